Source: an optimization exercise on an open RTL-to-GDS flow (aim: small area). Production flows keep margins and buffers that such runs may drop. RTL that was checked went through simulation tests only; none was proved equivalent to the original. Order is by start time. A run may have started before the one above it ended, and the first run may already hold edits. Some runs may be left out. An edit can pass the tests and still lose a function that they never use. Only the layout flow was run in run 2; the RTL was not checked for function there. Power and IR drop assume default switching activity.

## flow/config.mk

```make
export PLATFORM = sky130hd
export DESIGN_NAME = mycpu_top
export DESIGN_NICKNAME = mycpu_top
export VERILOG_FILES = /design/flow/design.v
export SDC_FILE = /design/flow/constraint.sdc
export NUM_CORES = 4
export LEC_CHECK = 0
export CAP_MARGIN = 20
export CORE_MARGIN = 2
export CORE_UTILIZATION = 30
export SLEW_MARGIN = 20
```

## flow/constraint.sdc

```tcl
create_clock -name core_clock -period 11.0 [get_ports {clk}]
set_input_delay 2.2000 -clock core_clock [delete_from_list [all_inputs] [get_ports {clk}]]
set_output_delay 2.2000 -clock core_clock [all_outputs]
set_load 0.01 [all_outputs]
```

## flow/design.v

```verilog
module ALU(
    input [3:0] control,
    input [31:0] alu_num1,
    input [31:0] alu_num2,
    input [5:0]  shamt_e,
    output [31:0] ans,
    output [1:0]zero_m,
    output  over
    );
    function [34:0]ALU_output; 
    input [3:0] control;
    input [31:0] alu_num1;
    input [31:0] alu_num2;
    input [5:0]  shamt_e;
    begin
        ALU_output = 35'b0;
        case(control)
            4'b0001:begin
                ALU_output[31:0] = alu_num1 + alu_num2;
                if (alu_num1[31]==alu_num2[31] && alu_num1[31]!=ALU_output[31]) begin
                        ALU_output[34]=1'b1;
                end
                else begin
                    ALU_output[34]=1'b0;
                end
            end
            4'b0010:begin
                ALU_output[31:0] = alu_num1 - alu_num2; 
                if (alu_num1[31]==alu_num2[31] && alu_num1[31]!=ALU_output[31]) begin
                   ALU_output[34]=1'b1;
                end
                else begin
                    ALU_output[34]=1'b0;
                end
            end
            4'b0011:begin
                ALU_output[31:0] = alu_num1&alu_num2; 
                ALU_output[34]=1'b0;
            end
            4'b0100:begin
                ALU_output[31:0] = alu_num1|alu_num2; 
                ALU_output[34]=1'b0;
            end
            4'b0101:begin
                ALU_output[31:0] = alu_num1^alu_num2; 
                ALU_output[34]=1'b0;
            end
            4'b0110:begin
                ALU_output[31:0] = alu_num2 << 16; 
                ALU_output[34]=1'b0;
            end
            4'b0111:begin
                case({alu_num1[31],alu_num2[31]})
                    2'b00:begin
                        if(alu_num1<alu_num2)begin
                            ALU_output[31:0]=32'b1;
                        end
                        else begin
                            ALU_output[31:0]=32'b0;
                        end
                    end
                    2'b10:begin
                        ALU_output[31:0]=32'b1;
                    end
                    2'b01:begin
                        ALU_output[31:0]=32'b0;
                    end
                    2'b11:begin
                         if(alu_num1<alu_num2)begin
                            ALU_output[31:0]=32'b1;
                        end
                        else begin
                            ALU_output[31:0]=32'b0;
                        end
                    end
                endcase
                ALU_output[34]=1'b0;
            end
            4'b1000:begin
                if({1'b0, alu_num1}<{1'b0,alu_num2}) begin
                    ALU_output[31:0]=32'b01;
                end
                else begin
                    ALU_output[31:0]=32'b0;
                end
                ALU_output[34]=1'b0;
            end
            4'b1001:begin
                ALU_output[31:0]=alu_num2>>shamt_e;
                ALU_output[34]=1'b0;
             end
             4'b1010:begin
                ALU_output[31:0]=alu_num2<<shamt_e;
                ALU_output[34]=1'b0;                
             end
            4'b1011:begin
                ALU_output[31:0]=alu_num1;
                ALU_output[34]=1'b0;  
            end
            4'b1100:begin
                ALU_output[31:0]=alu_num1+4;
                ALU_output[34]=1'b0;      
            end
            4'b0000:begin
                ALU_output[31:0]=32'b0;
                ALU_output[33:32] = 2'b00;
                ALU_output[34]=1'b0;
            end
            default:begin
                ALU_output[31:0]=32'b0;
                ALU_output[34]=1'b0;
            end
            endcase
            if(ALU_output[31:0] > 0) ALU_output[33:32] = 2'b01;
            else if(ALU_output[31:0] == 0) ALU_output[33:32] = 2'b10;
            else if(ALU_output[31:0] < 0) ALU_output[33:32] = 2'b11;
    end
    endfunction
    assign {over,zero_m,ans} = ALU_output(control,alu_num1,alu_num2,shamt_e);
endmodule
`timescale 1ns / 1ps
module D_E(
    input wire clk,
    input wire reset,
    input wire [2:0]branch_d,
    input wire reg_write_d,
    input wire mem_to_reg_d,
    input wire [3:0]mem_write_d,
    input wire [3:0]alu_control_d,
    input wire alu_src_d,
    input wire [4:0]reg_dst_d,
    input wire [31:0]rd1_d,
    input wire [31:0]rd2_d,
    input wire [4:0]rt_d,
    input wire [4:0]rd_d,
    input wire [31:0]sign_imm_d,
    input wire [31:0]PC_plus4_d,
    output reg [2:0]branch_e,
    output reg reg_write_e,
    output reg mem_to_reg_e,
    output reg [3:0]mem_write_e,
    output reg [3:0]alu_control_e,
    output reg alu_src_e,
    output reg [4:0]reg_dst_e,
    output reg [31:0]rd1_e,
    output reg [31:0]rd2_e,
    output reg [4:0]rt_e,
    output reg [4:0]rd_e,
    output reg [31:0]imm_e,
    output reg [31:0]PC_plus4_e,
    input wire [31:0]debug_wb_pc_d,
    output reg [31:0]debug_wb_pc_e,
    input wire [4:0] shamt_d,
    output reg [4:0] shamt_e,
    input wire [25:0] jmp_addr_d,
    output reg [25:0] jmp_addr_e
    );
    always@(posedge clk or posedge reset) begin
        if(reset) begin
            branch_e <= 0;
            reg_write_e <= 0;
            mem_to_reg_e <= 0;
            mem_write_e <= 0;
            alu_control_e <= 0;
            alu_src_e <= 0;
            reg_dst_e <= 0;
            rd1_e <= 0;
            rd2_e <= 0;
            rt_e <= 0;
            rd_e <= 0;
            imm_e <= 0;
            PC_plus4_e <= 0;
            debug_wb_pc_e<=0;
            jmp_addr_e<=0;
            shamt_e<=0;
        end
        else begin
            branch_e <= branch_d;
            reg_write_e <= reg_write_d;
            mem_to_reg_e <= mem_to_reg_d;
            mem_write_e <= mem_write_d;
            alu_control_e <= alu_control_d;
            alu_src_e <= alu_src_d;
            reg_dst_e <= reg_dst_d;
            rd1_e <= rd1_d;
            rd2_e <= rd2_d;
            rt_e <= rt_d;
            rd_e <= rd_d;
            PC_plus4_e <= PC_plus4_d; 
            jmp_addr_e<=jmp_addr_d;
            debug_wb_pc_e<=debug_wb_pc_d;
            shamt_e<=shamt_d;
            imm_e <= sign_imm_d;
        end
    end
endmodule
`timescale 1ns / 1ps
module E_M(
    input wire clk,
    input wire reset,
    input wire [2:0]branch_e,
    input wire reg_write_e,
    input wire mem_to_reg_e,
    input wire [3:0]mem_write_e,
    input wire [1:0]zero_e,
    input wire [31:0]alu_out_e,
    input wire [4:0]write_reg_e,
    input wire [31:0]write_data_e,
    input wire [31:0]PC_branch_e,
    output reg [2:0]branch_m,
    output reg reg_write_m,
    output reg mem_to_reg_m,
    output reg [3:0]mem_write_m,
    output reg [1:0]zero_m,
    output reg [31:0]alu_out_m,
    output reg [4:0]write_reg_m,
    output reg [31:0]write_data_m,
    output reg [31:0]PC_branch_m,
    input wire [31:0]debug_wb_pc_e,
    output reg [31:0]debug_wb_pc_m
    );
    always@(posedge clk or posedge reset) begin
        if(reset) begin
            branch_m <= 0;
            reg_write_m <= 0;
            mem_to_reg_m <= 0;
            mem_write_m <= 0;
            zero_m <= 0;
            alu_out_m <= 0;
            write_reg_m <= 0;
            write_data_m <= 0;
            PC_branch_m <= 0;
            debug_wb_pc_m<=0;
        end
        else begin
            branch_m <= branch_e;
            reg_write_m <= reg_write_e;
            mem_to_reg_m <= mem_to_reg_e;
            mem_write_m <= mem_write_e;
            zero_m <= zero_e;
            alu_out_m <= alu_out_e;
            write_reg_m <= write_reg_e;
            write_data_m <= write_data_e;
            PC_branch_m <= PC_branch_e;
            debug_wb_pc_m<=debug_wb_pc_e;
        end
    end
endmodule
`timescale 1ns / 1ps
module F_D(
    input wire clk,
    input wire reset,
    input wire [31:0]instr,
    input wire [31:0]PC_plus4_f,   
    output reg [4:0]addr1,
    output reg [4:0]addr2,
    output reg [4:0]rt_d,
    output reg [4:0]rd_d,
    output reg [15:0]imm,
    output reg [31:0]PC_plus4_d,
    output reg PC_stall,
    output reg [31:0] instr_d,
    input wire [31:0]debug_wb_pc_f,
    output reg [31:0]debug_wb_pc_d,       
    output reg [4:0] shamt_d,
    output reg [25:0] jmp_addr_d
    );
    reg [3:0]stall;
    always@(posedge clk or posedge reset) begin
        if(reset)begin
            instr_d<=0;
            addr1 <= 0;
            addr2 <= 0;
            rt_d <= 0;
            rd_d <= 0;
            imm <= 0;
            stall <= 0;
            PC_plus4_d <= 0;
            PC_stall <= 0;
            debug_wb_pc_d<=0;
            shamt_d<=0;
            jmp_addr_d<=0;            
        end
        else if(stall > 0)begin
            instr_d<=0;
            addr1 <= 0;
            addr2 <= 0;
            rt_d <= 0;
            rd_d <= 0;
            imm <= 0;
            PC_plus4_d <= 0;
            debug_wb_pc_d<=0;
            shamt_d<=0;
            jmp_addr_d<=0;
           if (stall>1)begin
                PC_stall <= 1;
                end
            else begin
                PC_stall<=0;
            end
            stall <= stall - 1;
        end
        else if(instr[31:26] == 6'b100011||instr[31:26] == 6'b101011) begin 
            instr_d<=instr;
            addr1 <= instr[25:21]; 
            addr2 <= instr[20:16];
            rt_d <= instr[20:16];
            rd_d <= instr[15:11];
            imm <= instr[15:0];
            shamt_d<=instr[10:6];
            jmp_addr_d<=instr[25:0];
            debug_wb_pc_d<=debug_wb_pc_f;
            PC_plus4_d <= PC_plus4_f;
            PC_stall <= 1;
            stall <= 2;
        end
        else if(instr[31:26] == 6'b000100||instr[31:26] == 6'b000101
        ||instr[31:26] == 6'b000001||instr[31:26] == 6'b000010||instr[31:26] ==6'b000011||(instr[31:26]==6'b000000 && instr[5:0]==6'b001000)) begin 
            instr_d<=instr;
            addr1 <= instr[25:21]; 
            addr2 <= instr[20:16];
            rt_d <= instr[20:16];
            rd_d <= instr[15:11];
            imm <= instr[15:0];
            shamt_d<=instr[10:6];
            jmp_addr_d<=instr[25:0];
            debug_wb_pc_d<=debug_wb_pc_f;
            PC_plus4_d <= PC_plus4_f;
            PC_stall <= 1;
            stall <= 3;
        end
        else begin
            instr_d<=instr;
            addr1 <= instr[25:21]; 
            addr2 <= instr[20:16];
            rt_d <= instr[20:16];
            rd_d <= instr[15:11];
            imm <= instr[15:0];
            shamt_d<=instr[10:6];
            jmp_addr_d<=instr[25:0];
            debug_wb_pc_d<=debug_wb_pc_f;
            PC_plus4_d <= PC_plus4_f;
            PC_stall <= 0;
        end
    end
endmodule
`timescale 1ns / 1ps
module M_W(
    input wire clk,
    input wire reset,
    input wire reg_write_m,
    input wire [31:0]result_m,
    input wire [4:0]write_reg_m,
    output reg reg_write_w,
    output reg [31:0]result_w,
    output reg [4:0]write_reg_w,
    input wire [31:0]debug_wb_pc_m,
    output reg [31:0]debug_wb_pc_w
    );
    always@(posedge clk or posedge reset) begin
        if(reset) begin
            reg_write_w <= 0;
            result_w <= 0;
            write_reg_w <= 0;
            debug_wb_pc_w<=0;
        end
        else begin
            reg_write_w <= reg_write_m;
            result_w <= result_m;
            write_reg_w <= write_reg_m;
            debug_wb_pc_w<=debug_wb_pc_m;
        end
    end
endmodule
`timescale 1ns / 1ps
module control(
    input wire [31:0] instr,
    output wire [2:0] branch,
    output wire reg_write,
    output wire mem_to_reg,
    output wire [3:0]mem_write,
    output wire [3:0] alu_control,
    output wire unsign,
    output wire alu_src,
    output wire reg_dst
    );
    wire [12:0] out;      
    wire [5:0] op;
    wire [5:0] func;
    assign op=instr[31:26];
    assign func=instr[5:0];
    assign out = opdec(op, func,instr);    
    function [12:0] opdec(input [5:0] op, input [5:0] func,input [31:0] instr);
    begin
        case(op)
            6'b000000:begin
                case(func)
                    6'b100000: opdec = {1'b0,3'b001, 1'b1, 1'b0, 1'b0, 4'b0001, 1'b0, 1'b0};    
                    6'b100010: opdec = {1'b0,3'b001, 1'b1, 1'b0, 1'b0, 4'b0010, 1'b0, 1'b0};    
                    6'b100100: opdec = {1'b0,3'b001, 1'b1, 1'b0, 1'b0, 4'b0011, 1'b0, 1'b0};    
                    6'b100101: opdec = {1'b0,3'b001, 1'b1, 1'b0, 1'b0, 4'b0100, 1'b0, 1'b0};    
                    6'b100110: opdec = {1'b0,3'b001, 1'b1, 1'b0, 1'b0, 4'b0101, 1'b0, 1'b0};    
                    6'b100001: opdec = {1'b0,3'b001, 1'b1, 1'b0, 1'b0, 4'b0001, 1'b0, 1'b0};  
                    6'b101010: opdec = {1'b0,3'b001, 1'b1, 1'b0, 1'b0, 4'b0111, 1'b0, 1'b0}; 
                    6'b101011: opdec = {1'b0,3'b001, 1'b1, 1'b0, 1'b0, 4'b1000, 1'b0, 1'b0}; 
                    6'b100011: opdec = {1'b0,3'b001, 1'b1, 1'b0, 1'b0, 4'b0010, 1'b0, 1'b0}; 
                    6'b000010: opdec = {1'b0,3'b001, 1'b1, 1'b0, 1'b0, 4'b1001, 1'b0, 1'b0}; 
                    6'b001000: opdec = {1'b0,3'b110, 1'b0, 1'b0, 1'b0, 4'b1011, 1'b0, 1'b0}; 
                    6'b000000: begin
                                if (instr==32'b0) begin
                                opdec = {1'b0,3'b000, 1'b0, 1'b0, 1'b0, 4'b0000, 1'b0, 1'b0};
                                end    
                                else begin
                                opdec = {1'b0,3'b001, 1'b1, 1'b0, 1'b0, 4'b1010, 1'b0, 1'b0}; 
                                end                               
                               end
                    default: opdec = 13'b0;
                endcase
            end
            6'b001000: opdec = {1'b0,3'b001, 1'b1, 1'b0, 1'b0, 4'b0001, 1'b1, 1'b1};    
            6'b001100: opdec = {1'b0,3'b001, 1'b1, 1'b0, 1'b0, 4'b0011, 1'b1, 1'b1};    
            6'b001101: opdec = {1'b1,3'b001, 1'b1, 1'b0, 1'b0, 4'b0100, 1'b1, 1'b1};    
            6'b001110: opdec = {1'b1,3'b001, 1'b1, 1'b0, 1'b0, 4'b0101, 1'b1, 1'b1};    
            6'b001111: opdec = {1'b0,3'b001, 1'b1, 1'b0, 1'b0, 4'b0110, 1'b1, 1'b1};    
            6'b100011: opdec = {1'b0,3'b001, 1'b1, 1'b1, 1'b0, 4'b0001, 1'b1, 1'b1};    
            6'b101011: opdec = {1'b0,3'b001, 1'b0, 1'b0, 1'b1, 4'b0001, 1'b1, 1'b0};    
            6'b000100: opdec = {1'b0,3'b010, 1'b0, 1'b0, 1'b0, 4'b0010, 1'b0, 1'b0};    
            6'b000101: opdec = {1'b0,3'b011, 1'b0, 1'b0, 1'b0, 4'b0010, 1'b0, 1'b0};    
            6'b000001: opdec = {1'b0,3'b100, 1'b0, 1'b0, 1'b0, 4'b0010, 1'b0, 1'b0};    
            6'b001001: opdec = {1'b0,3'b001, 1'b1, 1'b0, 1'b0, 4'b0001, 1'b1, 1'b1}; 
            6'b000011: opdec = {1'b0,3'b111, 1'b1, 1'b0, 1'b0, 4'b1100, 1'b0, 1'b0}; 
            6'b000010: opdec = {3'b101, 1'b0, 1'b0, 1'b0, 4'b0000, 1'b0, 1'b0};    
            default: opdec = 13'b0;
        endcase
    end
    endfunction
    assign unsign=out[12];
    assign branch = out[11:9];
    assign reg_write = out[8];
    assign mem_to_reg = out[7];
    assign mem_write = {out[6],out[6],out[6],out[6]};
    assign alu_control = out[5:2];
    assign alu_src = out[1];
    assign reg_dst = out[0];
endmodule
`timescale 1ns / 1ps
module  judge_is_jmp(
    input   [2:0]branch_m,
    input   [1:0]zero_m,
    output  is_jmp
);
assign is_jmp=judge(branch_m,zero_m);
function judge(input [2:0]branch_m, input [1:0]zero_m);
    case(branch_m)
        3'b001: judge = 1'b0;
        3'b010: begin
                    if (zero_m==2'b10) begin
                        judge=1'b1;
                    end
                    else begin
                        judge=1'b0;
                    end
                end
         3'b011: begin
                    if (zero_m==2'b10) begin
                        judge=1'b0;
                    end
                    else begin
                        judge=1'b1;
                    end
                end
          3'b100: begin
                    if (zero_m==2'b01) begin
                        judge=1'b1;
                    end
                    else if(zero_m==2'b10)begin
                        judge=1'b1;
                    end
                    else begin
                        judge=1'b0;
                    end
                end
           3'b101:begin
                    judge=1'b1;
                  end
           3'b110:begin
                    judge=1'b1;
           end
           3'b111:begin
                    judge=1'b1;
           end
           default: judge=1'b0;         
    endcase
endfunction
endmodule
module mux2_1_32(
    input [31:0]src1,
    input [31:0]src2,
    input select,
    output [31:0]out
);
assign out=choose(src1,src2,select);
function [31:0]choose(input [31:0] src1,input [31:0] src2,input select);
case(select)
    1'b0: choose=src1;
    1'b1: choose=src2;
    default: choose=32'b0;
endcase
endfunction
endmodule
module mux2_1_5(
    input [31:0]src1,
    input [31:0]src2,
    input select,
    output [31:0]out
);
assign out=choose(src1,src2,select);
function [31:0]choose(input [31:0] src1,input [31:0] src2,input select);
case(select)
    1'b0: choose=src1;
    1'b1: choose=src2;
    default: choose=32'b0;
endcase
endfunction
endmodule
module pc_plus4(
    input [31:0] pc,
    input PC_stall,
    output [31:0] out
);
assign out=outs(pc,PC_stall);
function [31:0]outs(input [31:0] pc, input PC_stall);
case(PC_stall)
       1'b0: outs=pc+32'b00100;
       1'b1: outs=pc;
endcase
endfunction
endmodule
module is_stall(
    input [5:0] opcode,
    output [1:0] number_of_stall
);
assign number_of_stall=choose(opcode);
function [1:0]choose(input [5:0] opcode);
case(opcode)
    6'b000010: choose=2'b10;
    6'b000001: choose=2'b10;
    6'b000101: choose=2'b10;
    6'b000100: choose=2'b10;
    6'b100011: choose=2'b01;
    default: choose=2'b00;
endcase
endfunction
endmodule
module pc_plus(
    input [31:0] pc,
    input [25:0] jmp,
    input [31:0] rd1_e,
    input [2:0] branch_e,
    output [31:0] out
);
assign out=outs(pc,jmp,branch_e);
function [31:0]outs(input [31:0] pc, input[25:0] jmp ,input [2:0]branch_e);
case(branch_e)
       3'b101: begin
            outs={pc[31:28],jmp[25:0],2'b0};
       end 
       3'b110:begin
            outs=rd1_e;
       end
       3'b111:begin
            outs={pc[31:28],jmp[25:0],2'b0};
       end
       default:outs=pc+{{14{jmp[15]}},jmp[15:0],2'b0};
endcase
endfunction
endmodule
module PC(
    input [31:0]pc_in,
    input clk,
    input reset,
    output [31:0]pc_out
);
reg [31:0] pc;
assign pc_out=pc;
always@(posedge clk) begin
          if(reset==1'b1) begin
                   pc<=32'hbfc00000;
          end
          else begin
            pc<=pc_in;
          end
     end
endmodule
`timescale 1ns / 1ps
module forwarding_unit(
    input [4:0] addr1,
    input [4:0] addr2,
    input reg_write_e,
    input reg_write_m,
    input [4:0]write_reg_e,
    input [4:0]write_reg_m,
    input [31:0]alu_out_e,
    input [31:0]result_m,
    output [31:0]rd1,
    output [31:0]rd2,
    output choose1,
    output choose2
    );
function [65:0]rd_cal; 
input [4:0] addr1,addr2;
input reg_write_e;
input reg_write_m;
input [4:0]write_reg_e;
input [4:0]write_reg_m;
input [31:0]alu_out_e;
input [31:0]result_m;
begin
    rd_cal[64] = 0;
    rd_cal[65] = 0;
    case({reg_write_e,reg_write_m})
        2'b01: begin
               if(write_reg_m==addr1) begin
                   rd_cal[63:32] = result_m;
                   rd_cal[65] = 1;
               end 
               if(write_reg_m==addr2) begin
                    rd_cal[31:0] = result_m;
                    rd_cal[64] = 1;
               end
        end
        2'b10:begin
               if(write_reg_e==addr1) begin
                   rd_cal[63:32] = alu_out_e;
                   rd_cal[65] = 1;
               end 
               if(write_reg_e==addr2) begin
                    rd_cal[31:0] = alu_out_e;
                    rd_cal[64] = 1;
               end 
        end
        2'b11:begin
            if(write_reg_e==write_reg_m) begin
               if(write_reg_e==addr1) begin
                   rd_cal[63:32] = alu_out_e;
                   rd_cal[65] = 1;
               end 
               if(write_reg_e==addr2) begin
                    rd_cal[31:0] = alu_out_e;
                    rd_cal[64] = 1;
               end
            end
            else begin
               if(write_reg_e==addr1) begin
                   rd_cal[63:32] = alu_out_e;
                   rd_cal[65] = 1;
               end 
               if(write_reg_e==addr2) begin
                    rd_cal[31:0] = alu_out_e;
                    rd_cal[64] = 1;
               end 
              if(write_reg_m==addr1) begin
                   rd_cal[63:32] = result_m;
                   rd_cal[65] = 1;
               end 
               if(write_reg_m==addr2) begin
                    rd_cal[31:0] = result_m;
                    rd_cal[64] = 1;
               end
            end
        end
    endcase
end
endfunction
assign {choose1,choose2,rd1,rd2} = rd_cal(addr1,addr2,reg_write_e,reg_write_m,write_reg_e,write_reg_m,alu_out_e,result_m);
endmodule
module jal_mux_32(
    input [31:0]src1,
    input [31:0]src2,
    input [2:0] select,
    output [31:0]out
);
assign out=choose(src1,src2,select);
function [31:0]choose(input [31:0] src1,input [31:0] src2,input [2:0]select);
case(select)
    3'b111: choose=src1;
    default: choose=src2;
endcase
endfunction
endmodule
module jal_mux_5(
    input [4:0]src1,
    input [4:0]src2,
    input [2:0] select,
    output [4:0]out
);
assign out=choose(src1,src2,select);
function [4:0]choose(input [4:0] src1,input [4:0] src2,input [2:0]select);
case(select)
    3'b111: choose=src1;
    default: choose=src2;
endcase
endfunction
endmodule
module pre_read(
    input [31:0]inst_in,
    input clk,
    output [31:0]inst_out
);
reg [31:0] pc;
assign inst_out=pc;
always@(negedge clk) begin
            pc<=inst_in;
     end
endmodule
`timescale 1ns / 1ps
module regfile(
    input wire clk,
	input wire reset,
	input wire [4:0] addr1,
	input wire [4:0] addr2,
	input wire [4:0] addr3,  
	input wire [31:0] wd,   
	input wire we,
	output wire [31:0] rd1,
	output wire [31:0] rd2
);
	reg [31:0] data[31:0];
	assign rd1 = data[addr1];
	assign rd2 = data[addr2];
	integer i;
	always @(posedge reset or negedge clk)
		if (reset)
			for (i = 0; i < 32; i = i + 1)
				data[i] <= 32'h00000000;
		else if (we)
			data[addr3] <= wd;
endmodule
`timescale 1ns / 1ps
module signextend( 
    input [15:0] imm,
    input unsign,
    output [31:0] imm_out
);
function [31:0] outs(input [15:0] imm,input unsign);
begin
case(unsign)
    1'b0:
        outs = {{16{imm[15]}},imm[15:0]};
    1'b1:
        outs = {16'b0,imm[15:0]};    
endcase
end
endfunction
assign imm_out=outs(imm,unsign);
endmodule
`timescale 1ns / 1ps
module mycpu_top(
    input clk,
    input resetn,
    input int_in, 
    output inst_sram_en,
    output [3:0] inst_sram_wen, 
    output [31:0] inst_sram_addr,
    output [31:0] inst_sram_wdata, 
    input  [31:0] inst_sram_rdata,
    output data_sram_en,
    output [3:0]data_sram_wen,
    output [31:0]data_sram_addr,
    output [31:0]data_sram_wdata,
    input  [31:0]data_sram_rdata,
    output [31:0]debug_wb_pc,
    output [3:0] debug_wb_rf_wen,
    output [4:0] debug_wb_rf_wnum,
    output [31:0]debug_wb_rf_wdata,
    output over
    );
assign inst_sram_wen=4'b0000;
assign inst_sram_wdata=32'b0;
wire [31:0]PC_plus4_f;
wire is_jmp;
wire [31:0]pc_in;
wire [31:0] rom_addr;
wire [31:0] rom_rd;
wire [4:0] ram_addr;
wire [31:0] ram_rd;
wire [31:0] ram_wd;
wire ram_we;
wire [5:0]op;
wire [5:0]func;
wire [4:0] addr1;
wire [4:0] addr2;
wire [4:0] rt_d;
wire [4:0] rd_d;
wire [15:0] imm;
wire[2:0] branch_d;
wire reg_write_d;
wire mem_to_reg_d;
wire [3:0]mem_write_d;
wire [3:0]alu_control_d;
wire alu_src_d;
wire reg_dst_d;
wire unsign_d;
wire [31:0]rd1_src0;
wire [31:0]rd2_src0;
wire [31:0]rd1_src1;
wire [31:0]rd2_src1;
wire rd1_choose;
wire rd2_choose;
wire [31:0]rd1;
wire [31:0]rd2;
wire [31:0] imm_out;
wire [4:0] rt_e;
wire [4:0] rd_e;
wire [4:0] write_data_e;
wire reg_dst_e;
wire [31:0] imm_e;
wire alu_src_e;
wire [31:0] alu_src2;
wire [31:0] alu_src1;
wire [1:0]  zero;
wire [31:0]alu_out_e;
wire [31:0]instr_d;
wire [31:0] PC_plus4_e;
wire [31:0]pc_jmp_out;
wire[2:0] branch_e;
wire reg_write_e;
wire mem_to_reg_e;
wire [3:0]mem_write_e;
wire [3:0]alu_control_e;
wire [31:0]rd1_e;
wire [31:0]rd2_e;
wire [31:0]PC_plus4_d;
wire [4:0]write_reg_e;
wire [31:0]write_reg_e_pre;
wire [31:0] rd1_e_final;
wire [2:0]branch_m;
wire reg_write_m;
wire mem_to_reg_m;
wire [3:0]mem_write_m;
wire [1:0]zero_m;
wire [31:0]alu_out_m;
wire [4:0] write_reg_m;
wire [31:0] write_data_m;
wire [31:0] PC_branch_m;
wire reg_write_w;
wire [31:0] result_w;
wire [4:0]write_reg_w;
wire [31:0]result_m;
wire over_flag;
assign over=over_flag;
wire PC_stall;
wire [31:0]debug_wb_pc_f;
wire [31:0]debug_wb_pc_d;
wire [31:0]debug_wb_pc_e;
wire [31:0]debug_wb_pc_m;
wire [31:0]debug_wb_pc_w;
wire [4:0]shamt_d;
wire [4:0]shamt_e;
wire [25:0] jmp_addr_e;
wire [25:0] jmp_addr_d;
assign debug_wb_rf_wen={reg_write_w,reg_write_w,reg_write_w,reg_write_w};
assign debug_wb_rf_wdata=result_w;
assign debug_wb_rf_wnum=write_reg_w;
assign debug_wb_pc=debug_wb_pc_w;
assign inst_sram_addr={3'b0,pc_in[28:0]};
pre_read cpu_pre_read(
    .inst_in(inst_sram_rdata),
    .clk(clk),
    .inst_out(rom_rd)
);
assign debug_wb_pc_f=rom_addr;
assign inst_sram_en=1'b1;
mux2_1_32 mux_choose_pc(
    .src1(PC_plus4_f),
    .src2(PC_branch_m),
    .select(is_jmp),
    .out(pc_in)
);
PC cpu_pc(
    .clk(clk),
    .reset(~resetn),
    .pc_in(pc_in),
    .pc_out(rom_addr)
);
pc_plus4 pc_plus(
    .pc(rom_addr),
    .out(PC_plus4_f),    
    .PC_stall(PC_stall)
);
F_D f_d(
    .clk(clk),
    .reset(~resetn),
    .instr(rom_rd),
    .PC_plus4_f(PC_plus4_f),
    .instr_d(instr_d),
    .addr1(addr1),
    .addr2(addr2),
    .rt_d(rt_d),
    .rd_d(rd_d),
    .imm(imm),
    .PC_plus4_d(PC_plus4_d),
    .PC_stall(PC_stall),
    .shamt_d(shamt_d),
    .debug_wb_pc_f(debug_wb_pc_f),
    .debug_wb_pc_d(debug_wb_pc_d),
    .jmp_addr_d(jmp_addr_d)
);
control cpu_control(
       .instr(instr_d),
       .branch(branch_d),
       .reg_write(reg_write_d),
       .mem_to_reg(mem_to_reg_d),
       .mem_write(mem_write_d),
       .alu_control(alu_control_d),
       .alu_src(alu_src_d),
       .reg_dst(reg_dst_d),
       .unsign(unsign_d)
);
jal_mux_32 jal_mux_data(
    .src1(debug_wb_pc_e+4),
    .src2(rd1_e),
    .select(branch_e),
    .out(rd1_e_final)
);
jal_mux_5 jal_mux_addr(
    .src1(32'b11111),
    .src2(write_reg_e_pre),
    .select(branch_e),
    .out(write_reg_e)  
);
regfile cpu_regfile(
    .clk(clk),
	.reset(~resetn),
	.addr1(addr1),
	.addr2(addr2),
	.addr3(write_reg_w),  
	.wd(result_w),   
	.we(reg_write_w),
	.rd1(rd1_src0),
	.rd2(rd2_src0)
);
signextend cpu_signextend( 
    .imm(imm),
    .unsign(unsign_d),
    .imm_out(imm_out)
);
forwarding_unit cpu_forwarding_unit(
    .addr1(addr1),
    .addr2(addr2),
    .reg_write_e(reg_write_e),
    .reg_write_m(reg_write_m),
    .write_reg_e(write_reg_e),
    .write_reg_m(write_reg_m),
    .alu_out_e(alu_out_e),
    .result_m(result_m),
    .rd1(rd1_src1),
    .rd2(rd2_src1),
    .choose1(rd1_choose),
    .choose2(rd2_choose)
    );
mux2_1_32 mux_choose_rd1(
    .src1(rd1_src0),
    .src2(rd1_src1),
    .select(rd1_choose),
    .out(rd1)
);
mux2_1_32 mux_choose_rd2(
    .src1(rd2_src0),
    .src2(rd2_src1),
    .select(rd2_choose),
    .out(rd2)
);
mux2_1_5 mux_choose_reg_write(
    .src1(rd_e),
    .src2(rt_e),
    .select(reg_dst_e),
    .out(write_reg_e_pre)
);
mux2_1_32 mux_choose_alu_src(
    .src1(rd2_e),
    .src2(imm_e),
    .select(alu_src_e),
    .out(alu_src2)
);
ALU cpu_alu(
    .control(alu_control_e),
    .alu_num1(rd1_e_final),
    .alu_num2(alu_src2),
    .shamt_e({1'b0,shamt_e}),
    .ans(alu_out_e),
    .zero_m(zero),
    .over(over_flag)
    );
pc_plus pc_plus_jmp(
    .pc(PC_plus4_e),
    .branch_e(branch_e),
    .rd1_e(rd1_e),
    .jmp(jmp_addr_e),
    .out(pc_jmp_out)
);
assign data_sram_wen=mem_write_m;
assign data_sram_wdata=write_data_m;
assign ram_rd=data_sram_rdata;
assign data_sram_en=1'b1;
mux2_1_32 mux_choos_ram_addr(
    .src1({3'b0,alu_out_e[28:0]}),
    .src2({3'b0,alu_out_m[28:0]}),
    .select(mem_write_m),
    .out(data_sram_addr)
);
judge_is_jmp  cpu_judge_is_jmp(
   .branch_m(branch_m),
    .zero_m(zero_m),
    .is_jmp(is_jmp)
);
mux2_1_32 mux_choose_result_src(
    .src1(alu_out_m),
    .src2(ram_rd),
    .select(mem_to_reg_m),
    .out(result_m)
);
D_E d_e(
    .clk(clk),
    .reset(~resetn),
    .branch_d(branch_d), 
    .reg_write_d(reg_write_d),
    .mem_to_reg_d(mem_to_reg_d),
    .mem_write_d(mem_write_d),
    .alu_control_d(alu_control_d), 
    .alu_src_d(alu_src_d),
    .reg_dst_d(reg_dst_d), 
    .rd1_d(rd1), 
    .rd2_d(rd2), 
    .rt_d(rt_d), 
    .rd_d(rd_d), 
    .sign_imm_d(imm_out), 
    .PC_plus4_d(PC_plus4_d), 
    .branch_e(branch_e), 
    .reg_write_e(reg_write_e),
    .mem_to_reg_e(mem_to_reg_e),
    .mem_write_e(mem_write_e),
    .alu_control_e(alu_control_e), 
    .alu_src_e(alu_src_e),
    .reg_dst_e(reg_dst_e), 
    .rd1_e(rd1_e), 
    .rd2_e(rd2_e), 
    .rt_e(rt_e), 
    .rd_e(rd_e), 
    .imm_e(imm_e), 
    .PC_plus4_e(PC_plus4_e), 
    .debug_wb_pc_d(debug_wb_pc_d),
    .debug_wb_pc_e(debug_wb_pc_e),
    .shamt_d(shamt_d),
    .shamt_e(shamt_e),
    .jmp_addr_e(jmp_addr_e),
    .jmp_addr_d(jmp_addr_d)
    );
E_M e_m(
     .clk(clk),
     .reset(~resetn),
     .branch_e(branch_e), 
     .reg_write_e(reg_write_e),
     .mem_to_reg_e(mem_to_reg_e),
     .mem_write_e(mem_write_e),
     .zero_e(zero), 
     .alu_out_e(alu_out_e), 
     .write_reg_e(write_reg_e), 
     .write_data_e(rd2_e), 
     .PC_branch_e(pc_jmp_out), 
     .branch_m(branch_m), 
     .reg_write_m(reg_write_m),
     .mem_to_reg_m(mem_to_reg_m),
     .mem_write_m(mem_write_m),
     .zero_m(zero_m), 
     .alu_out_m(alu_out_m), 
     .write_reg_m(write_reg_m), 
     .write_data_m(write_data_m), 
     .PC_branch_m(PC_branch_m), 
     .debug_wb_pc_e(debug_wb_pc_e),
    .debug_wb_pc_m(debug_wb_pc_m)
    );
M_W m_w(
     .clk(clk),
     .reset(~resetn),
     .reg_write_m(reg_write_m),
     .result_m(result_m), 
     .write_reg_m(write_reg_m), 
     .reg_write_w(reg_write_w),
     .result_w(result_w), 
     .write_reg_w(write_reg_w), 
     .debug_wb_pc_m(debug_wb_pc_m),
    .debug_wb_pc_w(debug_wb_pc_w)
    );
endmodule
```

## flow/run.sh

```bash
#!/bin/bash
# synth_recipe.tcl (not shown) runs the flow's synth.tcl, then flattens the netlist and writes it again
# the make line also repeats each setting of config.mk as NAME=value (left out here)
make -C /OpenROAD-flow-scripts/flow DESIGN_CONFIG=/design/flow/config.mk WORK_HOME=/design/flow/orfs CLKGATE_MAP_FILE= SYNTH_SCRIPT=/design/flow/synth_recipe.tcl finish
```

==> results of run 1 <==
worst max-delay path, cell delays in order, from the launching register on:
cell,delay (ns)
dfrtp_1,0.59
and4_1,0.66
a21oi_1,0.14
o21ai_0,0.60
o21ai_0,0.49
inv_1,0.23
ha_1,0.28
a211o_1,0.13
o22ai_1,0.12
a32oi_1,1.04
o31a_1,0.39
a311oi_1,0.21
nor4_1,0.41
buf_4,0.21
o21ai_0,0.12
o31a_1,0.29
mux2i_1,0.13
a211oi_1,0.28
buf_4,0.20
inv_1,0.05
mux2_2,0.37
clkdlybuf4s50_1,0.52
registers in the layout (all words and copies together), names as in the netlist, 7 cells and up:
name               count
cpu_regfile.data    1024
cpu_pc.pc             32
cpu_pre_read.pc       32
d_e.PC_plus4_e        32
d_e.rd1_e             32
d_e.rd2_e             32
e_m.PC_branch_m       32
e_m.alu_out_m         32
e_m.debug_wb_pc_m     32
e_m.write_data_m      32
f_d.PC_plus4_d        32
m_w.debug_wb_pc_w     32
m_w.result_w          32
d_e.debug_wb_pc_e     30
f_d.debug_wb_pc_d     30
d_e.jmp_addr_e        26
f_d.jmp_addr_d        25
f_d.instr_d            7
metal layers:
metal	part of all wire, %	track usage [%]	vias to the layer above
li1	-	-	28830
met4	8.9	20.42	34
met1	36	34.41	37290
met2	42	42.39	6383
met3	14	11.94	2140
met5	0.12	0.6496	-
kinds of logic after synthesis:
| family | Yosys count |
|---|---|
| fa+ha+maj | 145 |
| mux | 1252 |
| compound gates | 2051 |
| simple gates | 1584 |
| xor+xnor | 125 |
| flops | 1563 |
| buf+inv | 890 |
| other cells | 2 |
how the worst max path moves through the flow:
stage,startpoint,endpoint,slack [ns],cells past startpoint
after floorplan,d_e.branch_e[2],data_sram_addr[28],3.10,24
after global placement,d_e.branch_e[2],data_sram_addr[28],1.64,22
after detailed placement,d_e.branch_e[0],data_sram_addr[22],1.69,18
after CTS,d_e.branch_e[2],data_sram_addr[28],0.75,20
after global routing,d_e.branch_e[2],data_sram_addr[22],0.30,18
final,d_e.debug_wb_pc_e[4],data_sram_addr[28],0.45,21
cell type report:
cell class	count	share of cell area, %
diodes	24	0.06223
clock buffers	251	5.140
clock inverters	93	1.278
inverters	160	0.6223
multi-input cells	5201	43.10
flip-flops and latches	1563	40.22
well taps	3705	4.803
repair buffers	507	4.772
Yosys cell counts, types with 18 or more instances:
cell type / instances / share of area, %
mux2_2: 1092 / 15
dfrtn_1: 1024 / 31
clkbuf_1: 518 / 2.3
dfrtp_1: 475 / 14
nor2_1: 422 / 1.9
a22oi_1: 369 / 3.3
nand2_1: 339 / 1.5
a21oi_1: 293 / 1.8
a221oi_1: 291 / 3.1
a22o_1: 276 / 2.9
nand4_1: 200 / 1.5
o21ai_0: 190 / 1.1
inv_1: 157 / 0.71
ha_1: 138 / 2.1
nand3_1: 131 / 0.79
mux2i_1: 117 / 1.4
o22ai_1: 115 / 0.86
and2_1: 106 / 0.80
buf_4: 86 / 0.78
buf_1: 80 / 0.36
xnor2_1: 71 / 0.75
nor3_1: 69 / 0.41
o211ai_1: 69 / 0.62
dfxtp_1: 64 / 1.5
nand2b_1: 58 / 0.44
xor2_1: 52 / 0.55
a31oi_1: 45 / 0.34
a21o_1: 41 / 0.37
mux4_2: 41 / 1.1
nor2b_1: 38 / 0.29
a211oi_1: 35 / 0.32
a222oi_1: 35 / 0.42
and3_1: 35 / 0.26
buf_2: 33 / 0.20
nor4_1: 31 / 0.23
o32ai_1: 30 / 0.32
o221ai_1: 28 / 0.29
or3_1: 21 / 0.16
a211o_1: 20 / 0.21
or2_2: 19 / 0.14
nor3b_1: 18 / 0.16
per-stage QoR:
| step | utilization [%] | worst slack [ns] |
|---|---|---|
| 4_1_cts | 34.89 | 0.7493 |
| 6_report | 34.94 | 0.4529 |
| 3_5_place_dp | 32.65 | 1.692 |
| 5_1_grt | 34.92 | 0.2979 |
| 2_1_floorplan | - | 3.096 |
| 3_3_place_gp | 32.64 | 1.641 |
power by group through the flow:
stage	Clock, W	Sequential [W]	Combinational [W]
2_1_floorplan	0.0000183	0.00758	0.00631
3_3_place_gp	0.0000183	0.00854	0.0109
3_5_place_dp	0.0000183	0.00858	0.0109
4_1_cts	0.00626	0.00849	0.0110
5_1_grt	0.00652	0.00866	0.0118
6_report	0.00622	0.00858	0.0114
==> flow_summary.ini, run 1 <==
[grt]
grt_pass1_wl_microns = 577600
grt_pass1_vias = 71110
antenna_found_initial = 48
globalRouteOverflowTotal = 0
grt_max_degree = 200
grtUsageTotal_pct = 29.03

[placement]
gp_congestion = 1.009
io_buffer_count = 233
dp_hpwl_microns = 269600
place_area_sq_mm = 0.09020
dp_cells = 11130

[sta]
finalHoldViolCount = 0
tightestPinTransition_ns = 1.339
holdWs_ns = 0.3087
finalSetupViolations = 0
drv_slew = 0
rsz0062_at_grt = no
tns_ns = 0
post-route-min-period_ns = 10.55
skew_ns = 0.1794
period_share_pct = 95.88
fmax_mhz = 94.81
max_slew_margin_pct = 10.76

[yosys]
yosys.area_share.xor_xnor_pct = 1.333
yosys_most_used_dff = dfrtn_1
synth_cell_types = 118
synth_warnings = 25
seq_area_frac_synth_pct = 46.59
synth_fa_ha_area_share_pct = 2.195
syn_avg_cell_area_sq_um = 10.94
synthCells = 7612
synth_top_family_by_area = compound AO/OA/AOI/OAI gates
synth_compound_area_share_pct = 18.31
synth_edf_count = 0
netlist_area_sq_mm = 0.08327
synthMuxAreaShare_pct = 17.32
synth_seq_cells = 1563
synth-simple-area-share_pct = 9.680
async_reset_ff_share_pct = 95.91

[power_and_ir_drop]
power_density_mw_per_mm2 = 271.9
power.internal_w = 0.01430
power.total_w = 0.02624
ir_worst_vdd_uv = 206.6
pwr-share-comb_pct = 43.6
p_leak_nw = 42.43
p_seq_share_pct = 32.7
p_sw_w = 0.01194
p_clk_share_pct = 23.7
netSwitchingFraction_pct = 45.50

[cells_and_area]
regArea_sq_mm = 0.03882
area_growth_pct = 15.90
nFillCells = 27310
final_common_cell = mux2_2
final_cell_mix = mux2_2, dfrtn_1, dfrtp_1
multi_input_area_sq_mm = 0.04159
drive_above_1_share_pct = 24.14
finalNetCount = 7841
stdcell_area_sq_mm = 0.09651
instances_no_fill = 11500

[floorplanning]
ioPinCount = 279
initial_core_util_pct = 30.14
die_w_microns = 530.8
rows = 193
core_sq_mm = 0.2763
die_area_sq_mm = 0.2818
die_h_microns = 530.8

[clock_tree]
cts-root-buf = clkbuf_16
hold_buffers = 0
clk_latency_ns = 0.91
cts_buffer_depth = 3
path_clk_slew_ns = 0.06
cts_sinks = 1563
cts_resized = 0
tritoncts = done
cts_setup_buffers = 0
cts_buffers = 168
cts_max_level = 4

[detailed_routing]
vias = 74680
viasPerCell = 6.491
drcViolationCount = 0
ant_nets = 0
firstDrtPassIters = 11
totalWireLength_microns = 422300
drtIter0Drc = 12000
wl_per_cell_microns = 36.71

[worst_hold_path]
whs_path_depth = 0
whs_endpoint = d_e.PC_plus4_e[16]
min_from = f_d.PC_plus4_d[16]
hp-class = flip-flop to flip-flop

[run_status]
status = timing/DRC/antenna clean

[critical_path]
r2r_cells = 5
required_ns = 8.80
cp.arrival_ns = 8.35
r2r-start = m_w.reg_write_w
worstPathMaxFanout = 11
reg2reg_setup_slack_ns = 1.86
timing.rr.end = cpu_regfile.data[19][9]
crit_type = flip-flop to output port
cp-end-kind = output port
start_kind = flip-flop

[job]
maxCapViolCount = 0
==> inputs of run 2 (changes only) <==
==> flow/design.v (replaced) <==
`timescale 1ns / 1ps
module mycpu_top(
    input clk,
    input resetn,
    input int_in, 
    output inst_sram_en,
    output [3:0] inst_sram_wen,
    output [31:0] inst_sram_addr,
    output [31:0] inst_sram_wdata,
    input  [31:0] inst_sram_rdata,
    output data_sram_en,
    output [3:0]data_sram_wen,
    output [31:0]data_sram_addr,
    output [31:0]data_sram_wdata,
    input  [31:0]data_sram_rdata,
    output [31:0]debug_wb_pc,
    output [3:0] debug_wb_rf_wen,
    output [4:0] debug_wb_rf_wnum,
    output [31:0]debug_wb_rf_wdata,
    output over
    );
wire rst = ~resetn;
assign inst_sram_en    = 1'b1;
assign inst_sram_wen   = 4'b0000;
assign inst_sram_wdata = 32'b0;
assign data_sram_en    = 1'b1;
reg  [31:0] pc;
reg  [1:0]  stall;           
reg         isj_m;           
reg  [31:0] rd1_e;           
wire        pc_stall = |stall;
wire [31:0] pc_plus4 = pc + 32'd4;
wire [31:0] pc_in = isj_m ? rd1_e : (pc_stall ? pc : pc_plus4);
assign inst_sram_addr = {3'b0, pc_in[28:0]};
always @(posedge clk)
    if (rst) pc <= 32'hbfc00000;
    else     pc <= pc_in;
reg [31:0] ir_d;
reg        v_d;
wire [5:0] op_f = inst_sram_rdata[31:26];
wire memop_f = (op_f == 6'b100011) | (op_f == 6'b101011);
wire br_f    = (op_f == 6'b000100) | (op_f == 6'b000101) | (op_f == 6'b000001) |
               (op_f == 6'b000010) | (op_f == 6'b000011) |
               ((op_f == 6'b000000) & (inst_sram_rdata[5:0] == 6'b001000));
always @(posedge clk or posedge rst)
    if (rst) begin
        ir_d <= 32'b0; v_d <= 1'b0; stall <= 2'd0;
    end else if (pc_stall) begin
        ir_d <= 32'b0; v_d <= 1'b0; stall <= stall - 2'd1;
    end else begin
        ir_d <= inst_sram_rdata; v_d <= 1'b1;
        stall <= memop_f ? 2'd2 : br_f ? 2'd3 : 2'd0;
    end
reg          rw_w;
reg  [4:0]   wr_w;
reg  [31:0]  result_w;
reg  [1023:0] rf;
reg  [31:0]  rf_v;           
genvar gi;
generate for (gi = 0; gi < 32; gi = gi + 1) begin : g_rf
    always @(negedge clk)
        if (rw_w && wr_w == gi) rf[gi*32 +: 32] <= result_w;
end endgenerate
always @(negedge clk or posedge rst)
    if (rst) rf_v <= 32'b0;
    else if (rw_w) rf_v[wr_w] <= 1'b1;
wire [4:0] a1 = ir_d[25:21];
wire [4:0] a2 = ir_d[20:16];
reg  ph_p, ph_n;
always @(posedge clk) ph_p <= ~ph_p;
always @(negedge clk) ph_n <= ph_p;
wire ph_hi = ph_p ^ ph_n;
wire [4:0]  ra  = ph_hi ? a2 : a1;
wire [31:0] sel = (32'b1 << ra) & rf_v;
reg  [31:0] rfr;
integer k;
always @* begin
    rfr = 32'b0;
    for (k = 0; k < 32; k = k + 1)
        rfr = rfr | ({32{sel[k]}} & rf[k*32 +: 32]);
end
reg  [31:0] rt_val;
always @(negedge clk)
    rt_val <= (rw_w && wr_w == a2) ? result_w : rfr;
wire        rw_e;
wire [4:0]  wr_e;
wire [31:0] alu_out_e;
reg         rw_m;
reg  [4:0]  wr_m;
wire [31:0] result_m;
wire [31:0] rd1 = (rw_e && wr_e == a1) ? alu_out_e :
                  (rw_m && wr_m == a1) ? result_m : rfr;
wire [31:0] rd2 = (rw_e && wr_e == a2) ? alu_out_e :
                  (rw_m && wr_m == a2) ? result_m : rt_val;
reg [31:0] ir_e;
reg        v_e;
reg [31:0] rd2_e;
wire       br_e;
wire [31:0] tgt_e;
always @(posedge clk or posedge rst)
    if (rst) begin
        ir_e <= 32'b0; v_e <= 1'b0; rd2_e <= 32'b0;
    end else begin
        ir_e <= ir_d; v_e <= v_d; rd2_e <= rd2;
    end
always @(posedge clk)
    rd1_e <= br_e ? tgt_e : rd1;
wire [5:0] op = ir_e[31:26];
wire [5:0] fn = ir_e[5:0];
wire rtype = (op == 6'b000000);
wire r_add  = rtype & ((fn == 6'b100000) | (fn == 6'b100001));
wire r_sub  = rtype & ((fn == 6'b100010) | (fn == 6'b100011));
wire r_and  = rtype & (fn == 6'b100100);
wire r_or   = rtype & (fn == 6'b100101);
wire r_xor  = rtype & (fn == 6'b100110);
wire r_slt  = rtype & (fn == 6'b101010);
wire r_sltu = rtype & (fn == 6'b101011);
wire r_srl  = rtype & (fn == 6'b000010);
wire r_jr   = rtype & (fn == 6'b001000);
wire r_sll  = rtype & (fn == 6'b000000) & (ir_e[25:6] != 20'b0);
wire i_addi = (op == 6'b001000) | (op == 6'b001001);
wire i_andi = (op == 6'b001100);
wire i_ori  = (op == 6'b001101);
wire i_xori = (op == 6'b001110);
wire i_lui  = (op == 6'b001111);
wire i_lw   = (op == 6'b100011);
wire i_sw   = (op == 6'b101011);
wire i_beq  = (op == 6'b000100);
wire i_bne  = (op == 6'b000101);
wire i_bgez = (op == 6'b000001);
wire i_j    = (op == 6'b000010);
wire i_jal  = (op == 6'b000011);
wire c_add = r_add | i_addi | i_lw | i_sw;
wire c_sub = r_sub | i_beq | i_bne | i_bgez;
wire c_and = r_and | i_andi;
wire c_or  = r_or  | i_ori;
wire c_xor = r_xor | i_xori;
wire reg_dst = i_addi | i_andi | i_ori | i_xori | i_lui | i_lw;
wire alu_src = reg_dst | i_sw;
wire unsign  = i_ori | i_xori;
assign br_e  = i_beq | i_bne | i_bgez | i_j | i_jal | r_jr;
wire   stl_e = br_e | i_lw | i_sw;    
assign rw_e = r_add | r_sub | r_and | r_or | r_xor | r_slt | r_sltu | r_srl | r_sll |
              reg_dst | i_jal;
assign wr_e = i_jal ? 5'd31 : reg_dst ? ir_e[20:16] : ir_e[15:11];
wire [31:0] imm  = {{16{~unsign & ir_e[15]}}, ir_e[15:0]};
wire [31:0] num1 = rd1_e;
wire [31:0] num2 = alu_src ? imm : rd2_e;
wire        sub_mode = c_sub | r_slt | r_sltu;
wire [32:0] sum = {1'b0, num1} + {1'b0, sub_mode ? ~num2 : num2} + {32'b0, sub_mode};
wire        ltu = ~sum[32];
wire        slt = (num1[31] ^ num2[31]) ? num1[31] : ltu;
wire [4:0]  sh  = ir_e[10:6];
assign over = (c_add | c_sub) & (num1[31] == num2[31]) & (num1[31] != sum[31]);
assign alu_out_e =
      ({32{c_add | c_sub}} & sum[31:0])
    | ({32{c_and}}  & (num1 & num2))
    | ({32{c_or}}   & (num1 | num2))
    | ({32{c_xor}}  & (num1 ^ num2))
    | ({32{i_lui}}  & {ir_e[15:0], 16'b0})
    | ({32{r_slt}}  & {31'b0, slt})
    | ({32{r_sltu}} & {31'b0, ltu})
    | ({32{r_srl}}  & (num2 >> sh))
    | ({32{r_sll}}  & (num2 << sh))
    | ({32{r_jr}}   & num1)
    | ({32{i_jal}}  & pc_plus4);
wire zero = (alu_out_e == 32'b0);
wire isj_e = (i_beq & zero) | (i_bne & ~zero) | i_bgez | i_j | i_jal | r_jr;
assign tgt_e = r_jr ? rd1_e :
               (i_j | i_jal) ? {pc[31:28], ir_e[25:0], 2'b00} :
               pc + {{14{ir_e[15]}}, ir_e[15:0], 2'b00};
reg [31:0] alu_out_m, wdata_m;
reg        m2r_m, mw_m, v_m, stl_m;
always @(posedge clk or posedge rst)
    if (rst) begin
        wdata_m <= 32'b0; mw_m <= 1'b0; rw_m <= 1'b0; isj_m <= 1'b0;
    end else begin
        wdata_m <= rd2_e; mw_m <= i_sw; rw_m <= rw_e; isj_m <= isj_e;
    end
always @(posedge clk) begin
    alu_out_m <= alu_out_e; m2r_m <= i_lw; wr_m <= wr_e;
    v_m <= v_e; stl_m <= stl_e;
end
assign data_sram_wen   = {4{mw_m}};
assign data_sram_wdata = wdata_m;
assign data_sram_addr  = {3'b0, mw_m ? alu_out_m[28:0] : alu_out_e[28:0]};
assign result_m = m2r_m ? data_sram_rdata : alu_out_m;
wire [1:0]  back_m = stl_m ? 2'd1 : stl_e ? 2'd2 : 2'd3;
wire [31:0] pc_m   = {pc[31:2] - {28'b0, back_m}, pc[1:0]};
reg [31:0] pc_w;
always @(posedge clk or posedge rst)
    if (rst) begin
        rw_w <= 1'b0; wr_w <= 5'b0; result_w <= 32'b0; pc_w <= 32'b0;
    end else begin
        rw_w <= rw_m; wr_w <= wr_m; result_w <= result_m; pc_w <= v_m ? pc_m : 32'b0;
    end
assign debug_wb_pc       = pc_w;
assign debug_wb_rf_wen   = {4{rw_w}};
assign debug_wb_rf_wnum  = wr_w;
assign debug_wb_rf_wdata = result_w;
endmodule
==> flow_summary.ini, run 2 <==
[run_status]
status = timing/DRC/antenna clean

[clock_tree]
cts_setup_buffers = 0
hold_buffers = 0
cts_buffers = 146
cts_max_level = 4
cts_sinks = 1399
cts_resized = 0
tritoncts = done
cts-root-buf = clkbuf_16
path_clk_slew_ns = 0.06
cts_buffer_depth = 3
clk_latency_ns = 0.82

[sta]
tns_ns = 0
max_slew_margin_pct = 13.57
finalHoldViolCount = 0
skew_ns = 0.09661
finalSetupViolations = 0
tightestPinTransition_ns = 1.280
rsz0062_at_grt = no
drv_slew = 0

[critical_path]
cpMaxStageDelayCell = or4_1
cp_cell_sequence = xor2_2 > mux2i_1 > and2_1 > and3_2 > a22o_1 > a221oi_1 > nand3_1 > or4_1 > mux2i_1 > nor2_1 > a211oi_1 > nor3_1
slowest_delay_ns = 0.72
required_ns = 11.51
r2r-start = ph_n
reg2reg_setup_slack_ns = 0.69
cp-end-kind = flip-flop
cp.arrival_ns = 10.83
crit_type = flip-flop to flip-flop
critPathMostFrequentCell = mux2i_1
cp-startpoint = ph_n
worstPathMaxFanout = 20
start_kind = flip-flop

[power_and_ir_drop]
power.total_w = 0.01785
p_leak_nw = 32.74
ir_worst_vdd_uv = 157.6
power_density_mw_per_mm2 = 225.8

[grt]
grt_pass1_vias = 51410
grt_pass1_wl_microns = 386300
grtUsageTotal_pct = 25.18
grt_max_degree = 71
antenna_found_initial = 14
globalRouteOverflowTotal = 0

[yosys]
synth_compound_area_share_pct = 14.65
synth_warnings = 1
synthMuxAreaShare_pct = 5.571
synth_common_cells = edfxtp_1, a22oi_1, clkbuf_1, nand2_1, nor2_1
yosys_most_used_dff = edfxtp_1
synth_seq_cells = 1399
synth_area_leader_cell = edfxtp_1
synth_fa_ha_area_share_pct = 2.785
synth_most_common_cell = edfxtp_1
seq_area_frac_synth_pct = 61.97
netlist_area_sq_mm = 0.06416
yosys.area_share.xor_xnor_pct = 2.387
synth_cell_types = 100
synth-simple-area-share_pct = 8.848
synth_top_cells_by_area = edfxtp_1, dfrtp_1, a22oi_1, dfxtp_1, mux2_2
syn_avg_cell_area_sq_um = 12.84
synth_top_family_by_area = compound AO/OA/AOI/OAI gates
synth_top_area_share_pct = 49.42
synthCells = 4996
synth_edf_count = 1056
async_reset_ff_share_pct = 16.94

[detailed_routing]
ant_nets = 0
vias = 52180
viasPerCell = 5.675
wl_per_cell_microns = 30.83
drcViolationCount = 0
totalWireLength_microns = 283500
drtIter0Drc = 7408
firstDrtPassIters = 8

[cells_and_area]
largest_reg_flops = 1024
finalNetCount = 6451
final_cell_mix = inv_1, edfxtp_1, a22oi_1
max_flop_register = rf
final_util_pct = 37.25
area_growth_pct = 23.24
drive_above_1_share_pct = 12.23
final_common_cell = inv_1

[floorplanning]
core_sq_mm = 0.2123
die_w_microns = 466.5
die_area_sq_mm = 0.2176
die_h_microns = 466.5
ioPinCount = 279
initial_core_util_pct = 30.22
rows = 169

[placement]
gp_congestion = 1.012
dp_hpwl_microns = 187600
io_buffer_count = 233

[job]
maxCapViolCount = 0

[worst_hold_path]
hp-class = flip-flop to flip-flop
min_from = ir_d[6]
==> run 2: changes by cell type in the layout (fill, tap and decap cells not counted), moves of 65 or more <==
cell,change
o22ai_1,-95
a221oi_1,-163
nor2_1,-139
a22o_1,-167
mux2_2,-922
a21oi_1,-120
edfxtp_1,+1056
dfrtn_1,-992
buf_4,-73
nand4_1,-100
nand2_1,-65
dfrtp_1,-279
inv_1,+1010
==> run 2: layout make-up <==
cell class	instances	area, sq um
antenna	11	27.53
clock inverter	1159	4866
clock buffer	165	3850
multi-input combinational	3087	22450
inverter	114	427.9
timing repair buffer	438	4126
fill	20590	133200
tap	2821	3530
sequential	1399	39800
==> run 2: power breakdown <==
| part | switching [W] | leakage [nW] | internal (W) |
|---|---|---|---|
| clock network | 0.00322 | 8.01 | 0.00326 |
| registers | 0.000934 | 13.7 | 0.00649 |
| logic | 0.00248 | 11.0 | 0.00147 |
| total | 0.00663 | 32.7 | 0.0112 |
==> run 2: stage by stage <==
stage	area [sq um]	cells	hold WS, ns	setup slack, ns
floorplan	64320	5038	0.3242	1.936
global placement	70150	7852	0.3263	0.8445
detailed placement	70280	7858	0.3358	0.7894
CTS	78990	9181	0.3504	0.8089
global route	79050	9186	0.3538	0.5789
finish	79070	9194	0.3468	0.6876
==> run 2: path summary, 6_finish.rpt <==
kind | end | cells after the start
max | rd1_e[0] | 12
min | ir_e[6] | 0
max reg2reg | rd1_e[0] | 12
min reg2reg | ir_e[6] | 0
max in group asynchronous | rf_v[29] | 1
min in group asynchronous | rw_m | 1
==> run 2: logic make-up (layout without fill, tap and decap cells) <==
family	count (synthesis)	count (layout)
multiplexers	303	303
AND/OR/NAND/NOR	1116	1116
flip-flops	1399	1399
buffers and inverters	552	1876
XOR/XNOR	174	174
AO/OA/AOI/OAI	1309	1309
adder cells (fa/ha/maj)	141	141
other	2	55
==> run 2: worst max-delay path: cells and delay by family (launching register included) <==
kind | cells | cell delay (ns)
and+or+nand+nor | 6 | 1.88
AOI/OAI and AO/OA | 3 | 1.17
muxes | 2 | 0.64
xor gates and xnor gates | 1 | 0.50
DFF | 1 | 0.35
==> run 2: metal layers <==
metal  up-vias  GRT usage, %  wire length (microns)  part of all wire [%]
li1      21720             -                      -                     -
met1     26080         30.25                 103600                    37
met2      3627         40.09                 131200                    46
met3       748         7.336                  31330                    11
met4         4         14.72                  17290                   6.1
met5         -             0                     27                0.0095
==> inputs of run 3 (changes only) <==
--- a/flow/design.v
+++ b/flow/design.v
@@ -22,2 +22,46 @@
 wire rst = ~resetn;
+function [29:0] inc30(input [29:0] a);
+    integer i, j;
+    reg [5:0] bc;
+    reg c;
+    begin
+        bc[0] = 1'b1;
+        for (j = 1; j < 6; j = j + 1)
+            bc[j] = bc[j-1] & (&a[5*(j-1) +: 5]);
+        for (i = 0; i < 30; i = i + 1) begin
+            c = bc[i/5];
+            for (j = 5 * (i / 5); j < i; j = j + 1)
+                c = c & a[j];
+            inc30[i] = a[i] ^ c;
+        end
+    end
+endfunction
+function [29:0] addsx(input [29:0] a, input [15:0] b);
+    integer i;
+    reg c, s;
+    begin
+        c = 1'b0;
+        for (i = 0; i < 16; i = i + 1) begin
+            addsx[i] = a[i] ^ b[i] ^ c;
+            c = (a[i] & b[i]) | (a[i] & c) | (b[i] & c);
+        end
+        s = b[15];
+        c = c ^ s;
+        for (i = 16; i < 30; i = i + 1) begin
+            addsx[i] = a[i] ^ c;
+            c = (a[i] ^ s) & c;
+        end
+    end
+endfunction
+function [29:0] add30(input [29:0] a, input [29:0] b);
+    integer i;
+    reg c;
+    begin
+        c = 1'b0;
+        for (i = 0; i < 30; i = i + 1) begin
+            add30[i] = a[i] ^ b[i] ^ c;
+            c = (a[i] & b[i]) | (a[i] & c) | (b[i] & c);
+        end
+    end
+endfunction
 assign inst_sram_en    = 1'b1;
@@ -31,3 +75,3 @@
 wire        pc_stall = |stall;
-wire [31:0] pc_plus4 = pc + 32'd4;
+wire [31:0] pc_plus4 = {inc30(pc[31:2]), pc[1:0]};
 wire [31:0] pc_in = isj_m ? rd1_e : (pc_stall ? pc : pc_plus4);
@@ -58,28 +102,13 @@
 reg  [31:0]  rf_v;           
+wire [31:0] we = rw_w ? (32'b1 << wr_w) : 32'b0;    
 genvar gi;
 generate for (gi = 0; gi < 32; gi = gi + 1) begin : g_rf
-    always @(negedge clk)
-        if (rw_w && wr_w == gi) rf[gi*32 +: 32] <= result_w;
+    always @(posedge clk)
+        if (we[gi]) rf[gi*32 +: 32] <= result_w;
 end endgenerate
-always @(negedge clk or posedge rst)
+always @(posedge clk or posedge rst)
     if (rst) rf_v <= 32'b0;
-    else if (rw_w) rf_v[wr_w] <= 1'b1;
+    else rf_v <= rf_v | we;
 wire [4:0] a1 = ir_d[25:21];
 wire [4:0] a2 = ir_d[20:16];
-reg  ph_p, ph_n;
-always @(posedge clk) ph_p <= ~ph_p;
-always @(negedge clk) ph_n <= ph_p;
-wire ph_hi = ph_p ^ ph_n;
-wire [4:0]  ra  = ph_hi ? a2 : a1;
-wire [31:0] sel = (32'b1 << ra) & rf_v;
-reg  [31:0] rfr;
-integer k;
-always @* begin
-    rfr = 32'b0;
-    for (k = 0; k < 32; k = k + 1)
-        rfr = rfr | ({32{sel[k]}} & rf[k*32 +: 32]);
-end
-reg  [31:0] rt_val;
-always @(negedge clk)
-    rt_val <= (rw_w && wr_w == a2) ? result_w : rfr;
 wire        rw_e;
@@ -90,2 +119,19 @@
 wire [31:0] result_m;
+reg  ph_p, ph_n;
+always @(posedge clk) ph_p <= ~ph_p;
+always @(negedge clk) ph_n <= ph_p;
+wire ph_hi = ph_p ^ ph_n;
+wire [4:0]  ra  = ph_hi ? a2 : a1;
+wire fw  = rw_w & (wr_w == ra);                         
+wire [31:0] sel = (32'b1 << ra) & rf_v & ~we;
+reg  [31:0] rfr;
+integer k;
+always @* begin
+    rfr = {32{fw}} & result_w;
+    for (k = 0; k < 32; k = k + 1)
+        rfr = rfr | ({32{sel[k]}} & rf[k*32 +: 32]);
+end
+reg  [31:0] rt_val;
+always @(negedge clk)
+    rt_val <= rfr;
 wire [31:0] rd1 = (rw_e && wr_e == a1) ? alu_out_e :
@@ -149,3 +195,4 @@
 wire        sub_mode = c_sub | r_slt | r_sltu;
-wire [32:0] sum = {1'b0, num1} + {1'b0, sub_mode ? ~num2 : num2} + {32'b0, sub_mode};
+wire [32:0] sum;
+bk_add32 alu_add(.a(num1), .b(sub_mode ? ~num2 : num2), .cin(sub_mode), .s(sum));
 wire        ltu = ~sum[32];
@@ -153,2 +200,7 @@
 wire [4:0]  sh  = ir_e[10:6];
+function [31:0] rev(input [31:0] x);
+    integer i;
+    for (i = 0; i < 32; i = i + 1) rev[i] = x[31-i];
+endfunction
+wire [31:0] shr = (r_sll ? rev(num2) : num2) >> sh;
 assign over = (c_add | c_sub) & (num1[31] == num2[31]) & (num1[31] != sum[31]);
@@ -162,4 +214,4 @@
     | ({32{r_sltu}} & {31'b0, ltu})
-    | ({32{r_srl}}  & (num2 >> sh))
-    | ({32{r_sll}}  & (num2 << sh))
+    | ({32{r_srl}}  & shr)
+    | ({32{r_sll}}  & rev(shr))
     | ({32{r_jr}}   & num1)
@@ -170,3 +222,3 @@
                (i_j | i_jal) ? {pc[31:28], ir_e[25:0], 2'b00} :
-               pc + {{14{ir_e[15]}}, ir_e[15:0], 2'b00};
+               {addsx(pc[31:2], ir_e[15:0]), pc[1:0]};
 reg [31:0] alu_out_m, wdata_m;
@@ -188,3 +240,3 @@
 wire [1:0]  back_m = stl_m ? 2'd1 : stl_e ? 2'd2 : 2'd3;
-wire [31:0] pc_m   = {pc[31:2] - {28'b0, back_m}, pc[1:0]};
+wire [31:0] pc_m   = {add30(pc[31:2], {28'h fffffff, ~back_m + 2'd1}), pc[1:0]};
 reg [31:0] pc_w;
@@ -201 +253,27 @@
 endmodule
+module bk_add32(
+    input  [31:0] a,
+    input  [31:0] b,
+    input         cin,
+    output [32:0] s
+);
+    reg [31:0] g, pp, p;
+    integer l, i;
+    always @* begin
+        p  = a ^ b;
+        g  = a & b;
+        pp = p;
+        g[0] = g[0] | (p[0] & cin);
+        for (l = 1; l < 32; l = l * 2)
+            for (i = 2 * l - 1; i < 32; i = i + 2 * l) begin
+                g[i]  = g[i] | (pp[i] & g[i - l]);
+                pp[i] = pp[i] & pp[i - l];
+            end
+        for (l = 8; l >= 1; l = l / 2)
+            for (i = 3 * l - 1; i < 32; i = i + 2 * l) begin
+                g[i]  = g[i] | (pp[i] & g[i - l]);
+                pp[i] = pp[i] & pp[i - l];
+            end
+    end
+    assign s = {g[31], p ^ {g[30:0], cin}};
+endmodule
==> flow_summary.ini, run 3 <==
[run_status]
status = timing/DRC/antenna clean

[yosys]
async_reset_ff_share_pct = 16.94
synth_fa_ha_area_share_pct = 4.046
synth_top_family_by_area = compound AO/OA/AOI/OAI gates
yosys_most_used_dff = edfxtp_1
synth_compound_area_share_pct = 12.78
synth_area_leader_cell = edfxtp_1
synth_seq_cells = 1399
synthMuxAreaShare_pct = 5.533
synthCells = 4303
synth-simple-area-share_pct = 7.079
synth_top_cells_by_area = edfxtp_1, dfrtp_1, a22oi_1, dfxtp_1, ha_1
synth_top_area_share_pct = 52.15
synth_warnings = 2
netlist_area_sq_mm = 0.06080
yosys.area_share.xor_xnor_pct = 1.585
synth_cell_types = 93
syn_avg_cell_area_sq_um = 14.13
synth_edf_count = 1056
seq_area_frac_synth_pct = 65.40
synth_most_common_cell = edfxtp_1
synth_common_cells = edfxtp_1, a22oi_1, dfrtp_1, clkbuf_1, nand2_1

[detailed_routing]
firstDrtPassIters = 5
drtIter0Drc = 6144
totalWireLength_microns = 242800
vias = 42120
ant_nets = 0
wl_per_cell_microns = 32.59
drcViolationCount = 0
viasPerCell = 5.652

[worst_hold_path]
whs_path_depth = 0
hp-class = flip-flop to flip-flop

[clock_tree]
cts-root-buf = clkbuf_16
path_clk_slew_ns = 0.06
cts_buffer_depth = 3
tritoncts = done
clk_latency_ns = 0.80
cts_max_level = 4
cts_sinks = 1399
cts_buffers = 143
cts_setup_buffers = 0

[floorplanning]
die_area_sq_mm = 0.2063
ioPinCount = 279
initial_core_util_pct = 30.11
die_w_microns = 454.2
rows = 165
die_h_microns = 454.2
core_sq_mm = 0.2019

[cells_and_area]
area_growth_pct = 19.22
stdcell_area_sq_mm = 0.07249
max_flop_register = rf
regArea_sq_mm = 0.03977
multi_input_area_sq_mm = 0.01960
largest_reg_flops = 1024
final_cell_mix = edfxtp_1, a22oi_1, clkdlybuf4s50_1
final_common_cell = edfxtp_1
finalNetCount = 4906
drive_above_1_share_pct = 15.56
nFillCells = 19420

[job]
maxCapViolCount = 0

[grt]
grt_max_degree = 134
antenna_found_initial = 15
grt_pass1_wl_microns = 330400
globalRouteOverflowTotal = 0
grtUsageTotal_pct = 22.93
grt_pass1_vias = 40170

[sta]
skew_ns = 0.05436
tns_ns = 0
post-route-min-period_ns = 10.76
finalHoldViolCount = 0
period_share_pct = 97.83
drv_slew = 0
finalSetupViolations = 0
rsz0062_at_grt = no
tightestPinTransition_ns = 1.248
fmax_mhz = 92.92
max_slew_margin_pct = 16.79

[placement]
gp_congestion = 0.9949
place_area_sq_mm = 0.06769
io_buffer_count = 233
dp_hpwl_microns = 153100

[critical_path]
start_kind = flip-flop
required_ns = 8.80
worstPathMaxFanout = 9
cp.buffers_inverters = 5
crit_type = flip-flop to output port
slowest_delay_ns = 0.60
cp_num_cells = 28
cp.arrival_ns = 8.56
cp-end-kind = output port
r2r_cells = 14
worst_path_dominant_cell_family = compound AO/OA/AOI/OAI gates
cpMaxStageDelayCell = nor4_4

[power_and_ir_drop]
p_leak_nw = 26.26
power_density_mw_per_mm2 = 211.5
ir_worst_vdd_uv = 176.7
run 3: changes by cell type after synthesis, sizes merged, moves of 52 or more:
| cell | delta |
|---|---|
| o21ai | -67 |
| mux2 | -76 |
| nand2 | -67 |
| a21oi | -86 |
| nor2 | -101 |
| a22oi | +52 |
| clkbuf | -85 |
run 3: final timing paths:
kind | slack [ns] | startpoint | endpoint
max | 0.24 | ir_e[28] | data_sram_addr[27]
min | 0.34 | v_e | v_m
max reg2reg | 0.60 | ph_n | rd1_e[19]
min reg2reg | 0.34 | v_e | v_m
max in group asynchronous | 7.86 | resetn | rf_v[5]
min in group asynchronous | 1.50 | resetn | pc_w[15]
run 3: area by class of cell:
class	instances	share of cell area [%]
antenna	3	0.01036
clock buffer	180	5.275
clock inverter	113	1.319
inverter	142	0.7353
multi-input combinational	2467	27.04
sequential	1399	54.86
tap	2672	4.612
timing repair buffer	475	6.145
run 3: layer usage:
metal | routed length [microns] | up-vias | share of wire, % | global-route usage, %
met3 | 25280 | 467 | 10 | 4.719
met5 | 51 | - | 0.021 | 0
met1 | 91940 | 21620 | 38 | 29.61
li1 | - | 17340 | - | -
met4 | 10890 | 8 | 4.5 | 9.530
met2 | 114600 | 2679 | 47 | 37.41
run 3: where the power goes:
group | switching (W) | leakage, nW | internal (W)
Sequential | 0.000482 | 13.7 | 0.00640
Combinational | 0.00221 | 10.1 | 0.00133
Clock | 0.00219 | 2.44 | 0.00273
run 3: per-stage QoR:
step | cells | hold slack (ns) | util (%) | worst slack [ns] | total power, W
after floorplan | 4345 | 0.3242 | - | 1.448 | 0.008552
after global placement | 7155 | 0.3277 | 33.52 | 0.8663 | 0.01041
after detailed placement | 7156 | 0.3294 | 33.53 | 0.8233 | 0.01045
after CTS | 7448 | 0.3407 | 35.89 | 0.1338 | 0.01532
after global routing | 7448 | 0.3542 | 35.90 | 0.04985 | 0.01584
final | 7451 | 0.3377 | 35.90 | 0.2383 | 0.01533
run 3: worst reg2reg max path: cells and delay by family (launching register included):
family / cells / cell delay [ns]
mux: 1 / 0.33
xor+xnor: 1 / 0.18
flops: 1 / 0.34
buf+inv: 1 / 0.28
simple gates: 5 / 1.39
compound gates: 6 / 2.15
run 3: kinds of logic after synthesis:
logic type	Yosys count
compound gates	1053
xor+xnor	110
fa+ha+maj	178
buf+inv	479
flops	1399
mux	278
other cells	2
simple gates	804
run 3: what timing repair did:
action,in CTS,in global routing
endpoints found under the setup margin,0,6
hold buffers,0,0
gates resized for setup,0,3
==> inputs of run 4 (changes only) <==
--- a/flow/design.v
+++ b/flow/design.v
@@ -141,2 +141,11 @@
 reg [31:0] ir_e;
+reg        alu_src, sub_mode;    
+wire [5:0] op_d = ir_d[31:26];
+wire [5:0] fn_d = ir_d[5:0];
+wire alu_src_d = (op_d == 6'b001000) | (op_d == 6'b001001) | (op_d == 6'b001100) |
+                 (op_d == 6'b001101) | (op_d == 6'b001110) | (op_d == 6'b001111) |
+                 (op_d == 6'b100011) | (op_d == 6'b101011);
+wire sub_d = (op_d == 6'b000100) | (op_d == 6'b000101) | (op_d == 6'b000001) |
+             ((op_d == 6'b000000) & ((fn_d == 6'b100010) | (fn_d == 6'b100011) |
+                                     (fn_d == 6'b101010) | (fn_d == 6'b101011)));
 reg        v_e;
@@ -148,4 +157,6 @@
         ir_e <= 32'b0; v_e <= 1'b0; rd2_e <= 32'b0;
+        alu_src <= 1'b0; sub_mode <= 1'b0;
     end else begin
         ir_e <= ir_d; v_e <= v_d; rd2_e <= rd2;
+        alu_src <= alu_src_d; sub_mode <= sub_d;
     end
@@ -184,3 +195,2 @@
 wire reg_dst = i_addi | i_andi | i_ori | i_xori | i_lui | i_lw;
-wire alu_src = reg_dst | i_sw;
 wire unsign  = i_ori | i_xori;
@@ -194,3 +204,2 @@
 wire [31:0] num2 = alu_src ? imm : rd2_e;
-wire        sub_mode = c_sub | r_slt | r_sltu;
 wire [32:0] sum;
==> flow_summary.ini, run 4 <==
[placement]
io_buffer_count = 233
dp_hpwl_microns = 162800
gp_congestion = 1.023

[critical_path]
crit_type = flip-flop to flip-flop
cp.arrival_ns = 10.60
start_kind = flip-flop
cp-end-kind = flip-flop
worstPathMaxFanout = 25
required_ns = 11.65
r2r_cells = 13

[job]
maxCapViolCount = 0

[detailed_routing]
viasPerCell = 5.861
ant_nets = 0
totalWireLength_microns = 259700
drtIter0Drc = 5763
firstDrtPassIters = 6
wl_per_cell_microns = 34.25
drcViolationCount = 0
vias = 44450

[cells_and_area]
final_cell_mix = edfxtp_1, a221oi_1, a22o_1
final_util_pct = 35.70
largest_reg_flops = 1024
drive_above_1_share_pct = 15.23
final_common_cell = edfxtp_1
max_flop_register = rf
finalNetCount = 5003
area_growth_pct = 18.62

[clock_tree]
cts_resized = 0
path_clk_slew_ns = 0.06
cts_sinks = 1401
cts_setup_buffers = 0
cts_max_level = 4
hold_buffers = 0
cts-root-buf = clkbuf_16
cts_buffers = 148
tritoncts = done
cts_buffer_depth = 3
clk_latency_ns = 0.81

[floorplanning]
initial_core_util_pct = 30.09
die_area_sq_mm = 0.2107
rows = 167
core_sq_mm = 0.2064
die_h_microns = 459.1
ioPinCount = 279
die_w_microns = 459.1

[yosys]
syn_avg_cell_area_sq_um = 13.95
seq_area_frac_synth_pct = 64.08
synth_edf_count = 1056
synth_common_cells = edfxtp_1, a221oi_1, a22o_1, dfrtp_1, clkbuf_1
yosys_most_used_dff = edfxtp_1
synth_cell_types = 95
synth_warnings = 2
synth_most_common_cell = edfxtp_1
synth_seq_cells = 1401
netlist_area_sq_mm = 0.06213
synth_top_area_share_pct = 51.04
synthCells = 4455
synth_area_leader_cell = edfxtp_1
synth_top_cells_by_area = edfxtp_1, dfrtp_1, a221oi_1, a22o_1, dfxtp_1
async_reset_ff_share_pct = 17.06

[sta]
tightestPinTransition_ns = 1.327
drv_slew = 0
finalHoldViolCount = 0
finalSetupViolations = 0
max_slew_margin_pct = 10.57
skew_ns = 0.05328
tns_ns = 0
rsz0062_at_grt = no

[worst_hold_path]
whs_path_depth = 0
hp-class = flip-flop to flip-flop

[power_and_ir_drop]
ir_worst_vdd_uv = 200.7
p_leak_nw = 26.75
power_density_mw_per_mm2 = 210.8

[grt]
grtUsageTotal_pct = 23.97
grt_pass1_wl_microns = 353100
grt_pass1_vias = 42720
globalRouteOverflowTotal = 0
grt_max_degree = 86
antenna_found_initial = 9

[run_status]
status = timing/DRC/antenna clean
==> run 4: changes by cell type in the layout (fill, tap and decap cells not counted), sizes merged, moves of 26 or more <==
cell	delta
a22oi	-377
a22o	+188
a221oi	+178
mux2	+52
nor4	+44
a21oi	+32
buf	-30
nor2	+26
==> run 4: power by group <==
| part | total (W) | switching (W) | internal (W) |
|---|---|---|---|
| logic | 0.00357 | 0.00227 | 0.00130 |
| clock network | 0.00508 | 0.00222 | 0.00286 |
| registers | 0.00689 | 0.000534 | 0.00635 |
| total | 0.0155 | 0.00502 | 0.0105 |
==> run 4: cell families (layout without fill, tap and decap cells) <==
family / count (synthesis) / count (layout) / share of synthesized area, %
other: 2 / 50 / 0.01209
flip-flops: 1401 / 1401 / 64.08
adder cells (fa/ha/maj): 178 / 178 / 3.959
AND/OR/NAND/NOR: 817 / 817 / 6.853
buffers and inverters: 492 / 868 / 3.698
multiplexers: 307 / 307 / 5.579
XOR/XNOR: 108 / 108 / 1.523
AO/OA/AOI/OAI: 1150 / 1150 / 14.29
==> run 4: cell type report <==
class	count	area [sq um]
Multi-Input combinational cell	2604	20740
Fill cell	19760	132800
Timing Repair Buffer	445	4254
Antenna cell	6	15.01
Clock buffer	194	4020
Inverter	125	469.2
Clock inverter	104	987.2
Sequential cell	1401	39830
Tap cell	2704	3383
==> run 4: stage by stage <==
step | setup WS [ns] | total power, W | hold slack, ns | area [sq um] | std cells
floorplan | 1.820 | 0.008567 | 0.3242 | 62280 | 4497
global placement | 1.175 | 0.01043 | 0.3257 | 68650 | 7279
detailed placement | 1.176 | 0.01047 | 0.3302 | 68650 | 7279
CTS | 1.201 | 0.01550 | 0.3437 | 73660 | 7576
global route | 0.9294 | 0.01602 | 0.3453 | 73680 | 7577
finish | 1.052 | 0.01554 | 0.3429 | 73690 | 7583
==> run 4: layer usage <==
layer	GRT usage [%]	routed length, microns
met5	0	40
met4	12.11	14810
met3	5.609	26320
met2	39.35	122800
met1	29.46	95800
==> run 4: worst paths after layout <==
kind	from	end	slack, ns
min in group asynchronous	resetn	pc_w[10]	1.40
worst min-delay path	v_e	v_m	0.34
worst max register to register	ph_n	rd1_e[3]	1.05
worst min register to register	v_e	v_m	0.34
max in group asynchronous	resetn	ir_e[6]	8.05
worst max-delay path	ph_n	rd1_e[3]	1.05
==> run 4: worst max-delay path: stages, from the launching register on <==
cell and delay, ns:
dfxtp_1 0.32, xor2_1 0.13, buf_4 0.27, mux2_2 0.53, nor4_2 0.92, buf_12 0.33
a22o_1 0.19, a221oi_1 0.05, nand4_1 0.12, a211o_1 0.29, mux2i_1 0.14, a21oi_1 0.65
mux2i_1 0.15, o21ai_0 0.17
==> inputs of run 5 (changes only) <==
--- a/flow/design.v
+++ b/flow/design.v
@@ -101,4 +101,4 @@
 reg  [1023:0] rf;
-reg  [31:0]  rf_v;           
 wire [31:0] we = rw_w ? (32'b1 << wr_w) : 32'b0;    
+wire [31:0] wd = rst ? 32'b0 : result_w;
 genvar gi;
@@ -106,7 +106,4 @@
     always @(posedge clk)
-        if (we[gi]) rf[gi*32 +: 32] <= result_w;
+        if (we[gi] | rst) rf[gi*32 +: 32] <= wd;
 end endgenerate
-always @(posedge clk or posedge rst)
-    if (rst) rf_v <= 32'b0;
-    else rf_v <= rf_v | we;
 wire [4:0] a1 = ir_d[25:21];
@@ -125,3 +122,3 @@
 wire fw  = rw_w & (wr_w == ra);                         
-wire [31:0] sel = (32'b1 << ra) & rf_v & ~we;
+wire [31:0] sel = (32'b1 << ra) & ~we;
 reg  [31:0] rfr;
@@ -215,7 +212,11 @@
 assign over = (c_add | c_sub) & (num1[31] == num2[31]) & (num1[31] != sum[31]);
+wire [3:0] lu_tt = {c_and | c_or | r_jr, c_or | c_xor | r_jr, c_or | c_xor, 1'b0};
+reg  [31:0] lu;
+integer b;
+always @*
+    for (b = 0; b < 32; b = b + 1)
+        lu[b] = lu_tt[{num1[b], num2[b]}];
 assign alu_out_e =
       ({32{c_add | c_sub}} & sum[31:0])
-    | ({32{c_and}}  & (num1 & num2))
-    | ({32{c_or}}   & (num1 | num2))
-    | ({32{c_xor}}  & (num1 ^ num2))
+    | lu
     | ({32{i_lui}}  & {ir_e[15:0], 16'b0})
@@ -225,3 +226,2 @@
     | ({32{r_sll}}  & rev(shr))
-    | ({32{r_jr}}   & num1)
     | ({32{i_jal}}  & pc_plus4);
--- a/flow/config.mk
+++ b/flow/config.mk
@@ -10,2 +10,4 @@
 export CORE_UTILIZATION = 30
+export CTS_CLUSTER_DIAMETER = 60
+export CTS_CLUSTER_SIZE = 30
 export SLEW_MARGIN = 20
==> flow_summary.ini, run 5 <==
[run_status]
status = timing/DRC/antenna clean

[critical_path]
cp.buffers_inverters = 2
cp.arrival_ns = 10.51
r2r-start = ph_n
timing.rr.end = rd1_e[25]
required_ns = 11.45
cp-startpoint = ph_n
start_kind = flip-flop
reg2reg_setup_slack_ns = 0.94
cp_cell_sequence = xnor2_1 > buf_4 > mux2_2 > nand2_1 > nor3_2 > buf_4 > a22o_1 > a221oi_1 > nand4_1 > a211o_1 > mux2i_1 > nor2_1 > a21oi_1 > o21ai_0
slowest_delay_ns = 0.73
crit_type = flip-flop to flip-flop
cp-end-kind = flip-flop
cpMaxStageDelayCell = a21oi_1
worstPathMaxFanout = 32
worst_path_dominant_cell_family = compound AO/OA/AOI/OAI gates
r2r_cells = 14
critPathMostFrequentCell = buf_4

[clock_tree]
cts_resized = 0
path_clk_slew_ns = 0.09
tritoncts = done
cts_max_level = 3
cts_setup_buffers = 0
cts_buffer_depth = 3
clk_latency_ns = 0.79
cts_buffers = 89
cts_sinks = 1369
cts-root-buf = clkbuf_16
hold_buffers = 0

[floorplanning]
core_sq_mm = 0.1997
ioPinCount = 279
die_area_sq_mm = 0.2044
initial_core_util_pct = 30.18
rows = 164
die_h_microns = 452.1
die_w_microns = 452.1

[sta]
rsz0062_at_grt = no
holdWs_ns = 0.3278
finalHoldViolCount = 0
tightestPinTransition_ns = 1.139
skew_ns = 0.09732
drv_slew = 0
finalSetupViolations = 0
tns_ns = 0
max_slew_margin_pct = 22.09

[detailed_routing]
wl_per_cell_microns = 34.32
viasPerCell = 5.871
vias = 42510
drtIter0Drc = 5776
drcViolationCount = 0
firstDrtPassIters = 6
totalWireLength_microns = 248500
ant_nets = 0

[yosys]
yosys_most_used_dff = edfxtp_1
synth_cell_types = 93
synth_most_common_cell = edfxtp_1
synth_seq_cells = 1369
synth_top_cells_by_area = edfxtp_1, dfrtp_1, dfxtp_1, a221oi_1, a22o_1
async_reset_ff_share_pct = 15.12
synth_warnings = 2
synth_top_area_share_pct = 52.63
seq_area_frac_synth_pct = 64.75
synth_edf_count = 1056
netlist_area_sq_mm = 0.06025
synth_common_cells = edfxtp_1, a221oi_1, a22o_1, clkbuf_1, dfrtp_1
syn_avg_cell_area_sq_um = 14.03
synthCells = 4293
synth_area_leader_cell = edfxtp_1

[cells_and_area]
final_common_cell = edfxtp_1
largest_reg_flops = 1024
max_flop_register = rf
finalNetCount = 4685
final_cell_mix = edfxtp_1, a221oi_1, clkdlybuf4s50_1
nFillCells = 19180
drive_above_1_share_pct = 13.49
final_util_pct = 35.06
area_growth_pct = 16.17

[worst_hold_path]
whs_path_depth = 0
min_from = ir_d[7]
hp-class = flip-flop to flip-flop
whs_endpoint = ir_e[7]

[power_and_ir_drop]
ir_worst_vdd_uv = 148.2
p_leak_nw = 25.45
power_density_mw_per_mm2 = 226.2

[job]
maxCapViolCount = 0

[grt]
globalRouteOverflowTotal = 0
antenna_found_initial = 6
grt_pass1_wl_microns = 336700
grt_pass1_vias = 40730
grtUsageTotal_pct = 23.49
grt_max_degree = 100

[placement]
io_buffer_count = 233
dp_hpwl_microns = 151000
gp_congestion = 0.9842
run 5: cells by family (layout without fill, tap and decap cells):
kind of cell | after synthesis | after routing | share of synthesized area, %
flip-flops | 1369 | 1369 | 64.75
AO/OA/AOI/OAI | 1119 | 1119 | 14.11
other | 2 | 47 | 0.01246
XOR/XNOR | 109 | 109 | 1.585
buffers and inverters | 430 | 676 | 3.294
AND/OR/NAND/NOR | 808 | 808 | 7.115
adder cells (fa/ha/maj) | 114 | 114 | 2.754
multiplexers | 342 | 342 | 6.380
run 5: where the power goes:
part           internal, W  switching, W
registers          0.00663      0.000731
clock network      0.00179       0.00212
logic              0.00168       0.00289
total               0.0101       0.00574
run 5: metrics by stage:
step	area, sq um	setup slack [ns]	total power, W	instances
global placement	66490	1.102	0.01186	7037
detailed placement	66490	1.064	0.01192	7037
CTS	69990	1.086	0.01577	7237
global route	69990	0.8496	0.01634	7237
floorplan	60410	1.961	0.009453	4335
finish	69990	0.9374	0.01584	7240
run 5: worst reg2reg max path: stages (launching register included):
cell	delay, ns
dfxtp_1	0.30
xnor2_1	0.14
buf_4	0.20
mux2_2	0.36
nand2_1	0.45
nor3_2	0.11
buf_4	0.42
a22o_1	0.39
a221oi_1	0.20
nand4_1	0.12
a211o_1	0.44
mux2i_1	0.21
nor2_1	0.05
a21oi_1	0.73
o21ai_0	0.16
run 5: cell type report:
type                       count  area [sq um]  area share, %
sequential                  1369         39020          55.75
multi-input combinational   2536         19980          28.54
timing repair buffer         401          3886          5.552
tap                         2656          3323          4.748
clock buffer                  92          2248          3.212
clock inverter               109          1247          1.782
inverter                      74         277.8         0.3968
antenna                        3         7.507        0.01073
run 5: routing by layer:
metal / wire, microns / track usage (%) / vias to the layer above
li1: - / - / 17310
met1: 91850 / 29.29 / 21900
met2: 117000 / 38.56 / 2735
met3: 23960 / 4.267 / 567
met4: 15670 / 12.83 / 2
met5: 8 / 0 / -
run 5: worst max-delay path by stage:
stage | cells after the start | endpoint
3_3_place_gp | 14 | rd1_e[26]
2_1_floorplan | 13 | rd1_e[23]
6_report | 14 | rd1_e[25]
5_1_grt | 14 | rd1_e[22]
4_1_cts | 14 | rd1_e[22]
3_5_place_dp | 14 | rd1_e[22]
==> inputs of run 6 (changes only) <==
==> flow/flow/run.sh (new file) <==
#!/bin/bash
# Standard ORFS layout (standard.sh, unchanged synthesis), with two
# knobs the flow settings do not reach:
#  - port buffers use the smallest buffer cell instead of clkdlybuf4s50_1;
#  - clock tree sink clusters of up to 30 flops within 60 um, no dummy loads.
set -euo pipefail
export BUFFER_PORTS_ARGS="-buffer_cell sky130_fd_sc_hd__buf_1"
export CTS_ARGS="-sink_clustering_enable -repair_clock_nets -sink_clustering_size 30 -sink_clustering_max_diameter 60 -dont_use_dummy_load"
bash standard.sh > standard_flow.log 2>&1
==> flow/standard.sh (new file) <==
#!/bin/bash
# synth_recipe.tcl (not shown) runs the flow's synth.tcl, then flattens the netlist and writes it again
# the make line also repeats each setting of config.mk as NAME=value (left out here)
make -C /OpenROAD-flow-scripts/flow DESIGN_CONFIG=/design/flow/config.mk WORK_HOME=/design/flow/orfs CLKGATE_MAP_FILE= SYNTH_SCRIPT=/design/flow/synth_recipe.tcl "${@:-finish}"
--- a/flow/config.mk
+++ b/flow/config.mk
@@ -10,4 +10,2 @@
 export CORE_UTILIZATION = 30
-export CTS_CLUSTER_DIAMETER = 60
-export CTS_CLUSTER_SIZE = 30
 export SLEW_MARGIN = 20
removed: flow/run.sh
==> flow_summary.ini, run 6 <==
[detailed_routing]
drcViolationCount = 0
ant_nets = 0
drtIter0Drc = 6465
vias = 42320
wl_per_cell_microns = 34.61
totalWireLength_microns = 248600
viasPerCell = 5.893
firstDrtPassIters = 7

[clock_tree]
cts_buffers = 92
cts_buffer_depth = 3
cts_max_level = 3
cts_setup_buffers = 0
path_clk_slew_ns = 0.07
clk_latency_ns = 0.81
cts-root-buf = clkbuf_16
cts_sinks = 1369
tritoncts = done
cts_resized = 0
hold_buffers = 0

[sta]
rsz0062_at_grt = no
drv_slew = 0
skew_ns = 0.1663
fin_ws_ns = 0.9265
finalHoldViolCount = 0
tns_ns = 0
tightestPinTransition_ns = 1.284
finalSetupViolations = 0
max_slew_margin_pct = 13.05

[placement]
io_buffer_count = 233
pre_cts_slack_ns = 1.074
gp_congestion = 0.9721
dp_hpwl_microns = 152400

[yosys]
synth_seq_cells = 1369
synth_common_cells = edfxtp_1, a221oi_1, a22o_1, clkbuf_1, dfrtp_1
yosys_most_used_dff = edfxtp_1
synth_top_cells_by_area = edfxtp_1, dfrtp_1, dfxtp_1, a221oi_1, a22o_1
async_reset_ff_share_pct = 15.12
netlist_area_sq_mm = 0.06025
synth_edf_count = 1056
synth_most_common_cell = edfxtp_1
seq_area_frac_synth_pct = 64.75
synthCells = 4293
synth_cell_types = 93
syn_avg_cell_area_sq_um = 14.03
synth_warnings = 2
synth_area_leader_cell = edfxtp_1
synth_top_area_share_pct = 52.63

[critical_path]
required_ns = 11.37
start_kind = flip-flop
reg2reg_setup_slack_ns = 0.93
timing.rr.end = rd1_e[0]
crit_type = flip-flop to flip-flop
r2r-start = ph_n
r2r_cells = 15
cp-end-kind = flip-flop
cp.arrival_ns = 10.44
worstPathMaxFanout = 23

[power_and_ir_drop]
power_density_mw_per_mm2 = 219.3
p_clk_share_pct = 21.5
p_leak_nw = 24.42
p_sw_w = 0.005283
ir_worst_vdd_uv = 98.98
p_seq_share_pct = 49.5
netSwitchingFraction_pct = 35.71
pwr-share-comb_pct = 29.0
power.internal_w = 0.009512

[grt]
grt_max_degree = 80
grt_pass1_vias = 39940
busiest_layer = met2
grtUsageTotal_pct = 23.47
grtUsageMet2_pct = 38.33
globalRouteOverflowTotal = 0
grt_pass1_wl_microns = 335000
met1_usage_pct = 28.97
use_met3_pct = 4.705
antenna_found_initial = 10

[floorplanning]
initial_core_util_pct = 30.18
core_sq_mm = 0.1997
die_h_microns = 452.1
die_w_microns = 452.1
ioPinCount = 279
die_area_sq_mm = 0.2044
rows = 164

[cells_and_area]
final_common_cell = edfxtp_1
largest_reg_flops = 1024
final_cell_mix = edfxtp_1, a221oi_1, buf_1
drive_above_1_share_pct = 12.44
finalNetCount = 4702
area_growth_pct = 11.98
max_flop_register = rf

[worst_hold_path]
hp-class = flip-flop to flip-flop
whs_endpoint = ir_e[9]
whs_path_depth = 0
min_from = ir_d[9]

[job]
maxCapViolCount = 0

[run_status]
status = timing/DRC/antenna clean
==> run 6: cell counts after synthesis <==
No cell type changed its count.
==> run 6: critical path: stages (launching register included) <==
cell and delay (ns):
dfxtp_1 0.30, xnor2_1 0.15, buf_4 0.20, mux2_2 0.36
nand2_1 0.41, nor3_2 0.11, buf_4 0.34, buf_4 0.30
a22o_1 0.24, a221oi_1 0.24, nand4_1 0.13, a2111o_1 0.38
mux2i_1 0.26, nor2_1 0.08, a21oi_1 0.52, o21ai_0 0.15
==> run 6: worst max-delay path by stage <==
stage / from / endpoint / slack [ns] / cells past startpoint
6_report: ph_n / rd1_e[0] / 0.93 / 15
3_3_place_gp: ph_n / rd1_e[26] / 1.07 / 14
3_5_place_dp: ph_n / rd1_e[26] / 1.07 / 14
2_1_floorplan: ph_n / rd1_e[23] / 1.96 / 13
5_1_grt: ph_n / rd1_e[14] / 0.64 / 15
4_1_cts: ph_n / rd1_e[26] / 1.03 / 14
==> run 6: cell families after synthesis <==
logic type | share of synthesized area (%)
flip-flops | 64.75
AO/OA/AOI/OAI | 14.11
AND/OR/NAND/NOR | 7.115
buffers and inverters | 3.294
multiplexers | 6.380
adder cells (fa/ha/maj) | 2.754
XOR/XNOR | 1.585
other | 0.01246
==> run 6: layout make-up <==
cell class,instances,area [sq um]
Tap cell,2656,3323
Sequential cell,1369,39020
Clock inverter,33,123.9
Fill cell,19330,132200
Clock buffer,92,2302
Multi-Input combinational cell,2536,19980
Timing Repair Buffer,415,2420
Inverter,74,277.8
Antenna cell,6,15.01
==> run 6: per-layer routing <==
layer,share of wire [%],vias up
li1,-,17250
met5,0.069,-
met1,36,21700
met2,47,2778
met3,10,578
met4,6.5,8
==> run 6: power by group through the flow <==
| stage | clock, W | sequential, W | combinational, W |
|---|---|---|---|
| finish | 0.00318 | 0.00733 | 0.00429 |
| global route | 0.00340 | 0.00739 | 0.00451 |
| CTS | 0.00321 | 0.00730 | 0.00421 |
| detailed placement | 0.0000189 | 0.00741 | 0.00418 |
| global placement | 0.0000189 | 0.00738 | 0.00416 |
| floorplan | 0.0000189 | 0.00711 | 0.00233 |
==> run 6: stage by stage <==
stage               hold slack (ns)  total power (W)  instance area [sq um]  instances  utilization [%]
global placement             0.3254          0.01156                  65000       7050            32.56
floorplan                    0.3242         0.009453                  60410       4335                -
global route                 0.3503          0.01529                  67450       7176            33.78
detailed placement           0.3286          0.01161                  65000       7050            32.56
CTS                          0.3453          0.01472                  67430       7174            33.77
finish                       0.3463          0.01480                  67460       7181            33.79
==> inputs of run 7 (changes only) <==
--- a/flow/design.v
+++ b/flow/design.v
@@ -90,9 +90,11 @@
     if (rst) begin
-        ir_d <= 32'b0; v_d <= 1'b0; stall <= 2'd0;
+        v_d <= 1'b0; stall <= 2'd0;
     end else if (pc_stall) begin
-        ir_d <= 32'b0; v_d <= 1'b0; stall <= stall - 2'd1;
-    end else begin
-        ir_d <= inst_sram_rdata; v_d <= 1'b1;
+        v_d <= 1'b0; stall <= stall - 2'd1;
+    end else begin
+        v_d <= 1'b1;
         stall <= memop_f ? 2'd2 : br_f ? 2'd3 : 2'd0;
     end
+always @(posedge clk)
+    ir_d <= inst_sram_rdata;
 reg          rw_w;
@@ -109,3 +111,3 @@
 wire [4:0] a1 = ir_d[25:21];
-wire [4:0] a2 = ir_d[20:16];
+wire [4:0] a2 = v_d ? ir_d[20:16] : 5'd0;       
 wire        rw_e;
@@ -153,8 +155,9 @@
     if (rst) begin
-        ir_e <= 32'b0; v_e <= 1'b0; rd2_e <= 32'b0;
-        alu_src <= 1'b0; sub_mode <= 1'b0;
-    end else begin
-        ir_e <= ir_d; v_e <= v_d; rd2_e <= rd2;
-        alu_src <= alu_src_d; sub_mode <= sub_d;
-    end
+        v_e <= 1'b0; rd2_e <= 32'b0;
+    end else begin
+        v_e <= v_d; rd2_e <= rd2;
+    end
+always @(posedge clk) begin
+    ir_e <= ir_d; alu_src <= alu_src_d; sub_mode <= sub_d;
+end
 always @(posedge clk)
@@ -163,3 +166,3 @@
 wire [5:0] fn = ir_e[5:0];
-wire rtype = (op == 6'b000000);
+wire rtype = v_e & (op == 6'b000000);
 wire r_add  = rtype & ((fn == 6'b100000) | (fn == 6'b100001));
@@ -174,14 +177,14 @@
 wire r_sll  = rtype & (fn == 6'b000000) & (ir_e[25:6] != 20'b0);
-wire i_addi = (op == 6'b001000) | (op == 6'b001001);
-wire i_andi = (op == 6'b001100);
-wire i_ori  = (op == 6'b001101);
-wire i_xori = (op == 6'b001110);
-wire i_lui  = (op == 6'b001111);
-wire i_lw   = (op == 6'b100011);
-wire i_sw   = (op == 6'b101011);
-wire i_beq  = (op == 6'b000100);
-wire i_bne  = (op == 6'b000101);
-wire i_bgez = (op == 6'b000001);
-wire i_j    = (op == 6'b000010);
-wire i_jal  = (op == 6'b000011);
+wire i_addi = v_e & ((op == 6'b001000) | (op == 6'b001001));
+wire i_andi = v_e & ((op == 6'b001100));
+wire i_ori  = v_e & ((op == 6'b001101));
+wire i_xori = v_e & ((op == 6'b001110));
+wire i_lui  = v_e & ((op == 6'b001111));
+wire i_lw   = v_e & ((op == 6'b100011));
+wire i_sw   = v_e & ((op == 6'b101011));
+wire i_beq  = v_e & ((op == 6'b000100));
+wire i_bne  = v_e & ((op == 6'b000101));
+wire i_bgez = v_e & ((op == 6'b000001));
+wire i_j    = v_e & ((op == 6'b000010));
+wire i_jal  = v_e & ((op == 6'b000011));
 wire c_add = r_add | i_addi | i_lw | i_sw;
@@ -197,3 +200,3 @@
               reg_dst | i_jal;
-assign wr_e = i_jal ? 5'd31 : reg_dst ? ir_e[20:16] : ir_e[15:11];
+assign wr_e = i_jal ? 5'd31 : reg_dst ? ir_e[20:16] : v_e ? ir_e[15:11] : 5'd0;
 wire [31:0] imm  = {{16{~unsign & ir_e[15]}}, ir_e[15:0]};
==> flow_summary.ini, run 7 <==
[sta]
tightestPinTransition_ns = 1.264
finalHoldViolCount = 0
tns_ns = 0
skew_ns = 0.1717
max_slew_margin_pct = 14.68
drv_slew = 0
holdWs_ns = 0.3258
rsz0062_at_grt = no
finalSetupViolations = 0

[detailed_routing]
ant_nets = 1
firstDrtPassIters = 5
totalWireLength_microns = 241100
viasPerCell = 5.760
vias = 40980
drcViolationCount = 0
wl_per_cell_microns = 33.89
drtIter0Drc = 5763

[clock_tree]
hold_buffers = 0
tritoncts = done
cts_resized = 0
cts_setup_buffers = 0
path_clk_slew_ns = 0.05
cts_max_level = 3
cts_buffers = 90
cts-root-buf = clkbuf_16
cts_buffer_depth = 3
clk_latency_ns = 0.78
cts_sinks = 1369

[placement]
gp_congestion = 0.9773
dp_cells = 6985
place_area_sq_mm = 0.06384
io_buffer_count = 233
dp_hpwl_microns = 150800

[critical_path]
start_kind = flip-flop
cp.arrival_ns = 10.35
worstPathMaxFanout = 10
required_ns = 11.38
worst_path_dominant_cell_family = compound AO/OA/AOI/OAI gates
cp.buffers_inverters = 2
slowest_delay_ns = 0.71
cp-end-kind = flip-flop
cpMaxStageDelayCell = a211oi_1
critPathMostFrequentCell = buf_4
cp_cell_sequence = xor2_1 > buf_4 > mux2_2 > nand3_1 > nor3b_2 > buf_4 > a22o_1 > a221oi_1 > nand4_1 > a211o_1 > mux2i_1 > nor2_1 > a211oi_1 > a21oi_1
crit_type = flip-flop to flip-flop

[yosys]
netlist_area_sq_mm = 0.05888
synth_most_common_cell = edfxtp_1
synth_common_cells = edfxtp_1, a22oi_1, clkbuf_1, nand2_1, dfxtp_1
synth_top_cells_by_area = edfxtp_1, dfrtp_1, dfxtp_1, a22oi_1, mux2_2
synth_cell_types = 95
syn_avg_cell_area_sq_um = 13.87
yosys_most_used_dff = edfxtp_1
async_reset_ff_share_pct = 10.30
seq_area_frac_synth_pct = 65.70
synth_area_leader_cell = edfxtp_1
synth_top_area_share_pct = 53.86
synthCells = 4245
synth_seq_cells = 1369
synth_warnings = 2
synth_edf_count = 1056

[cells_and_area]
instances_no_fill = 7115
max_flop_register = rf
area_growth_pct = 12.54
stdcell_area_sq_mm = 0.06626
final_cell_mix = edfxtp_1, a22oi_1, buf_1
drive_above_1_share_pct = 12.04
final_util_pct = 33.98
largest_reg_flops = 1024
final_common_cell = edfxtp_1
finalNetCount = 4667

[power_and_ir_drop]
netSwitchingFraction_pct = 30.60
power_density_mw_per_mm2 = 184.3
p_seq_share_pct = 54.8
power.internal_w = 0.008475
p_clk_share_pct = 25.9
p_sw_w = 0.003737
p_leak_nw = 23.86
pwr-share-comb_pct = 19.2
ir_worst_vdd_uv = 162.6

[floorplanning]
ioPinCount = 279
die_w_microns = 447
core_sq_mm = 0.1950
rows = 162
die_area_sq_mm = 0.1998
initial_core_util_pct = 30.19
die_h_microns = 447

[run_status]
status = complete, but fails checks
so_faults = antenna rules

[grt]
grtUsageTotal_pct = 23.48
grt_pass1_vias = 39280
grt_pass1_wl_microns = 327000
grt_max_degree = 82
antenna_found_initial = 8
globalRouteOverflowTotal = 0

[job]
maxCapViolCount = 0

[worst_hold_path]
hp-class = flip-flop to flip-flop
-- run 7: changes by cell type after synthesis, sizes merged, moves of 27 or more --
cell / previous run / this run
a22oi: 101 / 241
a221oi: 235 / 156
a22o: 217 / 145
dfrtp: 207 / 141
dfxtp: 106 / 172
nor3: 58 / 98
nand2: 156 / 193
and2: 102 / 73
mux2i: 159 / 132
-- run 7: cell type report --
type | count | area, sq um
inverter | 82 | 307.8
multi-input combinational | 2499 | 18970
clock inverter | 33 | 123.9
timing repair buffer | 411 | 2614
sequential | 1369 | 38690
antenna | 7 | 17.52
fill | 19080 | 128700
clock buffer | 90 | 2252
tap | 2624 | 3283
-- run 7: power by group through the flow --
| stage | Sequential (W) | Combinational (W) | Clock (W) |
|---|---|---|---|
| 2_1_floorplan | 0.00662 | 0.00129 | 0.0000189 |
| 3_3_place_gp | 0.00679 | 0.00230 | 0.0000189 |
| 3_5_place_dp | 0.00680 | 0.00231 | 0.0000189 |
| 4_1_cts | 0.00669 | 0.00232 | 0.00319 |
| 5_1_grt | 0.00675 | 0.00249 | 0.00336 |
| 6_report | 0.00670 | 0.00235 | 0.00316 |
-- run 7: worst paths after layout --
| path | start | slack, ns | end | depth (start not counted) |
|---|---|---|---|---|
| min in group asynchronous | resetn | 1.49 | rd2_e[29] | 1 |
| max in group asynchronous | resetn | 7.72 | wr_w[3] | 3 |
| min reg2reg | ir_d[10] | 0.33 | ir_e[10] | 0 |
| min | ir_d[10] | 0.33 | ir_e[10] | 0 |
| max reg2reg | ph_n | 1.03 | rd1_e[16] | 14 |
| max | ph_n | 1.03 | rd1_e[16] | 14 |
-- run 7: metal layers --
layer / wire, microns / track usage (%) / up-vias
met4: 15740 / 13.56 / 0
met1: 87520 / 28.58 / 21030
met2: 114800 / 38.86 / 2505
met5: 0 / 0 / -
li1: - / - / 16930
met3: 23070 / 4.420 / 525
-- run 7: kinds of logic (layout without fill, tap and decap cells) --
family                     count (synthesis)  count (layout)  synth area share [%]
DFF                                     1369            1369                 65.70
AOI/OAI and AO/OA                       1097            1097                 13.76
and+or+nand+nor                          843             843                 7.251
buffers and inverters                    419             616                 3.218
muxes                                    297             297                 5.687
adders and majority gates                114             114                 2.818
xor gates and xnor gates                 104             104                 1.547
other                                      2              51               0.01276
-- run 7: worst register-to-register path, stage by stage (launching register included) --
cell and delay [ns]:
dfxtp_1 0.33, xor2_1 0.15, buf_4 0.21, mux2_2 0.41, nand3_1 0.30, nor3b_2 0.24
buf_4 0.27, a22o_1 0.25, a221oi_1 0.36, nand4_1 0.16, a211o_1 0.44, mux2i_1 0.19
nor2_1 0.06, a211oi_1 0.71, a21oi_1 0.08
-- run 7: per-stage QoR --
step	power, W	setup slack (ns)
after floorplan	0.007934	2.093
final	0.01221	1.033
after global routing	0.01260	0.8348
after detailed placement	0.009130	1.233
after global placement	0.009101	1.189
after CTS	0.01221	1.197
==> inputs of run 8 (changes only) <==
--- a/flow/flow/run.sh
+++ b/flow/flow/run.sh
@@ -1,4 +1,7 @@
 #!/bin/bash
-# Standard ORFS layout (standard.sh, unchanged synthesis), with two
+# Standard ORFS layout (standard.sh and synthesis script), with three
 # knobs the flow settings do not reach:
+#  - Yosys's ABC pass maps the logic with an area-oriented script
+#    (flow/abc_map.script: one &nf mapping with the delay relaxed) instead
+#    of ORFS's five-round delay-oriented one; registers are untouched;
 #  - port buffers use the smallest buffer cell instead of clkdlybuf4s50_1;
@@ -6,2 +9,7 @@
 set -euo pipefail
+work=$(pwd)
+rm -rf "$work/orfs_scripts"
+cp -r "$FLOW_HOME/scripts" "$work/orfs_scripts"
+cp "$work/flow/abc_map.script" "$work/orfs_scripts/abc_speed.script"
+export SCRIPTS_DIR="$work/orfs_scripts"
 export BUFFER_PORTS_ARGS="-buffer_cell sky130_fd_sc_hd__buf_1"
==> flow/flow/abc_map.script (new file) <==
&get -n
&st
&syn2
&dch -f
&nf -R 1000
&put
buffer -c
topo
stime -c
upsize -c
dnsize -c
==> flow_summary.ini, run 8 <==
[critical_path]
timing.rr.end = rd1_e[14]
crit_type = flip-flop to flip-flop
r2r_cells = 16
cp-end-kind = flip-flop
required_ns = 11.33
worstPathMaxFanout = 15
r2r-start = ph_n
reg2reg_setup_slack_ns = 0.59
cp-startpoint = ph_n
cp.arrival_ns = 10.74
start_kind = flip-flop

[placement]
io_buffer_count = 233
dp_hpwl_microns = 138100
gp_congestion = 0.9858
pre_cts_slack_ns = 0.7313

[detailed_routing]
drtIter0Drc = 5674
totalWireLength_microns = 196500
wl_per_cell_microns = 28.51
firstDrtPassIters = 9
drcViolationCount = 0
viasPerCell = 5.476
vias = 37750
ant_nets = 0

[grt]
grtUsageTotal_pct = 19.87
globalRouteOverflowTotal = 0
grt_pass1_wl_microns = 274000
grt_max_degree = 68
antenna_found_initial = 7
grt_pass1_vias = 35800

[clock_tree]
cts_max_level = 3
tritoncts = done
cts_setup_buffers = 0
cts_sinks = 1369
cts-root-buf = clkbuf_16
clk_latency_ns = 0.76
cts_buffer_depth = 3
cts_resized = 0
path_clk_slew_ns = 0.11
cts_buffers = 86
hold_buffers = 0

[yosys]
synth_warnings = 2
netlist_area_sq_mm = 0.05662
syn_avg_cell_area_sq_um = 13.65
synth_seq_cells = 1369
synth_cell_types = 78
seq_area_frac_synth_pct = 68.31
async_reset_ff_share_pct = 10.30
yosys_most_used_dff = edfxtp_1
synth_top_area_share_pct = 56.00
synth_most_common_cell = edfxtp_1
synth_common_cells = edfxtp_1, nand2_1, o21ai_0, clkbuf_1, a222oi_1
synthCells = 4148
synth_top_cells_by_area = edfxtp_1, dfrtp_1, dfxtp_1, a222oi_1, nand2_1
synth_edf_count = 1056
synth_area_leader_cell = edfxtp_1

[run_status]
status = timing/DRC/antenna clean

[floorplanning]
core_sq_mm = 0.1876
ioPinCount = 279
rows = 159
die_w_microns = 438.5
die_h_microns = 438.5
initial_core_util_pct = 30.18
die_area_sq_mm = 0.1922

[sta]
drv_slew = 0
finalSetupViolations = 0
max_slew_margin_pct = 19.33
fin_ws_ns = 0.5911
skew_ns = 0.1375
tightestPinTransition_ns = 1.176
finalHoldViolCount = 0
tns_ns = 0
rsz0062_at_grt = no
holdWs_ns = 0.2919

[cells_and_area]
max_flop_register = rf
drive_above_1_share_pct = 10.26
area_growth_pct = 12.67
multi_input_area_sq_mm = 0.01697
largest_reg_flops = 1024
final_util_pct = 34.01
final_common_cell = edfxtp_1
nFillCells = 18290
regArea_sq_mm = 0.03869
finalNetCount = 4578
final_cell_mix = edfxtp_1, nand2_1, buf_1

[power_and_ir_drop]
ir_worst_vdd_uv = 136.5
power_density_mw_per_mm2 = 182.3
p_leak_nw = 22.98
power.total_w = 0.01163

[job]
maxCapViolCount = 0

[worst_hold_path]
hp-class = flip-flop to flip-flop
whs_path_depth = 0
whs_endpoint = ir_e[14]
min_from = ir_d[14]
## run 8: critical path, stage by stage (launching register included)
cell and delay [ns]:
dfxtp_1 0.30, xor2_1 0.15, buf_4 0.18, o21ai_0 0.51, nor2_1 0.14, nand2_1 0.38
a211oi_4 0.20, buf_4 0.31, a222oi_1 0.25, nand4_1 0.16, a2111oi_0 0.49, buf_4 0.24
nand4_1 0.34, o21ai_0 0.26, o21ai_0 0.10, a21oi_1 0.42, a31oi_1 0.08
## run 8: layer usage
metal / track usage [%] / vias up / share of wire (%)
met5: 0 / - / 0.014
met4: 8.509 / 4 / 4.7
met3: 3.470 / 299 / 9.0
met2: 32.00 / 1909 / 47
met1: 26.34 / 19160 / 39
li1: - / 16380 / -
## run 8: final cells by class
cell class	count	share of cell area (%)
tap	2495	4.893
sequential	1369	60.64
inverter	91	0.5354
multi-input combinational	2401	26.59
antenna	3	0.01177
clock inverter	33	0.1942
clock buffer	86	3.373
timing repair buffer	415	3.758
## run 8: worst max path at each step
stage / to / slack [ns] / depth (start not counted)
3_5_place_dp: rd1_e[17] / 0.73 / 17
5_1_grt: rd1_e[17] / 0.30 / 17
6_report: rd1_e[14] / 0.59 / 16
4_1_cts: rd1_e[17] / 0.70 / 17
3_3_place_gp: rd1_e[17] / 0.84 / 17
2_1_floorplan: rd1_e[10] / 2.12 / 16
## run 8: cell families after synthesis
kind of cell | synth area share (%)
AOI/OAI and AO/OA | 13.58
adders and majority gates | 2.930
DFF | 68.31
other | 0.01326
muxes | 2.210
and+or+nand+nor | 7.990
buffers and inverters | 3.418
xor gates and xnor gates | 1.547
## run 8: power by group
group          total [W]  switching (W)  internal [W]  leakage (nW)
combinational    0.00193        0.00136      0.000568          7.64
sequential       0.00667       0.000382       0.00629          14.1
clock            0.00303        0.00163       0.00140          1.24
## run 8: stage by stage
step,instance area [sq um],instances
3_5_place_dp,61470,6771
5_1_grt,63800,6892
6_report,63800,6893
2_1_floorplan,56780,4190
4_1_cts,63740,6889
3_3_place_gp,61430,6768
==> inputs of run 9 (changes only) <==
--- a/flow/design.v
+++ b/flow/design.v
@@ -230,3 +230,3 @@
     | ({32{i_jal}}  & pc_plus4);
-wire zero = (alu_out_e == 32'b0);
+wire zero = (sum[31:0] == 32'b0);    
 wire isj_e = (i_beq & zero) | (i_bne & ~zero) | i_bgez | i_j | i_jal | r_jr;
@@ -249,3 +249,3 @@
 assign data_sram_wdata = wdata_m;
-assign data_sram_addr  = {3'b0, mw_m ? alu_out_m[28:0] : alu_out_e[28:0]};
+assign data_sram_addr  = {3'b0, (mw_m ? alu_out_m[28:0] : 29'b0) | alu_out_e[28:0]};
 assign result_m = m2r_m ? data_sram_rdata : alu_out_m;
--- a/flow/flow/run.sh
+++ b/flow/flow/run.sh
@@ -7,4 +7,6 @@
 #  - port buffers use the smallest buffer cell instead of clkdlybuf4s50_1;
-#  - clock tree sink clusters of up to 30 flops within 60 um, no dummy loads.
-set -euo pipefail
+#  - clock tree sink clusters of up to 30 flops within 70 um, no dummy loads.
+# If the routed layout still has an antenna violation or routing DRC, the
+# layout is redone at a slightly different core utilization (45% first).
+set -uo pipefail
 work=$(pwd)
@@ -15,3 +17,23 @@
 export BUFFER_PORTS_ARGS="-buffer_cell sky130_fd_sc_hd__buf_1"
-export CTS_ARGS="-sink_clustering_enable -repair_clock_nets -sink_clustering_size 30 -sink_clustering_max_diameter 60 -dont_use_dummy_load"
+export CTS_ARGS="-sink_clustering_enable -repair_clock_nets -sink_clustering_size 30 -sink_clustering_max_diameter 70 -dont_use_dummy_load"
+
+layout_ok() {
+    local res=orfs/results/sky130hd/mycpu_top/base
+    [[ -f $res/6_final.odb && -f out/final.def ]] || return 1
+    openroad -no_init -exit flow/check.tcl > "check_$1.log" 2>&1 || return 1
+    grep -q "^ANT 0$" "check_$1.log" || return 1
+    # the detailed router's own final violation count
+    local last
+    last=$(grep "Number of violations" orfs/logs/sky130hd/mycpu_top/base/5_2_route.log | tail -n 1)
+    [[ -z "$last" || "$last" == *"= 0."* ]]
+}
+
 bash standard.sh > standard_flow.log 2>&1
+if layout_ok first; then exit 0; fi
+for u in 40 50; do
+    mv orfs "orfs_before_u$u"
+    rm -f out/final.def
+    bash standard.sh "CORE_UTILIZATION=$u" finish > "standard_flow_u$u.log" 2>&1
+    if layout_ok "u$u"; then exit 0; fi
+done
+exit 0
==> flow/flow/check.tcl (new file) <==
# Count antenna violations on the finished layout.
read_db orfs/results/sky130hd/mycpu_top/base/6_final.odb
puts "ANT [check_antennas]"
--- a/flow/config.mk
+++ b/flow/config.mk
@@ -9,3 +9,4 @@
 export CORE_MARGIN = 2
-export CORE_UTILIZATION = 30
+export CORE_UTILIZATION = 45
+export PLACE_DENSITY = 0.65
 export SLEW_MARGIN = 20
==> flow_summary.ini, run 9 <==
[detailed_routing]
ant_nets = 0
drcViolationCount = 0
dr.max_layer_used = met5
drtIter0Drc = 6502
wl_per_cell_microns = 32.23
dr_wl_met3_microns = 21970
vias = 38090
totalWireLength_microns = 192500
firstDrtPassIters = 9
viasPerCell = 6.378
route.met2.wl_microns = 87860
wl_met1_microns = 70230

[cells_and_area]
final_cell_mix = edfxtp_1, nand2_1, buf_1
nFillCells = 10730
drive_above_1_share_pct = 10.60
finalNetCount = 4503
max_flop_register = rf
area_growth_pct = 10.36
final_common_cell = edfxtp_1
largest_reg_flops = 1024

[critical_path]
r2r_cells = 15
crit_type = flip-flop to flip-flop
cp-end-kind = flip-flop
cp.arrival_ns = 10.73
worstPathMaxFanout = 15
start_kind = flip-flop
required_ns = 11.37

[grt]
grt_pass1_wl_microns = 269500
grt_pass1_vias = 35950
antenna_found_initial = 11
grt_max_degree = 72
globalRouteOverflowTotal = 0
grtUsageTotal_pct = 29.29

[floorplanning]
die_w_microns = 359.0
die_h_microns = 359.0
ioPinCount = 279
die_area_sq_mm = 0.1289
rows = 130
initial_core_util_pct = 45.22
core_sq_mm = 0.1254

[run_status]
status = timing/DRC/antenna clean

[yosys]
netlist_area_sq_mm = 0.05671
yosys_most_used_dff = edfxtp_1
synth_top_area_share_pct = 55.91
synth_edf_count = 1056
syn_avg_cell_area_sq_um = 13.88
synth_area_leader_cell = edfxtp_1
synth_most_common_cell = edfxtp_1
synth_warnings = 2
synth_common_cells = edfxtp_1, nand2_1, a222oi_1, clkbuf_1
synthCells = 4086
seq_area_frac_synth_pct = 68.21
synth_cell_types = 93
async_reset_ff_share_pct = 10.30
synth_top_cells_by_area = edfxtp_1, dfrtp_1, dfxtp_1, a222oi_1, nand2_1
synth_seq_cells = 1369

[clock_tree]
cts_buffer_depth = 3
tritoncts = done
cts_resized = 0
cts_buffers = 87
cts-root-buf = clkbuf_16
cts_setup_buffers = 0
path_clk_slew_ns = 0.07
cts_sinks = 1369
cts_max_level = 3
clk_latency_ns = 0.79
hold_buffers = 0

[sta]
finalHoldViolCount = 0
tightestPinTransition_ns = 1.332
drv_slew = 0
skew_ns = 0.1342
holdWs_ns = 0.3000
rsz0062_at_grt = no
tns_ns = 0
max_slew_margin_pct = 10.24
fin_ws_ns = 0.6439
finalSetupViolations = 0

[worst_hold_path]
hp-class = flip-flop to flip-flop
whs_path_depth = 0

[placement]
gp_congestion = 1.037
dp_hpwl_microns = 131600
io_buffer_count = 233
pre_cts_slack_ns = 0.8154

[power_and_ir_drop]
power.total_w = 0.01167
power_density_mw_per_mm2 = 186.4
ir_worst_vdd_uv = 183.5
p_leak_nw = 23.09

[job]
maxCapViolCount = 0
[run 9: final timing paths]
kind	from	end	slack, ns
min reg2reg	ir_d[0]	ir_e[0]	0.30
min in group asynchronous	resetn	rd2_e[13]	1.57
max in group asynchronous	resetn	rd2_e[11]	7.67
max	ph_n	rd1_e[19]	0.64
min	ir_d[0]	ir_e[0]	0.30
max reg2reg	ph_n	rd1_e[19]	0.64
[run 9: logic make-up (layout without fill, tap and decap cells)]
kind of cell / Yosys count / after routing / synth area share, %
DFF: 1369 / 1369 / 68.21
xor gates and xnor gates: 92 / 92 / 1.421
muxes: 152 / 152 / 2.789
AOI/OAI and AO/OA: 1008 / 1008 / 13.11
adders and majority gates: 115 / 115 / 2.943
buffers and inverters: 381 / 573 / 3.206
other: 2 / 46 / 0.01324
and+or+nand+nor: 967 / 967 / 8.311
[run 9: cell type report]
type                    count  area, sq um  area share [%]
flip-flops and latches   1369        38690           61.82
multi-input cells        2378        17140           27.38
repair buffers            397         2180           3.482
clock buffers              87         2177           3.478
well taps                1650         2064           3.298
inverters                  56        210.2          0.3358
clock inverters            33        123.9          0.1979
diodes                      2        5.005        0.007996
[run 9: worst max-delay path, cell delays in order, from the launching register on]
cell and delay [ns]:
dfxtp_1 0.30, xor2_1 0.15, buf_4 0.17, o21ai_0 0.46
nand2b_1 0.58, buf_4 0.26, nor3_2 0.06, buf_4 0.24
a222oi_1 0.39, nand4_1 0.17, nor2_1 0.18, nand4_1 0.32
mux2i_1 0.24, o21ai_0 0.09, a21oi_1 0.83, a31oi_1 0.07
[run 9: through the flow]
step           util [%]  area (sq um)  instances
2_1_floorplan         -         56870       4128
3_3_place_gp      48.04         60250       5850
3_5_place_dp      48.05         60260       5850
4_1_cts           49.88         62550       5969
5_1_grt           49.90         62580       5970
6_report          49.91         62590       5972
[run 9: routing by layer]
| metal | track usage, % | vias up |
|---|---|---|
| li1 | - | 16190 |
| met1 | 37.49 | 18990 |
| met2 | 45.91 | 2467 |
| met3 | 7.134 | 443 |
| met4 | 16.22 | 2 |
| met5 | 0 | - |
[run 9: power by group]
part	internal (W)	switching, W	total [W]
logic	0.000579	0.00137	0.00195
registers	0.00629	0.000372	0.00666
clock network	0.00141	0.00164	0.00305
==> inputs of run 10 (changes only) <==
--- a/flow/design.v
+++ b/flow/design.v
@@ -119,4 +119,6 @@
 reg  ph_p, ph_n;
-always @(posedge clk) ph_p <= ~ph_p;
-always @(negedge clk) ph_n <= ph_p;
+always @(posedge clk) ph_p <= ~ph_n;
+always @(negedge clk or posedge rst)
+    if (rst) ph_n <= 1'b0;
+    else     ph_n <= ph_p;
 wire ph_hi = ph_p ^ ph_n;
@@ -216,7 +218,4 @@
 wire [3:0] lu_tt = {c_and | c_or | r_jr, c_or | c_xor | r_jr, c_or | c_xor, 1'b0};
-reg  [31:0] lu;
-integer b;
-always @*
-    for (b = 0; b < 32; b = b + 1)
-        lu[b] = lu_tt[{num1[b], num2[b]}];
+wire [31:0] lu = ({32{lu_tt[3]}} & num1 & num2) | ({32{lu_tt[2]}} & num1 & ~num2) |
+                 ({32{lu_tt[1]}} & ~num1 & num2);
 assign alu_out_e =
==> flow_summary.ini, run 10 <==
[yosys]
synth_cell_types = 72
synth_seq_cells = 1369
synthCells = 4101
synth_edf_count = 1056
netlist_area_sq_mm = 0.05646
yosys_most_used_dff = edfxtp_1
seq_area_frac_synth_pct = 68.52
synth_top_cells_by_area = edfxtp_1, dfrtp_1, dfxtp_1, a222oi_1, nand2_1
synth_area_leader_cell = edfxtp_1
synth_common_cells = edfxtp_1, nand2_1, nor2_1, clkbuf_1, a222oi_1
async_reset_ff_share_pct = 10.37
syn_avg_cell_area_sq_um = 13.77
synth_top_area_share_pct = 56.16
synth_most_common_cell = edfxtp_1
synth_warnings = 2

[detailed_routing]
viasPerCell = 6.360
wl_per_cell_microns = 32.13
drtIter0Drc = 5674
ant_nets = 0
firstDrtPassIters = 9
totalWireLength_microns = 191800
vias = 37960
drcViolationCount = 0

[cells_and_area]
regArea_sq_mm = 0.03869
finalNetCount = 4514
nFillCells = 10590
multi_input_area_sq_mm = 0.01691
stdcell_area_sq_mm = 0.06237
drive_above_1_share_pct = 9.490
final_cell_mix = edfxtp_1, nand2_1, nor2_1
max_flop_register = rf
final_common_cell = edfxtp_1
largest_reg_flops = 1024
area_growth_pct = 10.46
instances_no_fill = 5969

[power_and_ir_drop]
ir_worst_vdd_uv = 174.7
p_leak_nw = 23.19
power_density_mw_per_mm2 = 199.1

[clock_tree]
path_clk_slew_ns = 0.06
cts_buffer_depth = 3
cts_sinks = 1369
cts_setup_buffers = 0
cts_max_level = 3
cts-root-buf = clkbuf_16
cts_resized = 0
tritoncts = done
hold_buffers = 0
cts_buffers = 86
clk_latency_ns = 0.75

[placement]
place_area_sq_mm = 0.06007
dp_cells = 5850
gp_congestion = 1.034
io_buffer_count = 233
dp_hpwl_microns = 127300
pre_cts_slack_ns = 0.7638

[critical_path]
worstPathMaxFanout = 13
cp-startpoint = ph_n
required_ns = 11.53
timing.rr.end = rd1_e[25]
reg2reg_setup_slack_ns = 0.66
cp-end-kind = flip-flop
r2r-start = ph_n
crit_type = flip-flop to flip-flop
cp.arrival_ns = 10.87
start_kind = flip-flop
r2r_cells = 15

[grt]
globalRouteOverflowTotal = 0
antenna_found_initial = 7
grt_pass1_wl_microns = 266900
grt_pass1_vias = 36400
grt_max_degree = 105
grtUsageTotal_pct = 29.47

[worst_hold_path]
whs_endpoint = ir_e[10]
min_from = ir_d[10]
whs_path_depth = 0
hp-class = flip-flop to flip-flop

[run_status]
status = timing/DRC/antenna clean

[floorplanning]
core_sq_mm = 0.1241
die_h_microns = 358.2
ioPinCount = 279
die_area_sq_mm = 0.1283
rows = 129
die_w_microns = 358.2
initial_core_util_pct = 45.49

[sta]
max_slew_margin_pct = 23.66
tns_ns = 0
tightestPinTransition_ns = 1.145
finalHoldViolCount = 0
drv_slew = 0
fmax_mhz = 97.11
period_share_pct = 94.00
fin_ws_ns = 0.6602
finalSetupViolations = 0
rsz0062_at_grt = no
skew_ns = 0.1148
post-route-min-period_ns = 10.34

[job]
maxCapViolCount = 0
-- run 10: changes by cell type after synthesis, moves of 12 or more --
cell / change
nor2_1: +66
o21ai_0: -28
clkbuf_1: +12
a22o_1: +16
o21ai_1: +19
nand2_1: -13
o31ai_1: +29
mux2i_1: -15
a221oi_1: +12
a222oi_1: -17
-- run 10: through the flow --
| stage | hold slack, ns | util, % | power, W |
|---|---|---|---|
| after global placement | 0.3130 | 48.39 | 0.009384 |
| after detailed placement | 0.3135 | 48.40 | 0.009436 |
| final | 0.3244 | 50.25 | 0.01241 |
| after floorplan | 0.3096 | - | 0.008195 |
| after global routing | 0.3325 | 50.25 | 0.01284 |
| after CTS | 0.3290 | 50.23 | 0.01238 |
-- run 10: kinds of logic after synthesis --
logic type | Yosys count | synth area share (%)
AOI/OAI and AO/OA | 1023 | 13.19
and+or+nand+nor | 990 | 8.237
xor gates and xnor gates | 94 | 1.458
muxes | 136 | 2.515
buffers and inverters | 373 | 3.127
other | 2 | 0.01330
DFF | 1369 | 68.52
adders and majority gates | 114 | 2.938
-- run 10: how the worst max path moves through the flow --
| stage | to | slack, ns | cells past startpoint |
|---|---|---|---|
| 2_1_floorplan | rd1_e[26] | 2.18 | 16 |
| 3_3_place_gp | rd1_e[31] | 0.88 | 14 |
| 3_5_place_dp | rd1_e[24] | 0.76 | 13 |
| 4_1_cts | data_sram_addr[22] | 0.74 | 23 |
| 5_1_grt | data_sram_addr[22] | 0.46 | 23 |
| 6_report | rd1_e[25] | 0.66 | 15 |
-- run 10: worst max-delay path: stages, from the launching register on --
cell and delay, ns:
dfrtn_1 0.36, xor2_1 0.14, buf_4 0.17, o21ai_0 0.57, nand2b_1 0.62, a211oi_4 1.00
buf_4 0.38, buf_4 0.17, a222oi_1 0.06, nand4_1 0.12, nor2_1 0.05, nand4_1 0.27
nor2_1 0.07, o31ai_1 0.30, a21oi_1 0.22, a21oi_1 0.22
-- run 10: report_power, final --
| part | internal [W] | switching [W] | total, W |
|---|---|---|---|
| Clock | 0.00140 | 0.00163 | 0.00303 |
| Sequential | 0.00643 | 0.000439 | 0.00687 |
| Combinational | 0.000748 | 0.00176 | 0.00251 |
-- run 10: area by class of cell --
cell class | count | area share [%]
antenna | 1 | 0.004012
clock buffer | 86 | 3.451
clock inverter | 32 | 0.1926
inverter | 47 | 0.2829
multi-input combinational | 2401 | 27.12
sequential | 1369 | 62.04
tap | 1637 | 3.284
timing repair buffer | 396 | 3.629
-- run 10: per-layer routing --
| metal | GRT usage, % | routed length [microns] | vias up |
|---|---|---|---|
| met4 | 13.50 | 10230 | 2 |
| met3 | 6.025 | 19020 | 435 |
| li1 | - | - | 16230 |
| met5 | 0 | 11 | - |
| met1 | 37.77 | 72510 | 19140 |
| met2 | 48.33 | 90020 | 2162 |
==> inputs of run 11 (changes only) <==
--- a/flow/flow/run.sh
+++ b/flow/flow/run.sh
@@ -4,3 +4,4 @@
 #  - Yosys's ABC pass maps the logic with an area-oriented script
-#    (flow/abc_map.script: one &nf mapping with the delay relaxed) instead
+#    (flow/abc_map.script: one &nf mapping with the delay relaxed, cells
+#    only sized down) instead
 #    of ORFS's five-round delay-oriented one; registers are untouched;
==> flow/flow/abc_map.script (replaced) <==
&get -n
&st
&syn2
&dch -f
&nf -R 1000
&put
buffer -c
topo
stime -c
dnsize -c
==> flow_summary.ini, run 11 <==
[run_status]
status = timing/DRC/antenna clean

[clock_tree]
path_clk_slew_ns = 0.09
cts_sinks = 1369
cts-root-buf = clkbuf_16
cts_setup_buffers = 0
cts_buffers = 82
tritoncts = done
cts_resized = 0
cts_max_level = 3
clk_latency_ns = 0.72
hold_buffers = 0
cts_buffer_depth = 3

[cells_and_area]
max_flop_register = rf
largest_reg_flops = 1024
drive_above_1_share_pct = 8.657
area_growth_pct = 10.31
final_util_pct = 50.12
nFillCells = 10640
final_cell_mix = edfxtp_1, nand2_1, nor2_1, buf_1, a21oi_1
finalNetCount = 4503
final_common_cell = edfxtp_1

[yosys]
synth_seq_cells = 1369
syn_avg_cell_area_sq_um = 13.73
seq_area_frac_synth_pct = 68.69
synthMuxAreaShare_pct = 2.521
synth_cell_types = 63
synth_common_cells = edfxtp_1, nand2_1, nor2_1, clkbuf_1, o21ai_0
synth_edf_count = 1056
yosys_most_used_dff = edfxtp_1
async_reset_ff_share_pct = 10.37
synth_top_family_by_area = compound AO/OA/AOI/OAI gates
netlist_area_sq_mm = 0.05633
synth_top_cells_by_area = edfxtp_1, dfrtp_1, dfxtp_1, a222oi_1, nand2_1
synth_top_area_share_pct = 56.30
synthCells = 4101
synth-simple-area-share_pct = 8.246
synth_warnings = 2
synth_fa_ha_area_share_pct = 2.946
synth_most_common_cell = edfxtp_1
synth_compound_area_share_pct = 13.09
synth_area_leader_cell = edfxtp_1
yosys.area_share.xor_xnor_pct = 1.462

[sta]
drv_slew = 0
finalHoldViolCount = 0
tns_ns = 0
finalSetupViolations = 0
skew_ns = 0.09568
rsz0062_at_grt = no
max_slew_margin_pct = 24.44
tightestPinTransition_ns = 1.133

[critical_path]
cp-end-kind = flip-flop
slowest_delay_ns = 0.82
crit_type = flip-flop to flip-flop
worstPathMaxFanout = 18
cp_cell_sequence = xor2_1 > buf_4 > o21ai_0 > nand2b_1 > buf_4 > a211oi_4 > buf_4 > a222oi_1 > nand4_1 > nor2_1 > nand4_1 > nor2_1 > o31ai_1 > a21oi_1 > a21oi_1
critPathMostFrequentCell = buf_4
required_ns = 11.51
cpMaxStageDelayCell = a211oi_4
start_kind = flip-flop
r2r_cells = 15
cp.arrival_ns = 10.81

[placement]
gp_congestion = 1.037
io_buffer_count = 233
dp_hpwl_microns = 127100

[grt]
antenna_found_initial = 8
grt_max_degree = 118
grtUsageTotal_pct = 28.98
globalRouteOverflowTotal = 0
grt_pass1_vias = 35940
grt_pass1_wl_microns = 263100

[floorplanning]
die_w_microns = 357.8
initial_core_util_pct = 45.44
rows = 129
core_sq_mm = 0.1240
die_area_sq_mm = 0.1280
die_h_microns = 357.8
ioPinCount = 279

[detailed_routing]
viasPerCell = 6.389
wl_per_cell_microns = 31.65
drtIter0Drc = 5780
totalWireLength_microns = 188600
ant_nets = 0
firstDrtPassIters = 9
drcViolationCount = 0
vias = 38080

[power_and_ir_drop]
p_leak_nw = 23.09
ir_worst_vdd_uv = 179.2
power_density_mw_per_mm2 = 197.6

[job]
maxCapViolCount = 0

[worst_hold_path]
whs_path_depth = 0
hp-class = flip-flop to flip-flop
==> run 11: final cells by class <==
cell class	count	area [sq um]	share of cell area (%)
Sequential cell	1369	38690	62.28
Clock buffer	82	2052	3.303
Multi-Input combinational cell	2401	16840	27.11
Antenna cell	3	7.507	0.01208
Tap cell	1637	2048	3.297
Clock inverter	32	120.1	0.1933
Timing Repair Buffer	389	2186	3.518
Inverter	47	176.4	0.2840
==> run 11: path summary, 6_finish.rpt <==
path                         start         to  slack (ns)
setup / recovery              ph_n  rd1_e[25]        0.70
hold / removal             ir_d[9]    ir_e[9]        0.32
setup reg to reg              ph_n  rd1_e[25]        0.70
hold reg to reg            ir_d[9]    ir_e[9]        0.32
max in group asynchronous   resetn       ph_n        3.62
min in group asynchronous   resetn   rd2_e[1]        1.53
==> run 11: cells by family (layout without fill, tap and decap cells) <==
family,Yosys count,count (layout)
compound gates,1023,1023
xor+xnor,94,94
other cells,2,47
simple gates,990,990
mux,136,136
flops,1369,1369
fa+ha+maj,114,114
buf+inv,373,550
==> run 11: power breakdown <==
part | internal, W | switching (W) | total, W
Clock | 0.00134 | 0.00160 | 0.00294
Sequential | 0.00643 | 0.000452 | 0.00689
Combinational | 0.000737 | 0.00172 | 0.00245
==> run 11: per-layer routing <==
layer / track usage [%] / vias to the layer above / wire length [microns]
li1: - / 16200 / -
met1: 38.93 / 19130 / 73130
met2: 46.79 / 2343 / 87180
met3: 4.824 / 406 / 19210
met4: 12.30 / 4 / 9058
met5: 0 / - / 46
==> run 11: per-stage QoR <==
stage	cells	total power [W]	setup WS [ns]	cell area (sq um)	hold slack (ns)
after global placement	5841	0.009330	0.8870	59910	0.3143
after detailed placement	5843	0.009377	0.8995	59930	0.3120
after CTS	5956	0.01223	0.9265	62100	0.3251
after floorplan	4143	0.008173	1.971	56480	0.3096
after global routing	5957	0.01271	0.5048	62120	0.3290
final	5960	0.01228	0.6997	62130	0.3227
==> run 11: worst max-delay path, delay by kind of cell, from the launching register on <==
| kind | cells | cell delay [ns] |
|---|---|---|
| buffers and inverters | 3 | 0.95 |
| DFF | 1 | 0.35 |
| and+or+nand+nor | 5 | 1.04 |
| xor gates and xnor gates | 1 | 0.14 |
| AOI/OAI and AO/OA | 6 | 2.19 |
